Source: an optimization exercise on an open RTL-to-GDS flow (aim: small area). Production flows keep margins and buffers that such runs may drop. Where RTL was checked, it was by simulation tests only, not by an equivalence proof against the original. The runs stand in the order in which they began. Some may have run side by side, so a run need not build on the results above it, and the first need not be the original design. Not every run is shown, and edits may drop behaviour that the tests do not exercise. The RTL of runs 1 to 7 was laid out without a check of its function. Power figures rest on the tool's default switching activity, not on a simulated workload.

==> config.mk <==
export PLATFORM = sky130hd
export DESIGN_NAME = hsb_mipi_holo_shim
export DESIGN_NICKNAME = hsb_mipi_holo_shim
export VERILOG_FILES = /design/flow/design.v
export SDC_FILE = /design/flow/constraint.sdc
export NUM_CORES = 4
export LEC_CHECK = 0
export CAP_MARGIN = 20
export CORE_MARGIN = 2
export CORE_UTILIZATION = 40
export PLACE_DENSITY = 0.6
export SETUP_SLACK_MARGIN = 0.3
export SLEW_MARGIN = 20
==> constraint.sdc <==
create_clock -name core_clock -period 6.0 [get_ports {axis_aclk}]
set_input_delay 1.2000 -clock core_clock [delete_from_list [all_inputs] [get_ports {axis_aclk}]]
set_output_delay 1.2000 -clock core_clock [all_outputs]
set_load 0.01 [all_outputs]
==> design.v <==
module common_axis_shim #(
    parameter int C_AXIS_TDATA_WIDTH = 32,
    parameter int C_AXIS_TUSER_WIDTH = 2,
    parameter int C_USE_RDY_MSK      = 0    
)(
    input  logic                                 clk,
    input  logic                                 rst,
    input  logic [C_AXIS_TUSER_WIDTH-1:0]        s_axis_tuser,
    input  logic [C_AXIS_TDATA_WIDTH-1:0]        s_axis_tdata,
    input  logic [C_AXIS_TDATA_WIDTH/8-1:0]      s_axis_tkeep,
    input  logic [C_AXIS_TDATA_WIDTH/8-1:0]      s_axis_tstrb,
    input  logic                                 s_axis_tvalid,
    output logic                                 s_axis_tready,
    input  logic                                 s_axis_tlast,
    input  logic                                 in_rdy_msk,
    output logic [C_AXIS_TUSER_WIDTH-1:0]        m_axis_tuser,
    output logic [C_AXIS_TDATA_WIDTH-1:0]        m_axis_tdata,
    output logic [C_AXIS_TDATA_WIDTH/8-1:0]      m_axis_tkeep,
    output logic [C_AXIS_TDATA_WIDTH/8-1:0]      m_axis_tstrb,
    output logic                                 m_axis_tvalid,
    input  logic                                 m_axis_tready,
    output logic                                 m_axis_tlast
);
    logic m_axis_tvalid_dup, m_axis_tvalid_out;
    logic s_axis_tready_dup, s_axis_tready_out;
    logic [C_AXIS_TDATA_WIDTH-1:0]     tdata_reg;
    logic [C_AXIS_TDATA_WIDTH/8-1:0]   tkeep_reg, tstrb_reg;
    logic [C_AXIS_TUSER_WIDTH-1:0]     tuser_reg;
    logic                              tlast_reg;
    logic m_axis_tvalid_raw, s_axis_tready_raw;
    logic in_rdy_msk_int;
    assign m_axis_tvalid_raw = s_axis_tvalid | (m_axis_tvalid_dup & (~s_axis_tready_dup | ~m_axis_tready));
    assign s_axis_tready_raw = m_axis_tready | (s_axis_tready_dup & (~m_axis_tvalid_dup | ~s_axis_tvalid));
    generate
        if (C_USE_RDY_MSK == 1) begin : g_use_tready_mask
            always_comb in_rdy_msk_int = in_rdy_msk;
        end else begin : g_dont_use_tready_mask
            always_comb in_rdy_msk_int = 1'b1;
        end
    endgenerate
    always_ff @(posedge clk) begin
        if (rst) begin
            s_axis_tready_out  <= 1'b1;
            s_axis_tready_dup  <= 1'b1;
            m_axis_tvalid_out  <= 1'b0;
            m_axis_tvalid_dup  <= 1'b0;
            tdata_reg          <= '0;
            tkeep_reg          <= '0;
            tstrb_reg          <= '0;
            tuser_reg          <= '0;
            tlast_reg          <= 1'b0;
        end else begin
            m_axis_tvalid_out  <= m_axis_tvalid_raw;
            m_axis_tvalid_dup  <= m_axis_tvalid_raw;
            s_axis_tready_out  <= s_axis_tready_raw & in_rdy_msk_int;
            s_axis_tready_dup  <= s_axis_tready_raw;
            if (s_axis_tready_dup) begin
                tdata_reg <= s_axis_tdata;
                tlast_reg <= s_axis_tlast;
                tuser_reg <= s_axis_tuser;
                tkeep_reg <= s_axis_tkeep;
                tstrb_reg <= s_axis_tstrb;
            end
            if (m_axis_tready || !m_axis_tvalid_dup) begin
                if (!s_axis_tready_dup) begin
                    m_axis_tdata <= tdata_reg;
                    m_axis_tuser <= tuser_reg;
                    m_axis_tkeep <= tkeep_reg;
                    m_axis_tstrb <= tstrb_reg;
                    m_axis_tlast <= tlast_reg;
                end else begin
                    m_axis_tdata <= s_axis_tdata;
                    m_axis_tuser <= s_axis_tuser;
                    m_axis_tlast <= s_axis_tlast;
                    m_axis_tkeep <= s_axis_tkeep;
                    m_axis_tstrb <= s_axis_tstrb;
                end
            end
        end
    end
    assign s_axis_tready = s_axis_tready_out;
    assign m_axis_tvalid = m_axis_tvalid_out;
endmodule
module hsb_mipi_holo_shim #(
    parameter int C_AXIS_TUSER_WIDTH   = 1,
    parameter int C_M_AXIS_TDATA_WIDTH = 64,
    parameter int C_S_AXIS_TDATA_WIDTH = 64
)(
    input  logic                                 axis_aclk,
    input  logic                                 axis_aresetn,
    input  logic [C_AXIS_TUSER_WIDTH-1:0]        s_axis_tuser,
    input  logic                                 s_axis_tlast,
    output logic                                 s_axis_tready,
    input  logic                                 s_axis_tvalid,
    input  logic [C_S_AXIS_TDATA_WIDTH-1:0]      s_axis_tdata,
    input  logic [(C_S_AXIS_TDATA_WIDTH/8)-1:0]  s_axis_tkeep,
    output logic [C_AXIS_TUSER_WIDTH-1:0]        m_axis_tuser,
    output logic                                 m_axis_tlast,
    input  logic                                 m_axis_tready,
    output logic                                 m_axis_tvalid,
    output logic [C_M_AXIS_TDATA_WIDTH-1:0]      m_axis_tdata,
    output logic [(C_M_AXIS_TDATA_WIDTH/8)-1:0]  m_axis_tkeep,
    input  logic                                 stat_we,
    input  logic [5:0]                           stat_addr,
    input  logic [31:0]                          stat_wdata,
    output logic [31:0]                          stat_rdata
);
    localparam logic [5:0] PT_SOF = 6'b000000;
    localparam logic [5:0] PT_EOF = 6'b000001;
    localparam logic [5:0] PT_SOL = 6'b000010;
    localparam logic [5:0] PT_EOL = 6'b000011;
    localparam logic [5:0] PT_EOT = 6'b000100;
    localparam logic [5:0] PT_EMB = 6'b010010;
    localparam logic [5:0] PT_R10 = 6'b101011;
    localparam logic [5:0] PT_R12 = 6'b101100;
    localparam int EXP_EMB_SIZE = 5768;
    localparam int EXP_R10_SIZE = 4808;
    localparam int EXP_R12_SIZE = 5768;
    localparam int BYTES_PER_TICK = 8;
    logic axis_areset;
    logic [C_AXIS_TUSER_WIDTH-1:0] axis_tuser_int;
    logic [C_M_AXIS_TDATA_WIDTH-1:0] axis_tdata_int;
    logic axis_tvalid_int;
    logic axis_tready_int;
    logic axis_tready_int_d1;
    logic axis_tlast_int;
    logic axis_tlast_out;
    logic [(C_S_AXIS_TDATA_WIDTH/8)-1:0] axis_tkeep_int;
    logic tlast_mask, tlast_mask_d1, tlast_fast_mask;
    logic [5:0] packet_type, packet_type_reg;
    logic [15:0] packet_hdr_size;
    int sof_count, eof_count, sol_count, eol_count, eot_count, emb_count, r10_count, r12_count;
    int sof_size_good, eof_size_good, sol_size_good, eol_size_good, eot_size_good, emb_size_good, r10_size_good, r12_size_good;
    int sof_size_bad, eof_size_bad, sol_size_bad, eol_size_bad, eot_size_bad, emb_size_bad, r10_size_bad, r12_size_bad;
    int unknown_count, unknown_short, unknown_long;
    int packet_size, frame_lines, line_count;
    int unexpected_tuser;
    int ready_low_count, ready_low_latched, ready_low_max;
    assign axis_areset = ~axis_aresetn;
    common_axis_shim #(
        .C_AXIS_TDATA_WIDTH(C_M_AXIS_TDATA_WIDTH),
        .C_AXIS_TUSER_WIDTH(C_AXIS_TUSER_WIDTH)
    ) u_input_shim (
        .clk            (axis_aclk),
        .rst            (axis_areset),
        .s_axis_tuser   (s_axis_tuser),
        .s_axis_tdata   (s_axis_tdata),
        .s_axis_tkeep   (s_axis_tkeep),
        .s_axis_tstrb   ('0),  
        .s_axis_tvalid  (s_axis_tvalid),
        .s_axis_tready  (s_axis_tready),
        .s_axis_tlast   (s_axis_tlast),
        .m_axis_tuser   (axis_tuser_int),
        .m_axis_tdata   (axis_tdata_int),
        .m_axis_tkeep   (axis_tkeep_int),
        .m_axis_tstrb   (),    
        .m_axis_tvalid  (axis_tvalid_int),
        .m_axis_tready  (axis_tready_int),
        .m_axis_tlast   (axis_tlast_int)
    );
    common_axis_shim #(
        .C_AXIS_TDATA_WIDTH(C_M_AXIS_TDATA_WIDTH),
        .C_AXIS_TUSER_WIDTH(C_AXIS_TUSER_WIDTH)
    ) u_output_shim (
        .clk            (axis_aclk),
        .rst            (axis_areset),
        .s_axis_tuser   (axis_tuser_int),
        .s_axis_tdata   (axis_tdata_int),
        .s_axis_tkeep   (axis_tkeep_int),
        .s_axis_tstrb   ('0),
        .s_axis_tvalid  (axis_tvalid_int),
        .s_axis_tready  (axis_tready_int),
        .s_axis_tlast   (axis_tlast_out),
        .m_axis_tuser   (m_axis_tuser),
        .m_axis_tdata   (m_axis_tdata),
        .m_axis_tkeep   (m_axis_tkeep),
        .m_axis_tstrb   (),  
        .m_axis_tvalid  (m_axis_tvalid),
        .m_axis_tready  (m_axis_tready),
        .m_axis_tlast   (m_axis_tlast)
    );
    always_comb begin
        packet_type = axis_tdata_int[5:0];
    end
    always_comb begin
        tlast_fast_mask = 1'b1;
        if (axis_tuser_int[0] == 1'b1 && (packet_type == PT_EOF || packet_type == PT_EOT))
            tlast_fast_mask = 1'b0;
    end
    always_ff @(posedge axis_aclk) begin
        if (axis_areset) begin
            tlast_mask <= 1'b1;
        end else if (axis_tready_int && axis_tvalid_int && axis_tuser_int[0]) begin
            tlast_mask <= tlast_fast_mask;
        end
    end
    always_comb begin
        if ((axis_tuser_int[0] && tlast_fast_mask == 1'b0) || (!axis_tuser_int[0] && tlast_mask == 1'b0))
            axis_tlast_out = axis_tlast_int;
        else
            axis_tlast_out = 1'b0;
    end
    always_ff @(posedge axis_aclk) begin
        if (axis_areset) begin
            packet_type_reg <= 6'b111111;
            sof_count <= 0; eof_count <= 0; sol_count <= 0; eol_count <= 0; eot_count <= 0;
            emb_count <= 0; r10_count <= 0; r12_count <= 0;
            sof_size_good <= 0; eof_size_good <= 0; sol_size_good <= 0; eol_size_good <= 0; eot_size_good <= 0;
            emb_size_good <= 0; r10_size_good <= 0; r12_size_good <= 0;
            sof_size_bad <= 0; eof_size_bad <= 0; sol_size_bad <= 0; eol_size_bad <= 0; eot_size_bad <= 0;
            emb_size_bad <= 0; r10_size_bad <= 0; r12_size_bad <= 0;
            unknown_count <= 0; unknown_short <= 0; unknown_long <= 0;
            packet_size <= BYTES_PER_TICK;
            frame_lines <= 0; line_count <= 0;
            unexpected_tuser <= 0;
        end else begin
          if (axis_tready_int && axis_tvalid_int) begin
            packet_size <= packet_size + BYTES_PER_TICK;
            if (axis_tuser_int[0]) begin
                packet_type_reg <= packet_type;
                packet_hdr_size <= BYTES_PER_TICK;
                case (packet_type)
                    PT_SOF:  sof_count  <= sof_count + 1;
                    PT_EOF:  eof_count  <= eof_count + 1;
                    PT_SOL:  sol_count  <= sol_count + 1;
                    PT_EOL:  eol_count  <= eol_count + 1;
                    PT_EOT:  eot_count  <= eot_count + 1;
                    PT_EMB:  begin
                        emb_count <= emb_count + 1;
                        packet_hdr_size <= axis_tdata_int[23:8];
                    end
                    PT_R10:  begin
                        r10_count <= r10_count + 1;
                        packet_hdr_size <= axis_tdata_int[23:8];
                    end
                    PT_R12:  begin
                        r12_count <= r12_count + 1;
                        packet_hdr_size <= axis_tdata_int[23:8];
                    end
                    default: unknown_count <= unknown_count + 1;
                endcase
                if (packet_size != BYTES_PER_TICK)
                    unexpected_tuser <= unexpected_tuser + 1;
            end
            if (axis_tlast_int) begin
                packet_size <= BYTES_PER_TICK;
                if (axis_tuser_int[0]) begin
                    case (packet_type)
                        PT_SOF:  sof_size_good <= sof_size_good + 1;
                        PT_EOF:  begin
                            eof_size_good <= eof_size_good + 1;
                            frame_lines   <= line_count;
                            line_count    <= 0;
                        end
                        PT_SOL:  sol_size_good <= sol_size_good + 1;
                        PT_EOL:  eol_size_good <= eol_size_good + 1;
                        PT_EOT:  eot_size_good <= eot_size_good + 1;
                        PT_EMB:  emb_size_bad  <= emb_size_bad + 1;
                        PT_R10:  begin
                            r10_size_bad <= r10_size_bad + 1;
                            line_count   <= line_count + 1;
                        end
                        PT_R12:  begin
                            r12_size_bad <= r12_size_bad + 1;
                            line_count   <= line_count + 1;
                        end
                        default: unknown_short <= unknown_short + 1;
                    endcase
                end else begin
                    case (packet_type_reg)
                        PT_SOF:  sof_size_bad  <= sof_size_bad + 1;
                        PT_EOF:  begin
                            eof_size_bad <= eof_size_bad + 1;
                            frame_lines  <= line_count;
                            line_count   <= 0;
                        end
                        PT_SOL:  sol_size_bad  <= sol_size_bad + 1;
                        PT_EOL:  eol_size_bad  <= eol_size_bad + 1;
                        PT_EOT:  eot_size_bad  <= eot_size_bad + 1;
                        PT_EMB:  if ((packet_size == EXP_R10_SIZE) || (packet_size == EXP_R12_SIZE))
                                    emb_size_good <= emb_size_good + 1;
                                 else
                                    emb_size_bad  <= emb_size_bad + 1;
                        PT_R10:  begin
                            if (packet_size == EXP_R10_SIZE)
                                r10_size_good <= r10_size_good + 1;
                            else
                                r10_size_bad  <= r10_size_bad + 1;
                            line_count     <= line_count + 1;
                        end
                        PT_R12: begin
                            if (packet_size == EXP_R12_SIZE)
                                r12_size_good <= r12_size_good + 1;
                            else
                                r12_size_bad  <= r12_size_bad + 1;
                            line_count     <= line_count + 1;
                        end
                        default: unknown_long  <= unknown_long + 1;
                    endcase
                end
            end
          end
          if (stat_we) begin
            case (stat_addr)
                6'd0:  sof_count        <= stat_wdata;
                6'd1:  eof_count        <= stat_wdata;
                6'd2:  sol_count        <= stat_wdata;
                6'd3:  eol_count        <= stat_wdata;
                6'd4:  eot_count        <= stat_wdata;
                6'd5:  emb_count        <= stat_wdata;
                6'd6:  r10_count        <= stat_wdata;
                6'd7:  r12_count        <= stat_wdata;
                6'd8:  sof_size_good    <= stat_wdata;
                6'd9:  eof_size_good    <= stat_wdata;
                6'd10: sol_size_good    <= stat_wdata;
                6'd11: eol_size_good    <= stat_wdata;
                6'd12: eot_size_good    <= stat_wdata;
                6'd13: emb_size_good    <= stat_wdata;
                6'd14: r10_size_good    <= stat_wdata;
                6'd15: r12_size_good    <= stat_wdata;
                6'd16: sof_size_bad     <= stat_wdata;
                6'd17: eof_size_bad     <= stat_wdata;
                6'd18: sol_size_bad     <= stat_wdata;
                6'd19: eol_size_bad     <= stat_wdata;
                6'd20: eot_size_bad     <= stat_wdata;
                6'd21: emb_size_bad     <= stat_wdata;
                6'd22: r10_size_bad     <= stat_wdata;
                6'd23: r12_size_bad     <= stat_wdata;
                6'd24: unknown_count    <= stat_wdata;
                6'd25: unknown_short    <= stat_wdata;
                6'd26: unknown_long     <= stat_wdata;
                6'd27: packet_size      <= stat_wdata;
                6'd28: frame_lines      <= stat_wdata;
                6'd29: line_count       <= stat_wdata;
                6'd30: unexpected_tuser <= stat_wdata;
                default: ;
            endcase
          end
        end
    end
    always_ff @(posedge axis_aclk) begin
        if (axis_areset) begin
            ready_low_count      <= 0;
            ready_low_latched    <= 0;
            ready_low_max        <= 0;
            axis_tready_int_d1   <= 1'b0;
        end else begin
            axis_tready_int_d1 <= axis_tready_int;
            if (axis_tready_int && !axis_tready_int_d1) begin
                ready_low_latched <= ready_low_count;
                if (ready_low_count > ready_low_max)
                    ready_low_max <= ready_low_count;
                ready_low_count <= 0;
            end else if (!axis_tready_int) begin
                ready_low_count <= ready_low_count + 1;
            end
            if (stat_we) begin
                case (stat_addr)
                    6'd31: ready_low_count   <= stat_wdata;
                    6'd32: ready_low_latched <= stat_wdata;
                    6'd33: ready_low_max     <= stat_wdata;
                    default: ;
                endcase
            end
        end
    end
    always_comb begin
        case (stat_addr)
            6'd0:  stat_rdata = sof_count;
            6'd1:  stat_rdata = eof_count;
            6'd2:  stat_rdata = sol_count;
            6'd3:  stat_rdata = eol_count;
            6'd4:  stat_rdata = eot_count;
            6'd5:  stat_rdata = emb_count;
            6'd6:  stat_rdata = r10_count;
            6'd7:  stat_rdata = r12_count;
            6'd8:  stat_rdata = sof_size_good;
            6'd9:  stat_rdata = eof_size_good;
            6'd10: stat_rdata = sol_size_good;
            6'd11: stat_rdata = eol_size_good;
            6'd12: stat_rdata = eot_size_good;
            6'd13: stat_rdata = emb_size_good;
            6'd14: stat_rdata = r10_size_good;
            6'd15: stat_rdata = r12_size_good;
            6'd16: stat_rdata = sof_size_bad;
            6'd17: stat_rdata = eof_size_bad;
            6'd18: stat_rdata = sol_size_bad;
            6'd19: stat_rdata = eol_size_bad;
            6'd20: stat_rdata = eot_size_bad;
            6'd21: stat_rdata = emb_size_bad;
            6'd22: stat_rdata = r10_size_bad;
            6'd23: stat_rdata = r12_size_bad;
            6'd24: stat_rdata = unknown_count;
            6'd25: stat_rdata = unknown_short;
            6'd26: stat_rdata = unknown_long;
            6'd27: stat_rdata = packet_size;
            6'd28: stat_rdata = frame_lines;
            6'd29: stat_rdata = line_count;
            6'd30: stat_rdata = unexpected_tuser;
            6'd31: stat_rdata = ready_low_count;
            6'd32: stat_rdata = ready_low_latched;
            6'd33: stat_rdata = ready_low_max;
            6'd34: stat_rdata = {26'd0, packet_type_reg};
            default: stat_rdata = 32'd0;
        endcase
    end
endmodule
==> run.sh <==
#!/bin/bash
# synth_recipe.tcl (not shown) runs the flow's synth.tcl, then flattens the netlist and writes it again
# the make line also repeats each setting of config.mk as NAME=value (left out here)
make -C /OpenROAD-flow-scripts/flow DESIGN_CONFIG=/design/flow/config.mk WORK_HOME=/design/flow/orfs CLKGATE_MAP_FILE= SYNTH_SCRIPT=/design/flow/synth_recipe.tcl finish
==> impl_metrics.json, run 1 <==
{
  "cts_root_buf": "clkbuf_16",
  "synth_top_area_share_pct": 33.5,
  "yosysMostFrequentCell": "dfxtp_1",
  "grt-ovfl-total": 0,
  "critPathKind": "in2out",
  "cts_tree": "built",
  "cts_made_buffers": 163,
  "synthCells": 8870,
  "post-synth-top-area-cell": "dfxtp_1",
  "fin_crit_ns": 5.73,
  "syn_to_final_growth_pct": 18.0,
  "port_buffers": 224,
  "setup_violations": 0,
  "drtAntennaViolNets": 0,
  "core-area_um2": 185000,
  "powerDensity_nw_per_um2": 248,
  "grt_max_degree": 169,
  "drtIter0Drc": 11500,
  "clockBufferDepth": 3,
  "yosysSeqAreaShare_pct": 39.4,
  "htreeDepth": 4,
  "worst_pin_slew_ns": 1.36,
  "grt_pass1_vias": 70600,
  "routedWlPerCell_um": 40.5,
  "ir_worst_vdd_mv": 0.304,
  "die_y_um": 436,
  "place_area_um2": 81800,
  "synthTopCellsByCount": "dfxtp_1, nor2_1, clkbuf_1",
  "status": "complete, no violations",
  "dieArea_um2": 190000,
  "via_per_inst": 6.78,
  "dr.pass1.iters": 6,
  "synthDistinctLibCells": 82,
  "synth_area_um2": 74700,
  "hold_violations": 0,
  "synth_edf_count": 148,
  "finalClockSkew_ns": 0.0599,
  "async_reset_ff_share_pct": 0,
  "period_share_pct": 95.6,
  "synth_flop_cell": "dfxtp_1",
  "gp_congestion": 1.10,
  "relSlewSlack_pct": 9.23,
  "holdPathStages": 2,
  "start_kind": "input port",
  "crit_arrival_ns": 4.53,
  "io_pins": 225,
  "final_area_um2": 88200,
  "hp-start": "ready_low_latched[4]",
  "hold_class": "reg2reg",
  "grt_pass1_wl_um": 624000,
  "min_to": "ready_low_latched[4]",
  "crit_required_ns": 4.80,
  "power_mw": 21.9,
  "dieWidth_um": 436,
  "ys.warnings.count": 2,
  "drc": 0,
  "synth.net_count": 9050,
  "antenna_found_initial": 42,
  "maxCapViolations": 0,
  "grt_usage_pct": 47.7,
  "clk_pin_slew_worst_paths_ns": 0.06,
  "ys_ff_latch": 1396,
  "cp-end-kind": "output pin",
  "yosys-top-cells-area": "dfxtp_1, edfxtp_1, a211oi_1, xor2_1, nor2_1",
  "clock_sinks": 1396,
  "drive_gt1_share_pct": 12.3,
  "fmax_mhz": 174,
  "worstSkewPairLatency_ns": 0.87,
  "final_nets": 9164,
  "dp_hpwl_um": 358000,
  "fp-row-count": 158,
  "syn_avg_cell_area_um2": 8.42,
  "rr_startpoint": "packet_size[3]",
  "r2r_end": "unexpected_tuser[8]",
  "initial_utilization_pct": 40.3,
  "reg2reg_setup_slack_ns": 1.23,
  "rsz0062_at_grt": "yes",
  "wl_um": 471000,
  "vias": 78700,
  "fin_tns_setup_ns": 0,
  "final-max-slew-violation-count": 0,
  "reg2reg_depth": 8,
  "critPathMaxFanout": 9,
  "leakage_nw": 29.6
}
## stage by stage
step	hold WS, ns	worst slack [ns]	util, %	std cells
3_5_place_dp	0.476	-0.536	44.1	11300
4_1_cts	0.488	0.188	47.4	11600
3_3_place_gp	0.467	-0.595	44.1	11300
5_1_grt	0.502	0.239	47.5	11600
6_report	0.491	0.266	47.5	11600
2_1_floorplan	0.450	-0.0883	-	8870
## critical path: stages
cell and delay, ns:
dlygate4sd2_1 0.41, nand2b_1 0.35, buf_4 0.25, nor2_4 0.09, buf_12 0.15, buf_4 0.19
a22oi_1 0.19, nand2_1 0.14, nor4_2 0.23, buf_4 0.17, nand4_1 0.49, buf_4 0.36
dlygate4sd2_1 0.29
## area by class of cell
cell class,instances,area (µm²)
Sequential cell,1396,29400
Antenna cell,25,62.6
Clock inverter,65,1040
Inverter,140,533
Timing Repair Buffer,694,6650
Clock buffer,232,4620
Multi-Input combinational cell,6589,42700
Fill cell,18000,97300
Tap cell,2480,3100
## kinds of logic after synthesis
| logic type | share of synthesized area (%) |
|---|---|
| buffers and inverters | 4.50 |
| AOI/OAI and AO/OA | 19.5 |
| DFF | 39.4 |
| muxes | 3.23 |
| adders and majority gates | 1.06 |
| xor gates and xnor gates | 9.51 |
| and+or+nand+nor | 22.8 |
## metal layers
layer  up-vias  track usage (%)  wire length (µm)
met2      5690             69.6            193000
met4        24             47.1             59200
met1     38400             56.6            170000
met5         -                0               178
li1      32900                -                 -
met3      1693             11.3             47900
## power breakdown
group / leakage (nW) / switching, mW / internal, mW / total, mW
combinational: 15.4 / 0.933 / 0.383 / 1.32
clock: 2.73 / 4.59 / 6.13 / 10.7
sequential: 11.5 / 0.221 / 9.61 / 9.83
total: 29.6 / 5.74 / 16.1 / 21.9
## worst max path at each step
| stage | slack (ns) | cells past startpoint | startpoint | to |
|---|---|---|---|---|
| finish | 0.27 | 13 | stat_addr[1] | stat_rdata[9] |
| global route | 0.24 | 14 | stat_addr[1] | stat_rdata[6] |
| global placement | -0.60 | 12 | stat_addr[0] | stat_rdata[29] |
| CTS | 0.19 | 15 | stat_addr[5] | stat_rdata[6] |
| detailed placement | -0.54 | 12 | stat_addr[0] | stat_rdata[29] |
| floorplan | -0.09 | 5 | axis_aresetn | u_output_shim.m_axis_tdata[0] |
## layout by cell type (no fill, tap or decap), types with 28 or more instances in the layout
cell type	netlist	layout
dfxtp_1	1248	1246
nor2_1	1008	972
a211oi_1	577	577
nand2_1	575	539
nand3_1	484	483
xor2_1	444	444
a22oi_1	439	434
o21ai_0	402	402
buf_4	3	393
xnor2_1	367	367
nand4_1	331	331
a21oi_1	243	239
and2_1	207	207
clkdlybuf4s50_1	0	170
and3_1	169	169
clkbuf_16	0	164
mux2_2	159	159
edfxtp_1	148	148
nor3_1	151	145
inv_1	139	139
a311oi_1	114	114
and4_1	114	112
or3_1	105	105
buf_12	0	72
nor4_1	94	70
a22o_1	67	65
a221oi_1	73	63
ha_1	63	63
mux2i_1	62	62
a31oi_1	49	49
clkbuf_1	635	42
nor2_4	1	35
o22ai_1	33	33
nand2_2	0	28
## what timing repair did
item	4_1_cts	5_1_grt
resized for setup	55	21
buffers inserted	19	0
pin swaps	14	7
hold buffers	0	0
cloned	2	2
endpoints found under the setup margin	31	17
==> run 2, diff against run 1 <==
==> design.v (replaced) <==
module common_axis_shim #(
    parameter int W = 74
)(
    input  logic         clk,
    input  logic         rst,
    input  logic [W-1:0] s_data,
    input  logic         s_valid,
    output logic         s_ready,
    output logic [W-1:0] m_data,
    output logic         m_valid,
    input  logic         m_ready
);
    logic [W-1:0] skid;
    always_ff @(posedge clk) begin
        if (rst) begin
            s_ready <= 1'b1;
            m_valid <= 1'b0;
        end else begin
            m_valid <= s_valid | (m_valid & (~s_ready | ~m_ready));
            s_ready <= m_ready | (s_ready & (~m_valid | ~s_valid));
        end
    end
    always_ff @(posedge clk) begin
        if (s_ready)
            skid <= s_data;
        if (m_ready || !m_valid)
            m_data <= s_ready ? s_data : skid;
    end
endmodule
module hsb_mipi_holo_shim #(
    parameter int C_AXIS_TUSER_WIDTH   = 1,
    parameter int C_M_AXIS_TDATA_WIDTH = 64,
    parameter int C_S_AXIS_TDATA_WIDTH = 64
)(
    input  logic                                 axis_aclk,
    input  logic                                 axis_aresetn,
    input  logic [C_AXIS_TUSER_WIDTH-1:0]        s_axis_tuser,
    input  logic                                 s_axis_tlast,
    output logic                                 s_axis_tready,
    input  logic                                 s_axis_tvalid,
    input  logic [C_S_AXIS_TDATA_WIDTH-1:0]      s_axis_tdata,
    input  logic [(C_S_AXIS_TDATA_WIDTH/8)-1:0]  s_axis_tkeep,
    output logic [C_AXIS_TUSER_WIDTH-1:0]        m_axis_tuser,
    output logic                                 m_axis_tlast,
    input  logic                                 m_axis_tready,
    output logic                                 m_axis_tvalid,
    output logic [C_M_AXIS_TDATA_WIDTH-1:0]      m_axis_tdata,
    output logic [(C_M_AXIS_TDATA_WIDTH/8)-1:0]  m_axis_tkeep,
    input  logic                                 stat_we,
    input  logic [5:0]                           stat_addr,
    input  logic [31:0]                          stat_wdata,
    output logic [31:0]                          stat_rdata
);
    localparam int DW = C_M_AXIS_TDATA_WIDTH;
    localparam int KW = C_M_AXIS_TDATA_WIDTH / 8;
    localparam int UW = C_AXIS_TUSER_WIDTH;
    localparam int BW = UW + 1 + KW + DW;    
    localparam logic [5:0] PT_SOF = 6'h00;
    localparam logic [5:0] PT_EOF = 6'h01;
    localparam logic [5:0] PT_SOL = 6'h02;
    localparam logic [5:0] PT_EOL = 6'h03;
    localparam logic [5:0] PT_EOT = 6'h04;
    localparam logic [5:0] PT_EMB = 6'h12;
    localparam logic [5:0] PT_R10 = 6'h2B;
    localparam logic [5:0] PT_R12 = 6'h2C;
    localparam logic [31:0] SIZE_R10 = 32'd4808;
    localparam logic [31:0] SIZE_R12 = 32'd5768;
    localparam int A_HDR   = 0;     
    localparam int A_GOOD  = 8;     
    localparam int A_BAD   = 16;    
    localparam int A_UNK   = 24;
    localparam int A_UNKS  = 25;
    localparam int A_UNKL  = 26;
    localparam int A_PSIZE = 27;
    localparam int A_FLINE = 28;
    localparam int A_LCNT  = 29;
    localparam int A_UNEXP = 30;
    localparam int A_RLCNT = 31;
    localparam int A_RLLAT = 32;
    localparam int A_RLMAX = 33;
    localparam int NREG    = 34;
    logic rst;
    assign rst = ~axis_aresetn;
    logic [BW-1:0] beat_int, beat_mid, beat_out;
    logic          tvalid_int, tready_int;
    logic [UW-1:0] tuser_int;
    logic          tlast_int, tlast_out;
    logic [KW-1:0] tkeep_int;
    logic [DW-1:0] tdata_int;
    common_axis_shim #(.W(BW)) u_input_shim (
        .clk     (axis_aclk),
        .rst     (rst),
        .s_data  ({s_axis_tuser, s_axis_tlast, s_axis_tkeep, s_axis_tdata}),
        .s_valid (s_axis_tvalid),
        .s_ready (s_axis_tready),
        .m_data  (beat_int),
        .m_valid (tvalid_int),
        .m_ready (tready_int)
    );
    assign {tuser_int, tlast_int, tkeep_int, tdata_int} = beat_int;
    assign beat_mid = {tuser_int, tlast_out, tkeep_int, tdata_int};
    common_axis_shim #(.W(BW)) u_output_shim (
        .clk     (axis_aclk),
        .rst     (rst),
        .s_data  (beat_mid),
        .s_valid (tvalid_int),
        .s_ready (tready_int),
        .m_data  (beat_out),
        .m_valid (m_axis_tvalid),
        .m_ready (m_axis_tready)
    );
    assign {m_axis_tuser, m_axis_tlast, m_axis_tkeep, m_axis_tdata} = beat_out;
    logic       pass, hdr, last;
    logic [5:0] pt, pt_reg;
    assign pass = tvalid_int & tready_int;
    assign hdr  = tuser_int[0];
    assign last = tlast_int;
    assign pt   = tdata_int[5:0];
    always_ff @(posedge axis_aclk) begin
        if (rst)
            pt_reg <= 6'h3F;
        else if (pass && hdr)
            pt_reg <= pt;
    end
    logic [5:0] cur;
    assign cur = hdr ? pt : pt_reg;
    logic c_sof, c_eof, c_sol, c_eol, c_eot, c_emb, c_r10, c_r12, c_unk;
    assign c_sof = (cur == PT_SOF);
    assign c_eof = (cur == PT_EOF);
    assign c_sol = (cur == PT_SOL);
    assign c_eol = (cur == PT_EOL);
    assign c_eot = (cur == PT_EOT);
    assign c_emb = (cur == PT_EMB);
    assign c_r10 = (cur == PT_R10);
    assign c_r12 = (cur == PT_R12);
    assign c_unk = ~(c_sof | c_eof | c_sol | c_eol | c_eot | c_emb | c_r10 | c_r12);
    assign tlast_out = last & (c_eof | c_eot);
    logic [NREG-1:0][31:0] r;
    logic [NREG-1:0]       ld;
    logic [31:0]           bus;
    assign bus = rst ? 32'd0 : stat_wdata;
    always_comb
        for (int i = 0; i < NREG; i++)
            ld[i] = rst | (stat_we & (stat_addr == 6'(i)));
    logic [31:0] psize;
    assign psize = r[A_PSIZE];
    logic sz_r10, sz_r12, sz_hdr;
    assign sz_r10 = (psize == SIZE_R10);
    assign sz_r12 = (psize == SIZE_R12);
    assign sz_hdr = (psize == 32'd8);
    logic ph, pe, pl;            
    assign ph = pass & hdr;
    assign pe = pass & last;
    assign pl = pe & ~hdr;
    logic [NREG-1:0] inc;
    always_comb begin
        inc = '0;
        inc[A_HDR+0]  = ph & c_sof;
        inc[A_HDR+1]  = ph & c_eof;
        inc[A_HDR+2]  = ph & c_sol;
        inc[A_HDR+3]  = ph & c_eol;
        inc[A_HDR+4]  = ph & c_eot;
        inc[A_HDR+5]  = ph & c_emb;
        inc[A_HDR+6]  = ph & c_r10;
        inc[A_HDR+7]  = ph & c_r12;
        inc[A_UNK]    = ph & c_unk;
        inc[A_GOOD+0] = pe & hdr & c_sof;
        inc[A_GOOD+1] = pe & hdr & c_eof;
        inc[A_GOOD+2] = pe & hdr & c_sol;
        inc[A_GOOD+3] = pe & hdr & c_eol;
        inc[A_GOOD+4] = pe & hdr & c_eot;
        inc[A_GOOD+5] = pl & c_emb & (sz_r10 | sz_r12);
        inc[A_GOOD+6] = pl & c_r10 & sz_r10;
        inc[A_GOOD+7] = pl & c_r12 & sz_r12;
        inc[A_BAD+0]  = pl & c_sof;
        inc[A_BAD+1]  = pl & c_eof;
        inc[A_BAD+2]  = pl & c_sol;
        inc[A_BAD+3]  = pl & c_eol;
        inc[A_BAD+4]  = pl & c_eot;
        inc[A_BAD+5]  = pe & c_emb & (hdr | ~(sz_r10 | sz_r12));
        inc[A_BAD+6]  = pe & c_r10 & (hdr | ~sz_r10);
        inc[A_BAD+7]  = pe & c_r12 & (hdr | ~sz_r12);
        inc[A_UNKS]   = pe & hdr & c_unk;
        inc[A_UNKL]   = pl & c_unk;
        inc[A_UNEXP]  = ph & ~sz_hdr;
    end
    genvar g;
    generate
        for (g = 0; g < NREG; g++) begin : g_cnt
            if (g <= A_UNKL || g == A_UNEXP) begin : g_inc
                logic [32:0] c;
                assign c[0] = inc[g];
                for (genvar b = 0; b < 32; b++) begin : g_bit
                    assign c[b+1] = c[b] & r[g][b];
                    always_ff @(posedge axis_aclk)
                        r[g][b] <= ld[g] ? bus[b] : r[g][b] ^ c[b];
                end
            end
        end
    endgenerate
    always_ff @(posedge axis_aclk)
        if (ld[A_PSIZE])
            r[A_PSIZE] <= {bus[31:4], bus[3] | rst, bus[2:0]};
        else if (pass && last)
            r[A_PSIZE] <= 32'd8;
        else
            r[A_PSIZE] <= psize + {28'd0, pass, 3'd0};
    logic fend, lend;
    assign fend = pe & c_eof;
    assign lend = pe & (c_r10 | c_r12);
    always_ff @(posedge axis_aclk)
        if (ld[A_FLINE])
            r[A_FLINE] <= bus;
        else if (fend)
            r[A_FLINE] <= r[A_LCNT];
    always_ff @(posedge axis_aclk)
        if (ld[A_LCNT])
            r[A_LCNT] <= bus;
        else if (fend)
            r[A_LCNT] <= 32'd0;
        else
            r[A_LCNT] <= r[A_LCNT] + {31'd0, lend};
    logic tready_d1, rise;
    always_ff @(posedge axis_aclk)
        if (rst)
            tready_d1 <= 1'b0;
        else
            tready_d1 <= tready_int;
    assign rise = tready_int & ~tready_d1;
    always_ff @(posedge axis_aclk)
        if (ld[A_RLCNT])
            r[A_RLCNT] <= bus;
        else if (rise)
            r[A_RLCNT] <= 32'd0;
        else
            r[A_RLCNT] <= r[A_RLCNT] + {31'd0, ~tready_int};
    always_ff @(posedge axis_aclk)
        if (ld[A_RLLAT])
            r[A_RLLAT] <= bus;
        else if (rise)
            r[A_RLLAT] <= r[A_RLCNT];
    always_ff @(posedge axis_aclk)
        if (ld[A_RLMAX])
            r[A_RLMAX] <= bus;
        else if (rise && ($signed(r[A_RLCNT]) > $signed(r[A_RLMAX])))
            r[A_RLMAX] <= r[A_RLCNT];
    logic [NREG:0] rsel;
    always_comb begin
        for (int i = 0; i <= NREG; i++)
            rsel[i] = (stat_addr == 6'(i));
        stat_rdata = {26'd0, pt_reg} & {32{rsel[NREG]}};
        for (int i = 0; i < NREG; i++)
            stat_rdata = stat_rdata | (r[i] & {32{rsel[i]}});
    end
endmodule
==> run 2 against run 1 <==
  * Hold slack lost 0.020 ns
  * Synthesized area shrank 5.3%
  * Synthesized cell count shrank 15%
  * Clock power is essentially flat
  * Largest power group unchanged
  * Maximum frequency shrank 21%
  * Die area shrank 5.2%
  * Count of clock-buffer cells in the layout grew 21
  * Setup slack lost 1.5 ns
  * Now fails the layout checks on negative setup slack
  * First-iteration DRC count shrank 34%
  * Total power shrank 2.6%
  * Cell count shrank 12%
  * Register-to-register slack lost 2.5 ns
==> impl_metrics.json, run 2 <==
{
  "hold_class": "reg2reg",
  "synthDistinctLibCells": 63,
  "cts_made_buffers": 162,
  "critPathKind": "reg2reg",
  "synth_area_um2": 70700,
  "async_reset_ff_share_pct": 0,
  "timing.hold.ws_ns": 0.470,
  "grt_pass1_vias": 58500,
  "dr.pass1.iters": 7,
  "crit_required_ns": 6.74,
  "fp-row-count": 154,
  "syn_avg_cell_area_um2": 9.39,
  "pwr-share-seq_pct": 46.1,
  "crit_slowest_cell": "edfxtp_1",
  "p_int_mw": 16.2,
  "drive_gt1_share_pct": 26.9,
  "ys.warnings.count": 2,
  "rsz0062_at_grt": "yes",
  "yosysMostFrequentCell": "nand2_1",
  "finalClockSkew_ns": 0.0447,
  "fmax_mhz": 138,
  "vias": 61700,
  "hold_violations": 0,
  "ys_ff_latch": 1395,
  "grt_pass1_wl_um": 438000,
  "swShare_pct": 24.1,
  "reg2reg_setup_slack_ns": -1.26,
  "clock_sinks": 1395,
  "ir_worst_vdd_mv": 0.306,
  "synth_top_area_share_pct": 32.5,
  "port_buffers": 224,
  "yosysSeqAreaShare_pct": 43.0,
  "routedWlPerCell_um": 31.0,
  "power_mw": 21.3,
  "final-max-slew-violation-count": 0,
  "synth.net_count": 8560,
  "io_pins": 225,
  "fin_tns_setup_ns": -145.43,
  "yosys-top-cells-area": "dfxtp_1, ha_1, nand2_1, edfxtp_1, a22oi_1",
  "maxCapViolations": 0,
  "rr_startpoint": "u_input_shim.m_data[73]",
  "layout_commonest_cell": "nand2_1",
  "grt_max_degree": 222,
  "grt-ovfl-total": 0,
  "post-synth-top-area-cell": "dfxtp_1",
  "leakage_nw": 32.8,
  "hp-start": "u_output_shim.skid[28]",
  "die_y_um": 425,
  "largest_register_ffs": 1088,
  "wl_um": 316000,
  "initial_utilization_pct": 40.2,
  "relSlewSlack_pct": 16.9,
  "gp_congestion": 0.959,
  "syn_to_final_growth_pct": 34.8,
  "min_to": "u_output_shim.skid[28]",
  "antenna_found_initial": 12,
  "clk_pin_slew_worst_paths_ns": 0.06,
  "drtAntennaViolNets": 0,
  "dp_slack_ns": -1.40,
  "synthTopCellsByCount": "nand2_1, dfxtp_1, ha_1",
  "synth_edf_count": 247,
  "crit_arrival_ns": 8.00,
  "powerDensity_nw_per_um2": 223,
  "synthCells": 7537,
  "worst_pin_slew_ns": 1.25,
  "cts_root_buf": "clkbuf_16",
  "critPathMostFrequentCell": "ha_4",
  "status": "finished with violations",
  "clkPwrFrac_pct": 48.6,
  "crit_path_start": "u_input_shim.m_data[73]",
  "final_nets": 8729,
  "reg2reg_depth": 42,
  "final_util_pct": 54.2,
  "clockBufferDepth": 3,
  "fin_crit_ns": 7.26,
  "final_cell_mix": "nand2_1, dfxtp_1, ha_4",
  "critPathMaxFanout": 5,
  "drc": 0,
  "so_faults": "negative setup slack",
  "power_switching_mw": 5.13,
  "dieWidth_um": 425,
  "largest_register": "r",
  "r2r_end": "r[607]",
  "drtIter0Drc": 7575,
  "setup_slack_ns": -1.26,
  "holdPathStages": 1,
  "period_share_pct": 121,
  "grt_usage_pct": 33.9,
  "via_per_inst": 6.06,
  "synth_flop_cell": "dfxtp_1",
  "dp_hpwl_um": 217000,
  "setup_violations": 218,
  "worstSkewPairLatency_ns": 0.85,
  "htreeDepth": 4,
  "start_kind": "register",
  "max_stage_delay_ns": 0.50,
  "cp-end-kind": "register",
  "core-area_um2": 176000,
  "cts_hold_buffers": 0,
  "cts_tree": "built",
  "dieArea_um2": 180000,
  "combPwrFrac_pct": 5.3
}
## run 2: cell count changes after synthesis, sizes merged, moves of 369 or more
cell | previous run | this run
nand2 | 575 | 2141
nand3 | 484 | 115
a21boi | 1 | 947
xor2 | 444 | 50
nor2 | 1009 | 85
a211oi | 579 | 1
ha | 63 | 906
## run 2: how the worst max path moves through the flow
stage	end	cells past startpoint
6_report	r[607]	42
5_1_grt	r[863]	41
4_1_cts	r[735]	41
3_5_place_dp	r[287]	40
3_3_place_gp	r[31]	40
2_1_floorplan	r[799]	41
## run 2: power by group through the flow
stage	registers, mW	clock network [mW]	logic, mW
floorplan	9.99	0	0.512
global placement	10.0	0	1.03
detailed placement	10.0	0	1.04
CTS	9.81	10.4	1.06
global route	9.82	10.8	1.17
finish	9.81	10.4	1.13
## run 2: kinds of logic (layout without fill, tap and decap cells)
logic type | count (synthesis) | after routing | share of synthesized area [%]
adder cells (fa/ha/maj) | 906 | 906 | 16.0
AO/OA/AOI/OAI | 1669 | 1669 | 17.5
XOR/XNOR | 117 | 117 | 1.45
flip-flops | 1395 | 1395 | 43.0
other | 0 | 3 | 0
buffers and inverters | 667 | 972 | 4.02
AND/OR/NAND/NOR | 2629 | 2629 | 15.6
multiplexers | 154 | 154 | 2.44
## run 2: final cells by class
cell class                 instances  area [µm²]
fill                           15000       80600
multi-input combinational       5475       50000
sequential                      1395       30400
timing repair buffer             627        6320
clock buffer                     253        4910
tap                             2340        2930
clock inverter                    47         607
inverter                          45         169
antenna                            3        7.51
## run 2: stage by stage
stage,instance area [µm²],instances
final,95300,10200
after global routing,95300,10200
after CTS,92900,10100
after detailed placement,85100,9815
after global placement,85100,9815
after floorplan,79100,7537
## run 2: what timing repair did
| item | CTS | global route |
|---|---|---|
| endpoints found under the setup margin | 281 | 304 |
| pin swaps | 62 | 350 |
| resized for setup | 269 | 456 |
| cloned | 0 | 1 |
| buffers inserted | 16 | 50 |
## run 2: per-layer routing
layer	track usage [%]	part of all wire, %	vias to the layer above
li1	-	-	26800
met1	44.7	40	30600
met2	51.9	43	3437
met3	7.58	9.9	866
met4	17.5	6.3	16
met5	0	0.033	-
## run 2: worst max-delay path, delay by kind of cell, from the launching register on
kind                       cells  cell delay (ns)
buffers and inverters          4             0.56
and+or+nand+nor                4             0.49
xor gates and xnor gates       1             0.11
adders and majority gates     31             5.12
muxes                          1             0.19
DFF                            1             0.50
AOI/OAI and AO/OA              1             0.16
==> run 3, diff against run 2 <==
--- a/config.mk
+++ b/config.mk
@@ -9,4 +9,4 @@
 export CORE_MARGIN = 2
-export CORE_UTILIZATION = 40
-export PLACE_DENSITY = 0.6
+export CORE_UTILIZATION = 70
+export PLACE_DENSITY = 0.8
 export SETUP_SLACK_MARGIN = 0.3
==> run 3 against run 2 <==
  * The flow now stops in 5_1_grt
  * Synthesized cell count unchanged
  * Synthesized area unchanged
==> impl_metrics.json, run 3 <==
{
  "synthXorXnorAreaFrac_pct": 1.45,
  "htreeDepth": 4,
  "grt_max_degree": 203,
  "worst_endpoint": "r[799]$_DFF_P_/D",
  "clockBufferDepth": 3,
  "grt-ovfl-total": 428,
  "fp-row-count": 116,
  "cts_root_buf": "clkbuf_16",
  "synth_area_um2": 70700,
  "syn_avg_cell_area_um2": 9.39,
  "cts_made_buffers": 148,
  "synthTopCellsByCount": "nand2_1, dfxtp_1, ha_1",
  "port_buffers": 224,
  "yosys.area_share.simple_pct": 15.6,
  "dp.cells": 8731,
  "post-synth-top-area-cell": "dfxtp_1",
  "async_reset_ff_share_pct": 0,
  "synthCells": 7537,
  "die_y_um": 322,
  "synthDistinctLibCells": 63,
  "synth_edf_count": 247,
  "dp_slack_ns": -1.43,
  "synth_top_family_by_area": "compound AO/OA/AOI/OAI gates",
  "gp_congestion": 1.10,
  "yosysMostFrequentCell": "nand2_1",
  "error_line": "[ERROR GRT-0232] Routing congestion too high. Check the congestion heatmap in the GUI.",
  "io_pins": 225,
  "status": "stopped before the end",
  "synth_compound_area_share_pct": 17.5,
  "place_area_um2": 83200,
  "synth_fa_ha_area_share_pct": 16.0,
  "cts_hold_buffers": 0,
  "dieWidth_um": 322,
  "yosysSeqAreaShare_pct": 43.0,
  "failed_stage": "5_1_grt",
  "dp_hpwl_um": 210000,
  "synth.net_count": 8560,
  "grt_usage_pct": 87.1,
  "worst_path_end_type": "sequential cell input",
  "synth.area.mux_share_pct": 2.44,
  "clock_sinks": 1395,
  "synth_top_area_share_pct": 32.5,
  "ys.warnings.count": 2,
  "ys_ff_latch": 1395,
  "synth_flop_cell": "dfxtp_1",
  "initial_utilization_pct": 70.6,
  "yosys-top-cells-area": "dfxtp_1, ha_1, nand2_1, edfxtp_1, a22oi_1"
}
==> run 3: power groups by stage <==
stage | registers, mW | logic (mW) | clock network (mW)
3_3_place_gp | 9.99 | 0.983 | 0
4_1_cts | 9.82 | 1.09 | 9.40
2_1_floorplan | 9.99 | 0.512 | 0
3_5_place_dp | 10.0 | 1.02 | 0
==> run 3: worst min path at each step <==
| stage | start | to | slack (ns) | depth (start not counted) |
|---|---|---|---|---|
| after floorplan | u_output_shim.skid[72] | u_output_shim.skid[72] | 0.44 | 2 |
| after global placement | u_output_shim.skid[61] | u_output_shim.skid[61] | 0.45 | 1 |
| after detailed placement | u_input_shim.skid[68] | u_input_shim.skid[68] | 0.46 | 1 |
| after CTS | u_output_shim.skid[59] | u_output_shim.skid[59] | 0.48 | 1 |
==> run 3: cell families after synthesis <==
logic type | after synthesis
AND/OR/NAND/NOR | 2629
multiplexers | 154
AO/OA/AOI/OAI | 1669
adder cells (fa/ha/maj) | 906
flip-flops | 1395
XOR/XNOR | 117
buffers and inverters | 667
==> run 3: repair_timing <==
action,CTS
setup endpoints to repair,333
pin swaps,346
endpoints found under the hold margin,0
buffers inserted,56
gates resized for setup,574
==> run 3: layer usage <==
layer | global-route usage, % | overflow
met1 | 86.9 | 22
met2 | 96.9 | 188
met3 | 79.8 | 26
met4 | 85.1 | 189
met5 | 57.6 | 3
==> run 4, diff against run 3 <==
--- a/design.v
+++ b/design.v
@@ -190,9 +190,4 @@
             if (g <= A_UNKL || g == A_UNEXP) begin : g_inc
-                logic [32:0] c;
-                assign c[0] = inc[g];
-                for (genvar b = 0; b < 32; b++) begin : g_bit
-                    assign c[b+1] = c[b] & r[g][b];
-                    always_ff @(posedge axis_aclk)
-                        r[g][b] <= ld[g] ? bus[b] : r[g][b] ^ c[b];
-                end
+                always_ff @(posedge axis_aclk)
+                    r[g] <= ld[g] ? bus : r[g] + {31'd0, inc[g]};
             end
--- a/config.mk
+++ b/config.mk
@@ -9,4 +9,4 @@
 export CORE_MARGIN = 2
-export CORE_UTILIZATION = 70
-export PLACE_DENSITY = 0.8
+export CORE_UTILIZATION = 40
+export PLACE_DENSITY = 0.6
 export SETUP_SLACK_MARGIN = 0.3
==> run 4 against run 3 <==
  * The run now finishes clean
  * Synthesized cell count up 7.8%
  * Synthesized area fell by 0.22%
==> impl_metrics.json, run 4 <==
{
  "status": "complete, no violations",
  "drtAntennaViolNets": 0,
  "gr-usage-met1_pct": 50.1,
  "async_reset_ff_share_pct": 0,
  "drc": 0,
  "vias": 69800,
  "final_cell_mix": "dfxtp_1, nor2_1, nand2_1",
  "layout_commonest_cell": "dfxtp_1",
  "crit_required_ns": 6.71,
  "wl_um": 395000,
  "worstSkewPairLatency_ns": 0.91,
  "die_y_um": 424,
  "maxCapViolations": 0,
  "finalClockSkew_ns": 0.0719,
  "routedWlPerCell_um": 36.8,
  "largest_register": "r",
  "powerDensity_nw_per_um2": 259,
  "grt-ovfl-total": 0,
  "reg2reg_depth": 13,
  "initial_utilization_pct": 40.2,
  "synth.net_count": 8335,
  "rr_startpoint": "u_input_shim.m_data[73]",
  "drtIter0Drc": 9641,
  "grtUsageMet2_pct": 63.2,
  "via_per_inst": 6.51,
  "dieArea_um2": 180000,
  "grt_pass1_wl_um": 532000,
  "core-area_um2": 176000,
  "dp_slack_ns": -0.293,
  "holdPathStages": 1,
  "synthTopCellsByCount": "dfxtp_1, nor2_1, nand2_1",
  "grt-busiest-layer": "met2",
  "yosysSeqAreaShare_pct": 43.1,
  "dr.pass1.iters": 7,
  "synthDistinctLibCells": 59,
  "synthCells": 8124,
  "start_kind": "register",
  "fp-row-count": 154,
  "antenna_found_initial": 28,
  "critPathMaxFanout": 9,
  "dieWidth_um": 424,
  "final-max-slew-violation-count": 0,
  "multiInputGateArea_um2": 37900,
  "yosys-top-cells-area": "dfxtp_1, edfxtp_1, xor2_1, a211oi_1, nor2_1",
  "fin_crit_ns": 5.77,
  "post-synth-top-area-cell": "dfxtp_1",
  "yosysMostFrequentCell": "dfxtp_1",
  "ys_ff_latch": 1395,
  "grt_max_degree": 126,
  "hold_violations": 0,
  "final_nets": 8449,
  "clockBufferDepth": 3,
  "grt_usage_pct": 42.6,
  "setup_violations": 0,
  "cts_root_buf": "clkbuf_16",
  "syn_avg_cell_area_um2": 8.69,
  "cts_tree": "built",
  "crit_arrival_ns": 6.48,
  "synth_area_um2": 70600,
  "worst_pin_slew_ns": 1.22,
  "leakage_nw": 28.0,
  "min_to": "u_output_shim.skid[25]",
  "syn_to_final_growth_pct": 17.2,
  "setup_slack_ns": 0.231,
  "clock_sinks": 1395,
  "synth_edf_count": 247,
  "ir_worst_vdd_mv": 0.258,
  "cts_hold_buffers": 0,
  "htreeDepth": 4,
  "critPathKind": "reg2reg",
  "grt_pass1_vias": 62700,
  "cp-end-kind": "register",
  "r2r_end": "r[863]",
  "timing.hold.ws_ns": 0.471,
  "regArea_um2": 30400,
  "gp_congestion": 1.08,
  "reg2reg_setup_slack_ns": 0.23,
  "grt.met3_usage_pct": 10.1,
  "rsz0062_at_grt": "no",
  "synth_flop_cell": "dfxtp_1",
  "io_pins": 225,
  "clk_pin_slew_worst_paths_ns": 0.06,
  "hp-start": "u_output_shim.skid[25]",
  "port_buffers": 224,
  "n_fill_cell": 16900,
  "dp_hpwl_um": 298000,
  "cts_made_buffers": 162,
  "ys.warnings.count": 2,
  "period_share_pct": 96.1,
  "fmax_mhz": 173,
  "synth_top_area_share_pct": 32.6,
  "largest_register_ffs": 1088,
  "relSlewSlack_pct": 18.0,
  "drive_gt1_share_pct": 10.9,
  "hold_class": "reg2reg"
}
## run 4: final cells by class
| class | instances | area share (%) |
|---|---|---|
| clock buffers | 234 | 5.65 |
| inverters | 114 | 0.526 |
| multi-input cells | 5987 | 45.8 |
| repair buffers | 578 | 6.63 |
| diodes | 15 | 0.0454 |
| clock inverters | 63 | 1.05 |
| flip-flops and latches | 1395 | 36.8 |
| well taps | 2340 | 3.54 |
## run 4: stage by stage
step | power [mW] | instance area (µm²) | instances | setup TNS (ns) | util (%)
floorplan | 10.5 | 70600 | 8124 | 0 | -
global placement | 11.2 | 76900 | 10400 | -0.561 | 43.8
detailed placement | 11.2 | 77000 | 10400 | -0.523 | 43.8
CTS | 21.4 | 82600 | 10700 | 0 | 47.0
global route | 21.9 | 82700 | 10700 | 0 | 47.1
finish | 21.4 | 82700 | 10700 | 0 | 47.1
## run 4: worst max path at each step
stage,from,end,slack (ns),cells past startpoint
2_1_floorplan,stat_addr[2],stat_rdata[20],1.61,7
3_3_place_gp,stat_addr[0],stat_rdata[9],-0.30,14
3_5_place_dp,stat_addr[0],stat_rdata[9],-0.29,14
4_1_cts,stat_addr[5],stat_rdata[9],0.33,13
5_1_grt,stat_addr[4],stat_rdata[9],0.31,13
6_report,u_input_shim.m_data[73],r[863],0.23,13
## run 4: logic make-up after synthesis
group / after synthesis / share of synthesized area [%]
compound gates: 1881 / 17.9
buf+inv: 743 / 3.96
mux: 154 / 2.45
flops: 1395 / 43.1
fa+ha+maj: 94 / 1.67
xor+xnor: 876 / 10.9
simple gates: 2981 / 20.1
## run 4: report_power, final
part / switching [mW] / internal [mW]
combinational: 0.744 / 0.337
sequential: 0.224 / 9.73
clock: 4.45 / 5.92
total: 5.42 / 16.0
## run 4: what timing repair did
action | in CTS | in global routing
pin swaps | 5 | 6
setup buffers | 6 | 2
gates cloned | 1 | 0
gates resized for setup | 28 | 11
endpoints found under the setup margin | 32 | 4
## run 4: layer usage
| layer | vias up | share of wire (%) |
|---|---|---|
| met1 | 34000 | 36 |
| met2 | 4520 | 42 |
| li1 | 29800 | - |
| met4 | 16 | 12 |
| met5 | - | 0.027 |
| met3 | 1394 | 9.3 |
## run 4: worst max-delay path, cell delays in order, from the launching register on
cell      delay [ns]
edfxtp_1        0.59
mux2i_1         0.61
nor3_1          0.18
nand3_1         0.37
nand4_1         0.49
nor3_1          0.44
ha_1            0.31
nand4_1         0.46
nor4_1          1.07
buf_4           0.29
or3b_2          0.47
xnor2_1         0.14
nand3_1         0.08
o21ai_0         0.10
==> run 5, diff against run 4 <==
--- a/config.mk
+++ b/config.mk
@@ -10,2 +10,3 @@
 export CORE_UTILIZATION = 40
+export CTS_BUF_LIST = sky130_fd_sc_hd__clkbuf_4 sky130_fd_sc_hd__clkbuf_8
 export PLACE_DENSITY = 0.6
==> run 5 against run 4 <==
  * Still clean on timing, DRC and antenna
  * Clock skew rose by 0.0087 ns
  * Setup slack better by 0.0050 ns
  * First-iteration DRC count up 0.94%
  * Largest power group is now sequential cells
==> impl_metrics.json, run 5 <==
{
  "period_share_pct": 96.1,
  "grt_max_degree": 126,
  "yosysMostFrequentCell": "dfxtp_1",
  "hp-start": "u_input_shim.m_data[46]",
  "rsz0062_at_grt": "no",
  "htreeDepth": 4,
  "syn_avg_cell_area_um2": 8.69,
  "relSlewSlack_pct": 14.5,
  "dieArea_um2": 180000,
  "leakage_nw": 28.1,
  "hold_violations": 0,
  "ys.warnings.count": 2,
  "grt_usage_pct": 42.6,
  "ys_ff_latch": 1395,
  "synth.area.mux_share_pct": 2.45,
  "timing.hold.ws_ns": 0.457,
  "synth_area_um2": 70600,
  "routedWlPerCell_um": 36.4,
  "crit_path_start": "stat_addr[0]",
  "core-area_um2": 176000,
  "crit_required_ns": 4.80,
  "gp_congestion": 1.08,
  "worst_pin_slew_ns": 1.27,
  "dp_slack_ns": -0.293,
  "cts_tree": "built",
  "dr.pass1.iters": 6,
  "ir_worst_vdd_mv": 0.244,
  "fp-row-count": 154,
  "critPathMaxFanout": 22,
  "dp.cells": 10400,
  "synthXorXnorAreaFrac_pct": 10.9,
  "fmax_mhz": 173,
  "fin_cells": 10900,
  "final-max-slew-violation-count": 0,
  "layout_commonest_cell": "dfxtp_1",
  "synth_top_area_share_pct": 32.6,
  "port_buffers": 224,
  "cp-end-kind": "output pin",
  "vias": 70400,
  "n_fill_cell": 17000,
  "cts_made_buffers": 241,
  "reg2reg_depth": 16,
  "start_kind": "input port",
  "die_y_um": 424,
  "maxCapViolations": 0,
  "synth_compound_area_share_pct": 17.9,
  "synth_fa_ha_area_share_pct": 1.67,
  "post-synth-top-area-cell": "dfxtp_1",
  "synthDistinctLibCells": 59,
  "grt_pass1_vias": 63200,
  "final_area_um2": 82600,
  "drive_gt1_share_pct": 12.9,
  "final_nets": 8531,
  "largest_register_ffs": 1088,
  "wl_um": 396000,
  "fin_crit_ns": 5.76,
  "powerDensity_nw_per_um2": 251,
  "synth_flop_cell": "dfxtp_1",
  "yosysSeqAreaShare_pct": 43.1,
  "setup_violations": 0,
  "initial_utilization_pct": 40.2,
  "clockBufferDepth": 3,
  "dieWidth_um": 424,
  "yosys-top-cells-area": "dfxtp_1, edfxtp_1, xor2_1, a211oi_1, nor2_1",
  "setup_slack_ns": 0.236,
  "drtAntennaViolNets": 0,
  "critPathKind": "in2out",
  "rr_startpoint": "u_input_shim.m_data[73]",
  "synth_edf_count": 247,
  "hold_class": "reg2reg",
  "async_reset_ff_share_pct": 0,
  "synthCells": 8124,
  "reg2reg_setup_slack_ns": 0.24,
  "drtIter0Drc": 9732,
  "via_per_inst": 6.47,
  "crit_arrival_ns": 4.56,
  "synth_top_family_by_area": "simple AND/OR/NAND/NOR gates",
  "clk_pin_slew_worst_paths_ns": 0.06,
  "worstSkewPairLatency_ns": 1.08,
  "regArea_um2": 30400,
  "syn_to_final_growth_pct": 17.0,
  "yosys.area_share.simple_pct": 20.1,
  "power_mw": 20.7,
  "cts_root_buf": "clkbuf_8",
  "synthTopCellsByCount": "dfxtp_1, nor2_1, nand2_1",
  "final_cell_mix": "dfxtp_1, nor2_1, nand2_1",
  "finalClockSkew_ns": 0.0805,
  "largest_register": "r",
  "io_pins": 225,
  "antenna_found_initial": 33,
  "grt-ovfl-total": 0,
  "status": "complete, no violations",
  "clock_sinks": 1395,
  "holdPathStages": 1,
  "place_area_um2": 77000,
  "synth.net_count": 8335,
  "drc": 0,
  "multiInputGateArea_um2": 37900,
  "dp_hpwl_um": 298000,
  "grt_pass1_wl_um": 533000
}
## run 5: cell counts after synthesis
No cell type changed its count.
## run 5: timing repair
| action | in CTS | in global routing |
|---|---|---|
| hold buffers | 0 | 0 |
| setup endpoints to repair | 32 | 5 |
| pin swaps | 5 | 5 |
| buffers inserted | 6 | 4 |
| cloned | 1 | 0 |
| resized for setup | 28 | 13 |
## run 5: kinds of logic (layout without fill, tap and decap cells)
logic type | count (synthesis) | in the layout
fa+ha+maj | 94 | 94
mux | 154 | 154
simple gates | 2981 | 2982
xor+xnor | 876 | 876
buf+inv | 743 | 1143
flops | 1395 | 1395
other cells | 0 | 18
compound gates | 1881 | 1881
## run 5: worst paths after layout
kind                             to
max                   stat_rdata[9]
min          u_output_shim.skid[46]
max reg2reg                  r[863]
min reg2reg  u_output_shim.skid[46]
## run 5: area by class of cell
type / instances / area share, %
multi-input cells: 5987 / 45.9
flip-flops and latches: 1395 / 36.8
repair buffers: 581 / 6.68
clock buffers: 390 / 5.65
well taps: 2340 / 3.55
clock inverters: 58 / 0.811
inverters: 114 / 0.527
diodes: 18 / 0.0546
## run 5: worst max-delay path, stage by stage
cell	delay (ns)
clkdlybuf4s15_2	0.30
or2_4	0.24
buf_4	0.15
buf_4	0.11
nor2_4	0.04
buf_12	0.17
a22oi_1	0.88
nand4_1	0.63
buf_4	0.32
clkdlybuf4s50_1	0.47
## run 5: per-layer routing
metal	vias to the layer above	share of wire [%]	GRT usage, %
met5	-	0.042	0.108
met4	24	13	42.2
met3	1480	9.2	9.81
met2	4681	42	62.8
met1	34100	36	50.3
li1	30100	-	-
## run 5: power breakdown
group          total [mW]  switching, mW  internal, mW
clock                9.68           4.41          5.27
combinational        1.08          0.741         0.339
sequential           9.96          0.225          9.73
## run 5: metrics by stage
stage | util [%] | TNS (ns)
6_report | 47.0 | 0
5_1_grt | 47.0 | 0
4_1_cts | 46.9 | 0
3_5_place_dp | 43.8 | -0.523
3_3_place_gp | 43.8 | -0.561
2_1_floorplan | - | 0
==> run 6, diff against run 5 <==
--- a/design.v
+++ b/design.v
@@ -239,3 +239,3 @@
             r[A_RLMAX] <= bus;
-        else if (rise && ($signed(r[A_RLCNT]) > $signed(r[A_RLMAX])))
+        else if (rise && ({~r[A_RLCNT][31], r[A_RLCNT][30:0]} > {~r[A_RLMAX][31], r[A_RLMAX][30:0]}))
             r[A_RLMAX] <= r[A_RLCNT];
--- a/config.mk
+++ b/config.mk
@@ -10,3 +10,5 @@
 export CORE_UTILIZATION = 40
-export CTS_BUF_LIST = sky130_fd_sc_hd__clkbuf_4 sky130_fd_sc_hd__clkbuf_8
+export CTS_BUF_LIST = sky130_fd_sc_hd__clkbuf_16
+export CTS_CLUSTER_DIAMETER = 80
+export CTS_CLUSTER_SIZE = 24
 export PLACE_DENSITY = 0.6
==> run 6 against run 5 <==
  * Maximum frequency decreased by 0.23%
  * Core utilization decreased by 1.2 points
  * Count of clock-buffer cells in the layout decreased by 282
  * Cell area is 4.0% higher
  * Sequential share of layout area fell by 1.4 points
  * First-iteration DRC count is 45% higher
  * Still clean on timing, DRC and antenna
  * Hold slack better by 0.020 ns
  * Non-clock buffer count increased by 87
  * Setup slack got worse by 0.013 ns
  * Sequential cell count did not move
  * Die area rose by 6.6%
  * Largest cell class unchanged
==> impl_metrics.json, run 6 <==
{
  "finalClockSkew_ns": 0.0449,
  "cts_root_buf": "clkbuf_16",
  "synth_flop_cell": "dfxtp_1",
  "ys.warnings.count": 2,
  "critPathKind": "in2out",
  "synth_edf_count": 247,
  "clk_pin_slew_worst_paths_ns": 0.08,
  "rsz0062_at_grt": "yes",
  "syn_to_final_growth_pct": 14.1,
  "synthDistinctLibCells": 82,
  "grt_pass1_wl_um": 652000,
  "routedWlPerCell_um": 43.2,
  "wl_um": 495000,
  "synth.net_count": 9077,
  "leakage_nw": 28.9,
  "worst_pin_slew_ns": 1.36,
  "worstSkewPairLatency_ns": 0.83,
  "gp_congestion": 1.16,
  "yosysSeqAreaShare_pct": 40.4,
  "dieWidth_um": 438,
  "power_switching_mw": 5.56,
  "hold_class": "reg2reg",
  "fin_tns_setup_ns": 0,
  "yosys-top-cells-area": "dfxtp_1, edfxtp_1, xnor2_1, nand3_1, a211oi_1",
  "pwr-share-seq_pct": 51.3,
  "initial_utilization_pct": 40.2,
  "synth_top_area_share_pct": 30.5,
  "final-max-slew-violation-count": 0,
  "async_reset_ff_share_pct": 0,
  "grt_pass1_vias": 70300,
  "drtIter0Drc": 14100,
  "final_cell_mix": "dfxtp_1, nand3_1, nor2_1",
  "fp-row-count": 159,
  "synthCells": 8866,
  "powerDensity_nw_per_um2": 227,
  "fmax_mhz": 173,
  "layout_commonest_cell": "dfxtp_1",
  "ys_ff_latch": 1395,
  "grt_usage_pct": 49.9,
  "die_y_um": 438,
  "start_kind": "input port",
  "final_util_pct": 45.8,
  "yosysMostFrequentCell": "dfxtp_1",
  "dieArea_um2": 192000,
  "critPathMaxFanout": 42,
  "htreeDepth": 3,
  "core-area_um2": 187000,
  "drc": 0,
  "p_int_mw": 13.9,
  "crit_required_ns": 4.80,
  "timing.hold.ws_ns": 0.477,
  "ir_worst_vdd_mv": 0.276,
  "grt_max_degree": 133,
  "swShare_pct": 28.6,
  "cts_tree": "built",
  "clkPwrFrac_pct": 41.1,
  "cp-end-kind": "output pin",
  "largest_register": "r",
  "clockBufferDepth": 3,
  "dp_hpwl_um": 379000,
  "final_nets": 9063,
  "hold_violations": 0,
  "status": "complete, no violations",
  "antenna_found_initial": 87,
  "synth_area_um2": 75300,
  "combPwrFrac_pct": 7.6,
  "port_buffers": 224,
  "drtAntennaViolNets": 0,
  "via_per_inst": 6.94,
  "clock_sinks": 1395,
  "crit_arrival_ns": 4.58,
  "power_mw": 19.5,
  "synthTopCellsByCount": "dfxtp_1, nand3_1, nor2_1",
  "post-synth-top-area-cell": "dfxtp_1",
  "drive_gt1_share_pct": 11.9,
  "dr.pass1.iters": 7,
  "vias": 79600,
  "largest_register_ffs": 1088,
  "period_share_pct": 96.3,
  "cts_made_buffers": 106,
  "grt-ovfl-total": 0,
  "syn_avg_cell_area_um2": 8.49,
  "io_pins": 225,
  "cts_hold_buffers": 0,
  "setup_violations": 0,
  "maxCapViolations": 0,
  "fin_crit_ns": 5.78,
  "relSlewSlack_pct": 8.49
}
## run 6: what timing repair did
| action | in CTS | in global routing |
|---|---|---|
| pin swaps | 16 | 11 |
| gates cloned | 1 | 2 |
| setup buffers | 5 | 2 |
| resized for setup | 52 | 26 |
| setup endpoints to repair | 28 | 13 |
## run 6: layer usage
| metal | global-route usage, % | up-vias | wire (µm) |
|---|---|---|---|
| li1 | - | 32400 | - |
| met1 | 62.9 | 39200 | 185000 |
| met2 | 68.8 | 6321 | 195000 |
| met3 | 19.0 | 1609 | 69400 |
| met4 | 36.9 | 50 | 45400 |
| met5 | 0.0248 | - | 366 |
## run 6: per-stage QoR
stage | area [µm²] | setup WS, ns | std cells
detailed placement | 81700 | -0.252 | 11200
CTS | 85600 | 0.227 | 11400
global route | 85800 | 0.221 | 11400
floorplan | 75300 | 1.83 | 8866
finish | 85900 | 0.223 | 11500
global placement | 81700 | -0.407 | 11200
## run 6: critical path, stage by stage
cell and delay [ns]:
clkdlybuf4s50_1 0.48, buf_6 0.16, nor2_4 0.11, buf_12 0.19
buf_12 0.19, nand3_1 0.23, nand4_1 0.30, or4_1 0.64
or4_4 0.49, clkdlybuf4s50_1 0.51
## run 6: cell families after synthesis
logic type,share of synthesized area [%]
flip-flops,40.4
AND/OR/NAND/NOR,25.8
XOR/XNOR,9.96
multiplexers,2.75
AO/OA/AOI/OAI,14.3
buffers and inverters,5.28
adder cells (fa/ha/maj),1.56
## run 6: path summary, 6_finish.rpt
kind	to	from	slack, ns	cells past startpoint
min reg2reg	u_output_shim.skid[58]	u_output_shim.skid[58]	0.48	1
max	stat_rdata[7]	stat_addr[0]	0.22	10
min	u_output_shim.skid[58]	u_output_shim.skid[58]	0.48	1
max reg2reg	r[636]	u_input_shim.m_data[73]	0.71	11
## run 6: cell type report
type                       instances  area, µm²
fill                           18500     102000
multi-input combinational       6508      41400
sequential                      1395      30400
timing repair buffer             668       6490
tap                             2495       3120
clock buffer                     108       2700
clock inverter                    90        980
inverter                         173        657
antenna                           36       90.1
## run 6: power by group through the flow
stage,logic [mW],registers (mW),clock network (mW)
2_1_floorplan,0.577,10.1,0
3_3_place_gp,1.38,10.2,0
3_5_place_dp,1.39,10.2,0
4_1_cts,1.40,9.96,8.02
5_1_grt,1.47,9.98,8.33
6_report,1.48,9.98,8.00
==> run 7, diff against run 6 <==
--- a/config.mk
+++ b/config.mk
@@ -10,5 +10,5 @@
 export CORE_UTILIZATION = 40
-export CTS_BUF_LIST = sky130_fd_sc_hd__clkbuf_16
-export CTS_CLUSTER_DIAMETER = 80
-export CTS_CLUSTER_SIZE = 24
+export CTS_BUF_LIST = sky130_fd_sc_hd__clkbuf_8
+export CTS_CLUSTER_DIAMETER = 60
+export CTS_CLUSTER_SIZE = 14
 export PLACE_DENSITY = 0.6
==> run 7 against run 6 <==
  * Total power decreased by 2.3%
  * Global-route usage increased by 0.18 points
  * Synthesized cell count unchanged
  * Still clean
  * Sequential share of layout area increased by 0.069 points
  * Critical path depth unchanged
==> impl_metrics.json, run 7 <==
{
  "status": "complete, no violations",
  "port_buffers": 224,
  "dp_slack_ns": -0.252,
  "core-area_um2": 187000,
  "wl_um": 496000,
  "cts_hold_buffers": 0,
  "synth_top_family_by_area": "simple AND/OR/NAND/NOR gates",
  "ys.warnings.count": 2,
  "start_kind": "input port",
  "largest_register_ffs": 1088,
  "crit_slowest_cell": "or4_1",
  "period_share_pct": 96.6,
  "drc": 0,
  "hold_violations": 0,
  "synth_top_area_share_pct": 30.5,
  "fin_crit_ns": 5.80,
  "cp-end-kind": "output pin",
  "drtAntennaViolNets": 0,
  "n_fill_cell": 18500,
  "worst_pin_slew_ns": 1.25,
  "maxCapViolations": 0,
  "syn_to_final_growth_pct": 13.8,
  "synthCells": 8866,
  "yosysMostFrequentCell": "dfxtp_1",
  "multiInputGateArea_um2": 41400,
  "grt_pass1_vias": 70600,
  "synth_flop_cell": "dfxtp_1",
  "grt_max_degree": 133,
  "synthTopCellsByCount": "dfxtp_1, nand3_1, nor2_1",
  "syn_avg_cell_area_um2": 8.49,
  "finalClockSkew_ns": 0.0578,
  "regArea_um2": 30400,
  "cts_made_buffers": 153,
  "clk_pin_slew_worst_paths_ns": 0.09,
  "critPathMaxFanout": 16,
  "synth_edf_count": 247,
  "dieWidth_um": 438,
  "synth.area.mux_share_pct": 2.75,
  "cts_tree": "built",
  "relSlewSlack_pct": 16.4,
  "final_util_pct": 45.7,
  "synth_compound_area_share_pct": 14.3,
  "setup_slack_ns": 0.204,
  "final_nets": 9110,
  "fp-row-count": 159,
  "cts_root_buf": "clkbuf_8",
  "setup_violations": 0,
  "gp_congestion": 1.16,
  "crit_required_ns": 4.80,
  "routedWlPerCell_um": 42.9,
  "leakage_nw": 28.9,
  "largest_register": "r",
  "drive_gt1_share_pct": 12.6,
  "rsz0062_at_grt": "yes",
  "layout_commonest_cell": "dfxtp_1",
  "post-synth-top-area-cell": "dfxtp_1",
  "vias": 80200,
  "dr.pass1.iters": 9,
  "initial_utilization_pct": 40.2,
  "timing.hold.ws_ns": 0.474,
  "hold_class": "reg2reg",
  "io_pins": 225,
  "drtIter0Drc": 13900,
  "grt-ovfl-total": 0,
  "grt_pass1_wl_um": 654000,
  "power_mw": 19.0,
  "max_stage_delay_ns": 0.59,
  "async_reset_ff_share_pct": 0,
  "via_per_inst": 6.94,
  "yosys.area_share.simple_pct": 25.8,
  "clock_sinks": 1395,
  "powerDensity_nw_per_um2": 222,
  "final_cell_mix": "dfxtp_1, nand3_1, nor2_1",
  "crit_arrival_ns": 4.60,
  "antenna_found_initial": 85,
  "grt_usage_pct": 50.1,
  "yosysSeqAreaShare_pct": 40.4,
  "synthXorXnorAreaFrac_pct": 9.96,
  "yosys-top-cells-area": "dfxtp_1, edfxtp_1, xnor2_1, nand3_1, a211oi_1",
  "critPathKind": "in2out",
  "fmax_mhz": 173,
  "clockBufferDepth": 3,
  "die_y_um": 438,
  "worstSkewPairLatency_ns": 1.05,
  "final-max-slew-violation-count": 0,
  "synth_fa_ha_area_share_pct": 1.56,
  "ys_ff_latch": 1395,
  "dieArea_um2": 192000,
  "synthDistinctLibCells": 82,
  "synth_area_um2": 75300,
  "synth.net_count": 9077,
  "ir_worst_vdd_mv": 0.399,
  "fin_tns_setup_ns": 0,
  "htreeDepth": 4,
  "crit_chain": "clkdlybuf4s50_1 > buf_12 > and4bb_4 > buf_6 > nand3_1 > nand4_1 > or4_1 > or4_4 > buf_12 > clkdlybuf4s50_1",
  "dp_hpwl_um": 379000
}
[run 7: kinds of logic after synthesis]
logic type,after synthesis
buffers and inverters,964
adder cells (fa/ha/maj),94
XOR/XNOR,856
AO/OA/AOI/OAI,1603
flip-flops,1395
multiplexers,188
AND/OR/NAND/NOR,3766
[run 7: final timing paths]
kind                            slack [ns]  cells after the start               startpoint                endpoint
worst min-delay path                  0.47                      1  u_input_shim.m_data[70]  u_output_shim.skid[70]
worst max register to register        0.68                     11  u_input_shim.m_data[73]                  r[636]
worst max-delay path                  0.20                     10             stat_addr[2]           stat_rdata[8]
worst min register to register        0.47                      1  u_input_shim.m_data[70]  u_output_shim.skid[70]
[run 7: routing by layer]
layer,GRT usage [%],share of wire (%)
met1,63.1,37
met2,69.0,39
met3,19.4,14
met4,36.4,8.9
met5,0.422,0.11
[run 7: power breakdown]
group / switching (mW) / internal, mW / total (mW)
clock: 4.19 / 3.36 / 7.55
sequential: 0.255 / 9.73 / 9.98
combinational: 1.06 / 0.410 / 1.47
total: 5.50 / 13.5 / 19.0
[run 7: area by class of cell]
type | instances | area share [%]
Timing Repair Buffer | 669 | 7.61
Sequential cell | 1395 | 35.5
Clock inverter | 112 | 1.33
Tap cell | 2495 | 3.64
Clock buffer | 168 | 2.70
Antenna cell | 41 | 0.120
Inverter | 173 | 0.767
Multi-Input combinational cell | 6507 | 48.3
[run 7: critical path: cells and delay by family]
kind | cells | cell delay, ns
buffers and inverters | 5 | 1.51
AND/OR/NAND/NOR | 5 | 1.85
[run 7: stage by stage]
| stage | instances | instance area (µm²) |
|---|---|---|
| floorplan | 8866 | 75300 |
| detailed placement | 11200 | 81700 |
| finish | 11600 | 85700 |
| global placement | 11200 | 81700 |
| CTS | 11500 | 85400 |
| global route | 11500 | 85600 |
[run 7: what timing repair did]
action | in CTS | in global routing
pin swaps | 17 | 11
resized for setup | 48 | 37
setup endpoints to repair | 28 | 15
gates cloned | 1 | 1
buffers inserted | 4 | 3
==> run 8, diff against run 7 <==
--- a/design.v
+++ b/design.v
@@ -236,2 +236,7 @@
             r[A_RLLAT] <= r[A_RLCNT];
+    logic [31:0] rl_cnt, rl_max;
+    logic        rl_gt;
+    assign rl_cnt = r[A_RLCNT];
+    assign rl_max = r[A_RLMAX];
+    assign rl_gt  = (rl_cnt[31] != rl_max[31]) ? rl_max[31] : (rl_cnt[30:0] > rl_max[30:0]);
     always_ff @(posedge axis_aclk)
@@ -239,3 +244,3 @@
             r[A_RLMAX] <= bus;
-        else if (rise && ({~r[A_RLCNT][31], r[A_RLCNT][30:0]} > {~r[A_RLMAX][31], r[A_RLMAX][30:0]}))
+        else if (rise && rl_gt)
             r[A_RLMAX] <= r[A_RLCNT];
--- a/config.mk
+++ b/config.mk
@@ -10,5 +10,2 @@
 export CORE_UTILIZATION = 40
-export CTS_BUF_LIST = sky130_fd_sc_hd__clkbuf_8
-export CTS_CLUSTER_DIAMETER = 60
-export CTS_CLUSTER_SIZE = 14
 export PLACE_DENSITY = 0.6
==> run 8 against run 7 <==
  * Via count fell by 11%
  * First-iteration DRC count shrank 20%
  * Core utilization up 1.4 points
  * Die area decreased by 4.8%
  * Critical path depth up 2
  * Register-to-register slack about the same
  * Maximum frequency shrank 0.90%
  * Sequential share of layout area increased by 0.71 points
  * Count of clock-buffer cells in the layout is 72 higher
  * Cell count decreased by 6.5%
  * Sequential power about the same
  * Wire length decreased by 17%
  * Critical path type unchanged
  * Largest power group is now the clock network
  * Highest routed layer unchanged
==> impl_metrics.json, run 8 <==
{
  "final_area_um2": 84000,
  "antenna_found_initial": 43,
  "ir_worst_vdd_mv": 0.314,
  "final_cell_mix": "dfxtp_1, nor2_1, nand2_1",
  "drtAntennaViolNets": 0,
  "status": "complete, no violations",
  "drive_gt1_share_pct": 12.6,
  "clock_sinks": 1395,
  "grt-ovfl-total": 0,
  "leakage_nw": 29.0,
  "grt_usage_pct": 43.8,
  "start_kind": "input port",
  "ys_ff_latch": 1395,
  "grt_pass1_wl_um": 548000,
  "fmax_mhz": 171,
  "synth.net_count": 8363,
  "rr_startpoint": "u_input_shim.m_data[73]",
  "r2r_end": "r[828]",
  "hold_class": "reg2reg",
  "drc": 0,
  "cts_made_buffers": 159,
  "synth_top_area_share_pct": 32.1,
  "gp_congestion": 1.06,
  "synth_flop_cell": "dfxtp_1",
  "async_reset_ff_share_pct": 0,
  "critPathMaxFanout": 19,
  "port_buffers": 224,
  "ys.warnings.count": 2,
  "vias": 71100,
  "clk_pin_slew_worst_paths_ns": 0.06,
  "synthDistinctLibCells": 87,
  "finalClockSkew_ns": 0.0332,
  "period_share_pct": 97.5,
  "final-max-slew-violation-count": 0,
  "synth_edf_count": 247,
  "dieArea_um2": 182000,
  "fp-row-count": 155,
  "endpoint": "stat_rdata[29]",
  "fin_cells": 10800,
  "routedWlPerCell_um": 38.1,
  "hold_violations": 0,
  "critPathKind": "in2out",
  "final_nets": 8519,
  "gr-usage-met1_pct": 60.8,
  "relSlewSlack_pct": 18.5,
  "maxCapViolations": 0,
  "die_y_um": 427,
  "grt_pass1_vias": 63900,
  "powerDensity_nw_per_um2": 255,
  "cts_hold_buffers": 0,
  "yosys-top-cells-area": "dfxtp_1, edfxtp_1, xor2_1, a22oi_1, xnor2_1",
  "io_pins": 225,
  "dr.pass1.iters": 10,
  "place_area_um2": 78200,
  "synthCells": 8153,
  "setup_violations": 0,
  "yosysMostFrequentCell": "dfxtp_1",
  "dp.cells": 10500,
  "initial_utilization_pct": 40.2,
  "cts_root_buf": "clkbuf_16",
  "dp_slack_ns": -0.493,
  "grt-busiest-layer": "met1",
  "core-area_um2": 178000,
  "worst_pin_slew_ns": 1.22,
  "clockBufferDepth": 3,
  "crit_path_start": "stat_addr[4]",
  "synth_area_um2": 71600,
  "syn_avg_cell_area_um2": 8.78,
  "cts_tree": "built",
  "reg2reg_setup_slack_ns": 0.67,
  "rsz0062_at_grt": "yes",
  "grt_max_degree": 111,
  "grtUsageMet2_pct": 59.6,
  "crit_required_ns": 4.80,
  "post-synth-top-area-cell": "dfxtp_1",
  "layout_commonest_cell": "dfxtp_1",
  "synthTopCellsByCount": "dfxtp_1, nor2_1, nand2_1",
  "grt.met3_usage_pct": 15.9,
  "largest_register": "r",
  "yosysSeqAreaShare_pct": 42.4,
  "htreeDepth": 4,
  "wl_um": 412000,
  "cp-end-kind": "output pin",
  "largest_register_ffs": 1088,
  "crit_arrival_ns": 4.65,
  "via_per_inst": 6.58,
  "syn_to_final_growth_pct": 17.3,
  "setup_slack_ns": 0.151,
  "worstSkewPairLatency_ns": 0.85,
  "reg2reg_depth": 14,
  "dieWidth_um": 427,
  "fin_crit_ns": 5.85,
  "drtIter0Drc": 11000,
  "dp_hpwl_um": 316000
}
==> run 8: cell types whose count changed after synthesis, sizes merged, moves of 112 or more <==
| cell | change |
|---|---|
| nand4 | -116 |
| nand3 | -376 |
| nor3 | -112 |
| a22oi | +212 |
| xnor2 | -177 |
| xor2 | +231 |
| nor4 | -117 |
==> run 8: logic make-up (layout without fill, tap and decap cells) <==
group	Yosys count	after routing	share of synthesized area [%]
flops	1395	1395	42.4
simple gates	2980	2980	20.7
xor+xnor	910	910	11.1
mux	151	151	2.37
fa+ha+maj	93	93	1.62
other cells	0	16	0
compound gates	1853	1853	17.5
buf+inv	771	1060	4.26
==> run 8: worst min path at each step <==
stage	slack [ns]	end	cells past startpoint	from
2_1_floorplan	0.45	u_input_shim.skid[10]	1	u_input_shim.skid[10]
3_3_place_gp	0.45	u_output_shim.skid[71]	1	u_output_shim.skid[71]
3_5_place_dp	0.46	u_input_shim.skid[58]	1	u_input_shim.skid[58]
4_1_cts	0.47	u_input_shim.skid[58]	1	u_input_shim.skid[58]
5_1_grt	0.48	u_output_shim.skid[49]	1	u_output_shim.skid[49]
6_report	0.47	u_input_shim.skid[33]	1	u_input_shim.skid[33]
==> run 8: cell type report <==
cell class              instances  area (µm²)
multi-input cells            5987       38700
clock buffers                 240        4730
clock inverters                54         728
inverters                     119         454
fillers                     17000       94200
flip-flops and latches       1395       30400
well taps                    2355        2950
diodes                         16        40.0
repair buffers                647        6050
==> run 8: repair_timing <==
action                     4_1_cts  5_1_grt
hold endpoints to repair         0        0
gates cloned                     0        0
setup endpoints to repair       31       15
buffers inserted                 8        0
gates resized for setup         31       19
pin swaps                       13        7
==> run 8: through the flow <==
step	hold WS [ns]	power [mW]	setup TNS, ns	util, %
after global placement	0.453	11.2	-0.727	43.9
after CTS	0.474	21.4	0	47.1
after detailed placement	0.461	11.2	-1.32	43.9
after floorplan	0.447	10.5	0	-
final	0.470	21.4	0	47.1
after global routing	0.484	21.8	0	47.1
==> run 8: critical path: stages <==
cell and delay (ns):
clkdlybuf4s50_1 0.57, buf_4 0.19, nor4b_1 0.06, buf_4 0.17, and2_2 0.22, buf_12 0.19, a22oi_1 0.29, nand4_1 0.35
nor4_2 0.27, nand4_1 0.34, buf_6 0.28, clkdlybuf4s50_1 0.48
==> run 8: power breakdown <==
| part | leakage, nW | switching, mW | internal (mW) |
|---|---|---|---|
| clock | 2.65 | 4.37 | 5.95 |
| sequential | 11.9 | 0.224 | 9.73 |
| combinational | 14.4 | 0.779 | 0.344 |
| total | 29.0 | 5.37 | 16.0 |
==> run 8: layer usage <==
| metal | vias to the layer above | share of wire, % | routed length, µm |
|---|---|---|---|
| li1 | 30100 | - | - |
| met4 | 26 | 5.4 | 22400 |
| met3 | 770 | 14 | 59200 |
| met1 | 35300 | 41 | 169000 |
| met5 | - | 0.069 | 285 |
| met2 | 4924 | 39 | 161000 |
==> run 9, diff against run 8 <==
--- a/config.mk
+++ b/config.mk
@@ -10,2 +10,5 @@
 export CORE_UTILIZATION = 40
+export CTS_BUF_LIST = sky130_fd_sc_hd__clkbuf_8
+export CTS_CLUSTER_DIAMETER = 60
+export CTS_CLUSTER_SIZE = 14
 export PLACE_DENSITY = 0.6
==> run 9 against run 8 <==
  * Wire length shrank 0.22%
  * Largest power group is now sequential cells
  * Clock skew grew 0.035 ns
  * Largest cell class unchanged
  * Maximum frequency grew 0.61%
  * Hold slack gained 0.0068 ns
  * Via count shrank 0.52%
  * Sequential cell count is the same
  * First-iteration DRC count shrank 0.50%
  * Clock power shrank 32%
  * Register-to-register slack gained 0.05 ns
  * Highest routed layer unchanged
  * Synthesized area is the same
  * Still clean on timing, DRC and antenna
  * Sequential share of layout area grew 1.0 points
==> impl_metrics.json, run 9 <==
{
  "crit_required_ns": 4.80,
  "vias": 70800,
  "die_y_um": 427,
  "grt_usage_pct": 43.7,
  "drtIter0Drc": 11000,
  "synth_flop_cell": "dfxtp_1",
  "syn_avg_cell_area_um2": 8.78,
  "grtUsageMet2_pct": 60.1,
  "ys.warnings.count": 2,
  "clock_sinks": 1395,
  "drc": 0,
  "htreeDepth": 4,
  "status": "complete, no violations",
  "reg2reg_setup_slack_ns": 0.72,
  "crit_chain": "dlygate4sd2_1 > or4_1 > buf_4 > nor3_4 > buf_12 > a22oi_1 > nand4_1 > and4b_1 > nand4_1 > buf_4 > clkdlybuf4s50_1",
  "largest_register": "r",
  "yosysSeqAreaShare_pct": 42.4,
  "core-area_um2": 178000,
  "hold_class": "reg2reg",
  "powerDensity_nw_per_um2": 221,
  "clockBufferDepth": 3,
  "gp_congestion": 1.06,
  "fin_crit_ns": 5.81,
  "gr-usage-met1_pct": 60.3,
  "io_pins": 225,
  "synth_top_area_share_pct": 32.1,
  "maxCapViolations": 0,
  "via_per_inst": 6.56,
  "cts_tree": "built",
  "reg2reg_depth": 14,
  "dr.pass1.iters": 6,
  "crit_arrival_ns": 4.61,
  "hold_violations": 0,
  "grt-ovfl-total": 0,
  "multiInputGateArea_um2": 38700,
  "leakage_nw": 28.0,
  "routedWlPerCell_um": 38.1,
  "worstSkewPairLatency_ns": 1.02,
  "n_fill_cell": 17300,
  "drtAntennaViolNets": 0,
  "port_buffers": 224,
  "fp-row-count": 155,
  "power_mw": 18.1,
  "synth_edf_count": 247,
  "synthTopCellsByCount": "dfxtp_1, nor2_1, nand2_1",
  "cts_root_buf": "clkbuf_8",
  "final_cell_mix": "dfxtp_1, nor2_1, nand2_1",
  "drive_gt1_share_pct": 12.4,
  "yosysMostFrequentCell": "dfxtp_1",
  "synth.net_count": 8363,
  "rr_startpoint": "u_input_shim.m_data[73]",
  "antenna_found_initial": 35,
  "regArea_um2": 30400,
  "dp_hpwl_um": 316000,
  "worst_pin_slew_ns": 1.32,
  "cts_made_buffers": 145,
  "crit_path_start": "stat_addr[5]",
  "grt_max_degree": 111,
  "dieArea_um2": 182000,
  "grt-busiest-layer": "met1",
  "critPathKind": "in2out",
  "post-synth-top-area-cell": "dfxtp_1",
  "max_stage_delay_ns": 0.71,
  "initial_utilization_pct": 40.2,
  "grt_pass1_wl_um": 547000,
  "grt_pass1_vias": 63600,
  "async_reset_ff_share_pct": 0,
  "period_share_pct": 96.9,
  "final-max-slew-violation-count": 0,
  "finalClockSkew_ns": 0.0678,
  "fin_tns_setup_ns": 0,
  "dieWidth_um": 427,
  "final_nets": 8505,
  "ys_ff_latch": 1395,
  "hp-start": "u_input_shim.skid[26]",
  "rsz0062_at_grt": "yes",
  "clk_pin_slew_worst_paths_ns": 0.08,
  "setup_violations": 0,
  "start_kind": "input port",
  "wl_um": 411000,
  "largest_register_ffs": 1088,
  "relSlewSlack_pct": 11.3,
  "yosys-top-cells-area": "dfxtp_1, edfxtp_1, xor2_1, a22oi_1, xnor2_1",
  "grt.met3_usage_pct": 16.7,
  "synthCells": 8153,
  "critPathMaxFanout": 30,
  "syn_to_final_growth_pct": 14.0,
  "cp-end-kind": "output pin",
  "synth_area_um2": 71600,
  "fmax_mhz": 172,
  "ir_worst_vdd_mv": 0.225,
  "holdPathStages": 1,
  "synthDistinctLibCells": 87,
  "crit_slowest_cell": "or4_1",
  "layout_commonest_cell": "dfxtp_1"
}
-- run 9: cell counts after synthesis --
No cell type changed its count.
-- run 9: metal layers --
metal / vias to the layer above / wire [µm]
li1: 30000 / -
met1: 35200 / 168000
met2: 4799 / 162000
met4: 16 / 21200
met3: 709 / 59700
met5: - / 98
-- run 9: cell type report --
class	count	share of cell area (%)
clock buffers	156	2.63
well taps	2355	3.61
flip-flops and latches	1395	37.2
diodes	14	0.0429
repair buffers	647	7.40
clock inverters	106	1.21
inverters	119	0.556
multi-input cells	5987	47.3
-- run 9: worst max-delay path: cells and delay by family --
family	cells	cell delay, ns
buffers and inverters	5	1.68
and+or+nand+nor	5	1.56
AOI/OAI and AO/OA	1	0.13
-- run 9: what timing repair did --
| item | CTS | global route |
|---|---|---|
| hold buffers | 0 | 0 |
| endpoints found under the setup margin | 31 | 14 |
| buffers inserted | 8 | 0 |
| pin swaps | 13 | 7 |
| cloned | 0 | 0 |
| resized for setup | 31 | 17 |
-- run 9: logic make-up (layout without fill, tap and decap cells) --
logic type,Yosys count,in the layout,synth area share [%]
buf+inv,771,1028,4.26
simple gates,2980,2980,20.7
flops,1395,1395,42.4
compound gates,1853,1853,17.5
xor+xnor,910,910,11.1
mux,151,151,2.37
fa+ha+maj,93,93,1.62
other cells,0,14,0
-- run 9: worst paths after layout --
kind | to
worst min register to register | u_input_shim.skid[26]
worst max register to register | r[828]
worst max-delay path | stat_rdata[10]
worst min-delay path | u_input_shim.skid[26]
-- run 9: report_power, final --
| part | leakage (nW) | internal (mW) | switching (mW) |
|---|---|---|---|
| sequential | 11.9 | 9.72 | 0.225 |
| combinational | 14.4 | 0.343 | 0.779 |
| clock | 1.71 | 3.04 | 3.98 |
-- run 9: stage by stage --
stage / hold WS [ns] / instances / area (µm²) / utilization (%) / setup WS, ns
2_1_floorplan: 0.447 / 8153 / 71600 / - / 1.87
3_3_place_gp: 0.453 / 10500 / 78200 / 43.9 / -0.450
3_5_place_dp: 0.461 / 10500 / 78200 / 43.9 / -0.493
4_1_cts: 0.481 / 10800 / 81600 / 45.8 / 0.230
5_1_grt: 0.493 / 10800 / 81700 / 45.8 / 0.199
6_report: 0.477 / 10800 / 81700 / 45.8 / 0.187

## afterwards: timing with drivers on the ports
Ports are ideal in the flow. The routed layouts listed here were re-timed in OpenROAD. Step 1: set_driving_cell puts a clkbuf_16 on axis_aclk and a buf_2 on each other input, an assumption about the parent block. Step 2 adds t to the input delays and takes it off the output delays; t is the mean of the earliest and latest rising clock arrival at the registers after step 1. Input paths then give back, and output paths get back, about the clock's delay inside the block. Slacks: no drivers / after step 1 / after step 2; pairs: no drivers / after step 1.
run	t (ns)	slack for setup (ns)	worst register clock-pin slew, ns	cell pins on the clock port's net
run 1	0.944	0.266 / 0.241 / 0.241	0.07 / 0.07	1
run 2	0.921	-1.262 / -1.262 / -1.262	0.07 / 0.07	1
run 4	0.967	0.231 / 0.144 / 0.144	0.07 / 0.07	1
run 5	1.135	0.236 / 0.166 / 0.166	0.07 / 0.07	1
run 6	0.912	0.223 / 0.188 / 0.188	0.10 / 0.10	1
run 7	1.121	0.204 / 0.174 / 0.174	0.10 / 0.10	1
run 8	0.926	0.151 / 0.040 / 0.040	0.07 / 0.07	1
run 9	1.083	0.187 / 0.117 / 0.117	0.11 / 0.11	1
For run 8, which loses most, drivers alone change the setup slack by -0.111 ns; drivers and shift together by -0.111 ns.
